This design comes from an exercise in tuning for small area and a short achievable clock period on the open sky130 flow, not from production work.
RTL that was checked went through simulation tests only; none was proved equivalent to the original.
Order is by start time. A run may have started before the one above it ended, and the first run may already hold edits.
The series may have gaps, and a smaller design here may also do less where the tests do not look.
No functional check of the RTL was part of runs 3 to 6.
Power is estimated from default activity; no workload was simulated.

--- flow/config.mk ---
export PLATFORM = sky130hd
export DESIGN_NAME = top_module
export DESIGN_NICKNAME = top_module
export VERILOG_FILES = /design/flow/design.v
export SDC_FILE = /design/flow/constraint.sdc
export NUM_CORES = 4
export LEC_CHECK = 0
export CAP_MARGIN = 20
export CORE_MARGIN = 2
export CORE_UTILIZATION = 40
export SLEW_MARGIN = 20
--- flow/design.v ---
`timescale 1ns / 1ps
module instruction_fetch_unit (
    input clk,
    input rst,
    output reg [31:0] pc
);
    always @(posedge clk or posedge rst) begin
        if (rst) begin
            pc <= 32'b0;        
        end else begin
                pc <= pc + 4;      
            end
        end
endmodule
`timescale 1ns / 1ps
module register_file_unit1(
     input clk,                    
    input rst,                    
    input [4:0] rs1,              
    input [4:0] rs2,              
    input [4:0] rd,               
    input [31:0] write_data,      
    input reg_write_enable,       
    output [31:0] data_rs1,       
    output [31:0] data_rs2        
);
    reg [31:0] registers [0:31];
    integer i;
    always @(posedge clk or posedge rst) begin
        if (rst) begin
            for (i = 0; i < 32; i = i + 1) begin
                registers[i] <= i;  
            end
        end else begin
            if (reg_write_enable && (rd != 0)) begin
                registers[rd] <= write_data;   
            end
        end
    end
    assign data_rs1 = (rs1 == 0) ? 32'b0 : registers[rs1];
    assign data_rs2 = (rs2 == 0) ? 32'b0 : registers[rs2];
endmodule
`timescale 1ns / 1ps
module control_unit1(
    input  [6:0] opcode,
    input  [2:0] funct3,
    input  [6:0] funct7,
    output reg [3:0] alu_control,
    output reg       reg_write_enable
);
    always @(*) begin
        alu_control      = 4'b0000;
        reg_write_enable = 0;
        case (opcode)
            7'b0110011: begin
                reg_write_enable = 1;
                case (funct3)
                    3'b000: begin
                        if (funct7 == 7'b0100000)
                            alu_control = 4'b0001;  
                        else
                            alu_control = 4'b0000;  
                    end
                    3'b111: alu_control = 4'b0010;  
                    3'b110: alu_control = 4'b0011;  
                    3'b100: alu_control = 4'b0100;  
                    3'b010: alu_control = 4'b0101;  
                    default: alu_control = 4'b0000;
                endcase
            end
            7'b0010011: begin
                reg_write_enable = 1;
                case (funct3)
                    3'b000: alu_control = 4'b0000;  
                    3'b111: alu_control = 4'b0010;  
                    3'b110: alu_control = 4'b0011;  
                    3'b100: alu_control = 4'b0100;  
                    3'b010: alu_control = 4'b0101;  
                    default: alu_control = 4'b0000;  
                endcase
            end
            default: begin
                alu_control      = 4'b0000;
                reg_write_enable = 0;
            end
        endcase
    end
endmodule
`timescale 1ns / 1ps
module arithmetic_logic_unit1(
    input [31:0] operand1,
    input [31:0] operand2,
    input [3:0] alu_control,     
    output reg [31:0] alu_result,
    output zero_flag
);
   always @(*) begin
    case (alu_control)
        4'b0000: alu_result = operand1 + operand2;         
        4'b0001: alu_result = operand1 - operand2;         
        4'b0010: alu_result = operand1 & operand2;         
        4'b0011: alu_result = operand1 | operand2;         
        4'b0100: alu_result = operand1 ^ operand2;         
        4'b0101: alu_result = (operand1 < operand2) ? 1 : 0;  
        default: alu_result = 32'b0;
    endcase
end
    assign zero_flag = (alu_result == 0);
endmodule
`timescale 1ns / 1ps
module top_module(
    input clk,
    input rst,
    input [31:0] ins_in,
    output [31:0] pc_out,
    output [31:0] ins_out,
    output [31:0] alu_result_out
);
    wire [31:0] pc;
    wire [31:0] ins_code;
    wire [31:0] data_rs1, data_rs2;
    wire [3:0]  alu_control;
    wire        reg_write_enable;
    wire [31:0] alu_out;
    wire        zero_flag;
    reg  [63:0] pipeline_IF_ID;    
    reg  [73:0] pipeline_ID_EX;    
    reg [37:0] pipeline_EX_MEM;   
    reg  [37:0] pipeline_MEM_WB;   
    wire [31:0] IF_ID_pc   = pipeline_IF_ID[63:32];
    wire [31:0] IF_ID_ins  = pipeline_IF_ID[31:0];
    wire [6:0]  opcode = IF_ID_ins[6:0];
    wire [4:0]  rd     = IF_ID_ins[11:7];
    wire [2:0]  funct3 = IF_ID_ins[14:12];
    wire [4:0]  rs1    = IF_ID_ins[19:15];
    wire [4:0]  rs2    = IF_ID_ins[24:20];
    wire [6:0]  funct7 = IF_ID_ins[31:25];
    wire [31:0] imm_i = {{20{IF_ID_ins[31]}}, IF_ID_ins[31:20]};
    wire [31:0] ID_EX_op1  = pipeline_ID_EX[73:42];
    wire [31:0] ID_EX_op2  = pipeline_ID_EX[41:10];
    wire [4:0]  ID_EX_rd   = pipeline_ID_EX[9:5];
    wire [3:0]  ID_EX_ctrl = pipeline_ID_EX[4:1];
    wire        ID_EX_we   = pipeline_ID_EX[0];
    wire [31:0] EX_MEM_alu_out = pipeline_EX_MEM[37:6];
    wire [4:0]  EX_MEM_rd      = pipeline_EX_MEM[5:1];
    wire        EX_MEM_we      = pipeline_EX_MEM[0];
    wire [31:0] MEM_WB_wb_data = pipeline_MEM_WB[37:6];
    wire [4:0]  MEM_WB_rd      = pipeline_MEM_WB[5:1];
    wire        MEM_WB_we      = pipeline_MEM_WB[0];
    instruction_fetch_unit ifu(
        clk,
        rst,
        pc
    );
    assign ins_code = ins_in;
    register_file_unit1 rfu(
        clk,
        rst,
        rs1,
        rs2,
        MEM_WB_rd,
        MEM_WB_wb_data,
        MEM_WB_we,
        data_rs1,
        data_rs2
    );
    control_unit1 cu( 
        opcode,
        funct3,
        funct7,
        alu_control,
        reg_write_enable
    );
    arithmetic_logic_unit1 alu (
        ID_EX_op1,
        ID_EX_op2,
        ID_EX_ctrl,
        alu_out,
        zero_flag
    );
    always @(posedge clk or posedge rst) begin
        if (rst) begin
            pipeline_IF_ID  <= 64'd0;
            pipeline_ID_EX  <= 74'd0;
            pipeline_EX_MEM <= 38'd0;
            pipeline_MEM_WB <= 38'd0;
        end else begin
            pipeline_IF_ID <= { pc, ins_code };
            pipeline_ID_EX <= { data_rs1,
                                (opcode == 7'b0010011) ? imm_i : data_rs2,
                                rd,
                                alu_control,
                                reg_write_enable };
            pipeline_EX_MEM <= { alu_out, ID_EX_rd, ID_EX_we };
            pipeline_MEM_WB <= { EX_MEM_alu_out, EX_MEM_rd, EX_MEM_we };
        end
    end
    assign pc_out         = pc;
    assign ins_out        = ins_code;
    assign alu_result_out = alu_out;
endmodule
--- flow/run.sh ---
#!/bin/bash
# synth_recipe.tcl (not shown) runs the flow's synth.tcl, then flattens the netlist and writes it again
# the make line also repeats each setting of config.mk as NAME=value (left out here)
make -C /OpenROAD-flow-scripts/flow DESIGN_CONFIG=/design/flow/config.mk WORK_HOME=/design/flow/orfs CLKGATE_MAP_FILE= SYNTH_SCRIPT=/design/flow/synth_recipe.tcl finish
--- flow/constraint.sdc ---
create_clock -name core_clock -period 6.5 [get_ports {clk}]
set_input_delay 1.3000 -clock core_clock [delete_from_list [all_inputs] [get_ports {clk}]]
set_output_delay 1.3000 -clock core_clock [all_outputs]
set_load 0.01 [all_outputs]
==> metrics.md, run 1 <==
| Metric | Value |
|---|---|
| Run status | complete, no violations |
| RSZ-0062 raised after global routing | no |
| Worst hold endpoint | pipeline_ID_EX[7]$_DFF_PP0_ |
| Die H | between 300 and 400 um |
| Die ar. | 152000 um^2 |
| Setup CP Type | flip-flop to primary output |
| Pwr dens | 244 nW/um^2 |
| Final-layout fill cell count | 13500 |
| Root Buffer | clkbuf_16 |
| Worst EP required | 5200 ps |
| Fin util | 45.9% |
| Hold/Removal Path Class | flip-flop to flip-flop |
| DRT iter0 DRCs | 9645 |
| CP max stage cell | clkdlybuf4s50_1 |
| Endpoint class of the critical path | primary output |
| Via count | approximately 51000 |
| Min Tclk post-route | 6100 ps |
| GRT overflow | 0 |
| Initial Utilization | 40.3% |
| Setup Viol. Count Final | 0 |
| Post-Route WL | between 200000 and 300000 um |
| Lkg Pwr | slightly above 30 nW |
| R2R Setup Slk | 1920 ps |
| Fin area | 67800 um^2 |
| Vias in the first global route | between 40000 and 50000 |
| Ys async rst share | 100% |
| Post-synth top flop | dfrtp_1 |
| Critical-path cell list | inv_1 > ha_1 > inv_2 > a21oi_1 > o31ai_1 > a2111oi_1 > buf_4 > o31ai_2 > a21oi_2 > or4_1 > a311oi_2 > mux2_2 > o22ai_1 > clkdlybuf4s50_1 |
| Global-route usage over all layers | a little over a third |
| Post-synth EDFFs | 0 |
| Top Ports | 130 |
| Placed insts | ~6800 |
| Yosys warning count | 6 |
| Largest net degree at the start of global routing | 112 |
| FF-to-FF Start | pipeline_IF_ID[15]$_DFF_PP0_ |
| Netlist cell types | 77 |
| Post-synthesis cell count | 5038 |
| Final period utilization | 93.8% |
| Worst vdd ir | 0.000317 V |
| Met1 usage | 44.9% |
| Max Slew Vio Count | 0 |
| Met2 Track Usage GR | 50.0% |
| # DRC | 0 |
| Most Crowded Layer GR | met2 |
| TritonCTS buffer count | 134 |
| Setup bufs post-CTS | 0 |
| Hold path startpoint | pipeline_IF_ID[9]$_DFF_PP0_ |
| Fin Setup TNS | 0 ps |
| Area Overhead vs Synth | 13.9% |
| Core area | about 150000 um^2 |
| Final HPWL DP | 155000 um |
| Multi-input gate area | between 20000 and 30000 um^2 |
| GR Util met3 | 14.9% |
| Worst Max-Slew Pin Slew | 1250 ps |
| R2r worst-path depth | 8 |
| Via density | between 7 and 8 |
| Worst EP arrival | 4800 ps |
| CP Launch Type | flip-flop |
| CP Max Fanout | 9 |
| Final-report hold violation count | 0 |
| Clk latency of the worst-skew pair | slightly below 800 ps |
| Max-cap viol count | 0 |
| Max incr delay on CP | 500 ps |
| Synthesized area per cell | 11.8 um^2 |
| RePlAce Congestion | 0.965 |
| DRT antenna net count | 0 |
| Sequential area share after synthesis | between 50 and 60% |
| Share of layout cells above drive strength 1 | 30.7% |
| Max Clk Rate | 0.164 GHz |
| Gates resized, CTS repair | 0 |
| Global-route wire length before repair | 383000 um |
| Post-Synthesis Cell Area | slightly below 60000 um^2 |
| Post-DP Area | 63200 um^2 |
| Initial antenna violation count | 15 |
| Drt wl/cell | 39.4 um |
| FF-to-FF End | pipeline_ID_EX[70]$_DFF_PP0_ |
| Clock buffer depth | 3 |
| Pwr Total | 16.6 mW |
| Worst Hold Depth | 0 |
| CTS tree | done |
| Row count | 141 |
| First-pass detailed-route iteration total | 9 |
| Sequential Area | 30200 um^2 |
| Clock-pin slew on the worst setup and hold paths | 60 ps |
| Slew HR | between 10% and 20% |
| Setup Skew | a little under 40 ps |
| Fin nets | around 5100 |
| Port-buffer cells | between 100 and 150 |
| Clk sinks | roughly 1200 |
| Seq cells post-synth | 1203 |
| Clock H-tree levels | 4 |
| Die width | a little under 400 um |
| Cts hold-fix bufs | 0 |
| Cell Count, Final, Fillers Out | between 7000 and 8000 |
power breakdown:
group	total [mW]	switching, mW	internal, mW
Sequential	7.76	0.185	7.57
Clock	7.92	3.33	4.60
Combinational	0.900	0.654	0.246
critical path: cells and delay by family, from the launching register on:
family	cells	cell delay [ps]
buffers and inverters	4	910
DFF	1	400
muxes	1	200
AOI/OAI and AO/OA	7	1630
and+or+nand+nor	1	430
adders and majority gates	1	440
sequential cells by signal, summed over array words and instances (netlist names):
| register | count |
|---|---|
| pipeline_EX_MEM | 38 |
| pipeline_IF_ID | 32 |
| pipeline_ID_EX | 73 |
| rfu.registers | 992 |
| pipeline_MEM_WB | 38 |
| ifu.pc | 30 |
logic make-up after synthesis:
family / synth area share (%)
AO/OA/AOI/OAI: 17.2
flip-flops: 50.7
multiplexers: 18.9
AND/OR/NAND/NOR: 6.02
buffers and inverters: 4.00
adder cells (fa/ha/maj): 2.38
XOR/XNOR: 0.735
other: 0.00630
cell usage in the layout (no fill, tap or decap), drive strengths merged, types with 9 or more instances in the layout:
cell / netlist / routed
a21o: 16 / 16
a21oi: 196 / 196
a221oi: 221 / 221
a222oi: 64 / 64
a22o: 220 / 220
a22oi: 403 / 403
a31oi: 9 / 9
and3: 14 / 14
buf: 108 / 158
bufinv: 0 / 10
clkbuf: 382 / 190
clkdlybuf4s50: 0 / 127
clkinv: 1 / 23
dfrtp: 1123 / 1123
dfstp: 80 / 80
ha: 110 / 110
inv: 102 / 116
mux2: 996 / 996
nand2: 133 / 133
nand2b: 16 / 16
nand3: 97 / 97
nand4: 145 / 145
nor2: 154 / 154
nor3: 88 / 88
nor4: 18 / 18
o211ai: 10 / 10
o21ai: 117 / 117
o21bai: 9 / 9
o221ai: 14 / 14
o22ai: 16 / 16
o31ai: 14 / 14
or3: 11 / 11
xnor2: 40 / 40
xor2: 10 / 10
synth_stat cells, types with 7 or more instances:
cell type,instances,area (um^2)
dfrtp_1,1123,28100
mux2_2,978,11000
a22oi_1,403,3030
clkbuf_1,382,1430
a221oi_1,221,1940
a22o_1,220,1930
a21oi_1,193,966
nor2_1,154,578
nand4_1,145,907
nand2_1,133,499
ha_1,110,1380
o21ai_0,100,500
nand3_1,97,485
inv_1,95,357
nor3_1,88,440
dfstp_2,80,2100
a222oi_1,64,641
buf_1,59,221
xnor2_1,40,350
buf_4,35,263
mux2_1,18,203
o21ai_1,17,85.1
a21o_1,16,120
nand2b_1,16,100
nor4_1,16,100
o22ai_1,16,100
and3_1,14,87.6
buf_2,13,65.1
o221ai_1,13,114
o31ai_1,13,97.6
or3_1,11,68.8
o211ai_1,10,75.1
xor2_1,10,87.6
a31oi_1,9,56.3
o21bai_1,9,67.6
nand3b_1,8,60.1
o22a_1,8,70.1
a211oi_1,7,52.6
inv_2,7,26.3
nor2b_1,7,43.8
o21a_1,7,52.6
per-stage QoR:
stage                     hold slack (ps)  setup WS [ps]
after CTS                             346            389
after global routing                  352            138
after global placement                335           1220
final                                 345            403
after floorplan                       331         -11350
after detailed placement              335           1230
per-layer routing:
| layer | vias to the layer above | part of all wire (%) |
|---|---|---|
| met5 | - | 0.054 |
| met2 | 4662 | 41 |
| met3 | 1432 | 15 |
| met4 | 20 | 7.9 |
| li1 | 19200 | - |
| met1 | 25700 | 36 |
final cells by class:
cell class | instances | area share [%]
sequential | 1203 | 44.5
tap | 1930 | 3.56
timing repair buffer | 285 | 4.02
antenna | 5 | 0.0184
clock buffer | 190 | 5.74
inverter | 103 | 0.575
multi-input combinational | 3243 | 40.7
clock inverter | 49 | 0.887
how the worst max path moves through the flow:
| stage | startpoint | cells past startpoint | slack, ps | to |
|---|---|---|---|---|
| after floorplan | rst | 1 | -11350 | ifu.pc[10]$_DFF_PP0_ |
| after global placement | pipeline_ID_EX[45]$_DFF_PP0_ | 13 | 1220 | alu_result_out[31] |
| after detailed placement | pipeline_ID_EX[42]$_DFF_PP0_ | 15 | 1230 | alu_result_out[26] |
| after CTS | pipeline_ID_EX[42]$_DFF_PP0_ | 15 | 390 | alu_result_out[26] |
| after global routing | pipeline_ID_EX[57]$_DFF_PP0_ | 12 | 140 | alu_result_out[31] |
| final | pipeline_ID_EX[59]$_DFF_PP0_ | 14 | 400 | alu_result_out[26] |
==> run 2, diff against run 1 <==
==> flow/design.v (replaced) <==
`timescale 1ns / 1ps
module instruction_fetch_unit (
    input clk,
    input rst,
    output [31:0] pc
);
    reg [29:0] pc_word;
    always @(posedge clk or posedge rst) begin
        if (rst)
            pc_word <= 30'b0;
        else
            pc_word <= pc_word + 30'd1;
    end
    assign pc = {pc_word, 2'b00};
endmodule
`timescale 1ns / 1ps
module register_file_unit1(
    input         clk,
    input         rst,
    input  [31:1] sel1,           
    input  [31:1] sel2,           
    input  [4:0]  wr_rd,          
    input  [31:0] wr_data,
    output [31:0] data1,
    output [31:0] data2
);
    wire [31:0] and1 [1:31];
    wire [31:0] and2 [1:31];
    genvar g;
    generate
        for (g = 1; g < 32; g = g + 1) begin : xr
            reg [4:0]  lo;
            reg [31:5] hi;
            reg        written;
            wire       we = (wr_rd == g);
            always @(posedge clk or posedge rst) begin
                if (rst) begin
                    lo      <= g;
                    written <= 1'b0;
                end else if (we) begin
                    lo      <= wr_data[4:0];
                    written <= 1'b1;
                end
            end
            always @(posedge clk)
                if (we)
                    hi <= wr_data[31:5];
            assign and1[g] = {{27{sel1[g] & written}} & hi, {5{sel1[g]}} & lo};
            assign and2[g] = {{27{sel2[g] & written}} & hi, {5{sel2[g]}} & lo};
        end
    endgenerate
    reg [31:0] r1, r2;
    integer i;
    always @(*) begin
        r1 = 32'b0;
        r2 = 32'b0;
        for (i = 1; i < 32; i = i + 1) begin
            r1 = r1 | and1[i];
            r2 = r2 | and2[i];
        end
    end
    assign data1 = r1;
    assign data2 = r2;
endmodule
`timescale 1ns / 1ps
module control_unit1(
    input  [31:0] ins,
    output [5:0]  alu_sel,
    output        alu_inv,
    output        is_itype,
    output [4:0]  rd_w
);
    wire [6:0] opcode = ins[6:0];
    wire [2:0] funct3 = ins[14:12];
    wire [6:0] funct7 = ins[31:25];
    wire rtype = (opcode == 7'b0110011);
    wire itype = (opcode == 7'b0010011);
    wire alu   = rtype | itype;
    wire op_sub = rtype & (funct3 == 3'b000) & (funct7 == 7'b0100000);
    wire op_and = alu & (funct3 == 3'b111);
    wire op_or  = alu & (funct3 == 3'b110);
    wire op_xor = alu & (funct3 == 3'b100);
    wire op_slt = alu & (funct3 == 3'b010);
    wire op_add = ~(op_sub | op_and | op_or | op_xor | op_slt);
    assign alu_sel  = {op_slt, op_xor, op_or, op_and, op_sub, op_add};
    assign alu_inv  = op_sub | op_slt;
    assign is_itype = itype;
    assign rd_w     = alu ? ins[11:7] : 5'd0;
endmodule
`timescale 1ns / 1ps
module arithmetic_logic_unit1(
    input  [31:0] operand1,
    input  [31:0] operand2,
    input  [5:0]  alu_sel,
    input         alu_inv,
    output [31:0] alu_result
);
    wire [32:0] sum = {1'b0, operand1} + {1'b0, operand2 ^ {32{alu_inv}}} + {32'b0, alu_inv};
    wire ltu = ~sum[32];
    assign alu_result = ({32{alu_sel[0] | alu_sel[1]}} & sum[31:0])
                      | ({32{alu_sel[2]}} & (operand1 & operand2))
                      | ({32{alu_sel[3]}} & (operand1 | operand2))
                      | ({32{alu_sel[4]}} & (operand1 ^ operand2))
                      | {31'b0, alu_sel[5] & ltu};
endmodule
`timescale 1ns / 1ps
module top_module(
    input clk,
    input rst,
    input [31:0] ins_in,
    output [31:0] pc_out,
    output [31:0] ins_out,
    output [31:0] alu_result_out
);
    wire [31:0] pc;
    instruction_fetch_unit ifu(
        .clk(clk),
        .rst(rst),
        .pc(pc)
    );
    wire [5:0] alu_sel;
    wire       alu_inv;
    wire       is_itype;
    wire [4:0] rd_w;
    control_unit1 cu(
        .ins(ins_in),
        .alu_sel(alu_sel),
        .alu_inv(alu_inv),
        .is_itype(is_itype),
        .rd_w(rd_w)
    );
    wire [4:0] rs1 = ins_in[19:15];
    wire [4:0] rs2 = ins_in[24:20];
    wire [31:0] imm_i = {{20{ins_in[31]}}, ins_in[31:20]};
    reg [31:1] sel1, sel2;
    integer j;
    always @(*) begin
        for (j = 1; j < 32; j = j + 1) begin
            sel1[j] = (rs1 == j);
            sel2[j] = (rs2 == j) & ~is_itype;
        end
    end
    reg [31:0] ex_op1, ex_op2;
    reg [5:0]  ex_sel;
    reg        ex_inv;
    reg [4:0]  ex_rd;
    reg [31:0] m_res;           
    reg [4:0]  m_rd;
    reg [31:0] wb_res;          
    reg [4:0]  wb_rd;
    wire [31:0] data1, data2;
    register_file_unit1 rfu(
        .clk(clk),
        .rst(rst),
        .sel1(sel1),
        .sel2(sel2),
        .wr_rd(wb_rd),
        .wr_data(wb_res),
        .data1(data1),
        .data2(data2)
    );
    wire [31:0] alu_out;
    arithmetic_logic_unit1 alu(
        .operand1(ex_op1),
        .operand2(ex_op2),
        .alu_sel(ex_sel),
        .alu_inv(ex_inv),
        .alu_result(alu_out)
    );
    always @(posedge clk) begin
        ex_op1 <= data1;
        ex_op2 <= data2 | ({32{is_itype}} & imm_i);
        wb_res <= m_res;
    end
    always @(posedge clk or posedge rst) begin
        if (rst) begin
            ex_sel <= 6'b0;
            ex_inv <= 1'b0;
            ex_rd  <= 5'b0;
            m_res  <= 32'b0;
            m_rd   <= 5'b0;
            wb_rd  <= 5'b0;
        end else begin
            ex_sel <= alu_sel;
            ex_inv <= alu_inv;
            ex_rd  <= rd_w;
            m_res  <= alu_out;
            m_rd   <= ex_rd;
            wb_rd  <= m_rd;
        end
    end
    assign pc_out         = pc;
    assign ins_out        = ins_in;
    assign alu_result_out = m_res;
endmodule
==> metrics.md, run 2 <==
| Metric | Value |
|---|---|
| Vias in the first global route | around 40000 |
| Fin util | 46.6% |
| Hold/Removal Path Class | flip-flop to flip-flop |
| Most frequent cells in the layout | edfxtp_1 (837), a22oi_1 (403), a22o_1 (217), a221oi_1 (207), dfrtp_1 (189) |
| Die ar. | 133000 um^2 |
| Root Buffer | clkbuf_16 |
| Share of layout cells above drive strength 1 | 17.9% |
| RSZ-0062 raised after global routing | no |
| Via density | between 7 and 8 |
| Max Clk Rate | 0.218 GHz |
| Worst vdd ir | 0.000236 V |
| Number of flip-flops in the largest register | 837 |
| Post-synth top flop | edfxtp_1 |
| TritonCTS buffer count | 133 |
| Max Slew Vio Count | 0 |
| Setup Skew | about 28 ps |
| Clk latency of the worst-skew pair | 790 ps |
| Final setup margin | between 1500 and 2000 ps |
| Seq cells post-synth | 1203 |
| Endpoint class of the critical path | primary output |
| Worst EP arrival | 3290 ps |
| Post-Synthesis Cell Area | 52200 um^2 |
| Slew HR | 11.2% |
| Top Ports | 130 |
| Synth top area share | between 40% and 50% |
| Synth area leader | edfxtp_1 |
| Die H | 365 um |
| CP Launch Type | primary input |
| Synth top cells by count | edfxtp_1 (837), a22oi_1 (403), a22o_1 (217) |
| Final period utilization | a little over two thirds |
| Cts hold-fix bufs | 0 |
| Clk sinks | 1203 |
| Core area | 129000 um^2 |
| Final-report hold violation count | 0 |
| Synthesized area per cell | 13.7 um^2 |
| Top reg by flops | rfu.xr.hi |
| Pre-CTS setup slack | 1310 ps |
| Initial antenna violation count | 14 |
| R2R Setup Slk | 2040 ps |
| Synth top area cells | edfxtp_1 (48%), dfrtp_1 (9.1%), a22oi_1 (5.8%) |
| Largest registers | rfu.xr.hi x837, rfu.xr.lo x155 |
| Final HPWL DP | around 140000 um |
| Worst Max-Slew Pin Slew | 1330 ps |
| Setup bufs post-CTS | 0 |
| Setup CP Type | primary input to primary output |
| Worst EP required | 5200 ps |
| Worst setup path end | ins_out[24] |
| Post-Route WL | 242000 um |
| DRT antenna net count | 0 |
| Yosys warning count | 3 |
| Initial Utilization | approximately two fifths |
| DRT iter0 DRCs | 10200 |
| CTS tree | done |
| Commonest non-fill, non-tap cell in the layout | edfxtp_1 |
| Die width | around 370 um |
| Setup Viol. Count Final | 0 |
| Fin Setup TNS | 0 ps |
| Worst Setup SP | ins_in[24] |
| Run status | complete, no violations |
| Area Overhead vs Synth | 15.5% |
| FF-to-FF Start | ex_inv$_DFF_PP0_ |
| Worst hold slack | 346 ps |
| Post-synthesis cell count | 3803 |
| Sequential area share after synthesis | 64.9% |
| Gates resized, CTS repair | 0 |
| Netlist cell types | 75 |
| Fin nets | 4066 |
| Min Tclk post-route | 4590 ps |
| Via count | 42400 |
| Port-buffer cells | 127 |
| RePlAce Congestion | between 1 and 1.5 |
| Lkg Pwr | 22.6 nW |
| R2r worst-path depth | 12 |
| Pwr dens | 274 nW/um^2 |
| Ys async rst share | 22.4% |
| Clock-pin slew on the worst setup and hold paths | 50 ps |
| GRT overflow | 0 |
| Global-route wire length before repair | 327000 um |
| FF-to-FF End | m_res[0]$_DFF_PP0_ |
| Most numerous cell in the Yosys netlist | edfxtp_1 |
| Clock buffer depth | 3 |
| Largest net degree at the start of global routing | 116 |
| Clock H-tree levels | 4 |
| Drt wl/cell | between 40 and 50 um |
| Max-cap viol count | 0 |
| Row count | 132 |
| Post-synth EDFFs | 837 |
| Global-route usage over all layers | 35.7% |
| First-pass detailed-route iteration total | 16 |
| CP Max Fanout | 19 |
| # DRC | 0 |
## run 2: changes by cell type in the layout (fill, tap and decap cells not counted), moves of 51 or more
cell      before  now
nor3_1        82   31
edfxtp_1       0  837
a21oi_1      193   66
o21ai_0       99   48
nor2_4        71    9
a222oi_1      64  115
dfrtp_1     1114  189
mux2_2       978  141
dfxtp_1        0   89
## run 2: layout make-up
class	count	area [um^2]
timing repair buffer	286	2540
tap	1742	2180
multi-input combinational	2188	16800
clock inverter	62	649
clock buffer	182	3750
sequential	1203	33900
fill	11400	69200
inverter	123	472
antenna	9	22.5
## run 2: worst min path at each step
stage / cells past startpoint / to / startpoint / slack (ps)
after floorplan: 0 / m_rd[0]$_DFF_PP0_ / ex_rd[0]$_DFF_PP0_ / 330
after global placement: 0 / wb_rd[0]$_DFF_PP0_ / m_rd[0]$_DFF_PP0_ / 340
after detailed placement: 0 / m_rd[4]$_DFF_PP0_ / ex_rd[4]$_DFF_PP0_ / 330
after CTS: 0 / m_rd[4]$_DFF_PP0_ / ex_rd[4]$_DFF_PP0_ / 350
after global routing: 0 / wb_rd[4]$_DFF_PP0_ / m_rd[4]$_DFF_PP0_ / 350
final: 0 / m_rd[4]$_DFF_PP0_ / ex_rd[4]$_DFF_PP0_ / 350
## run 2: per-stage QoR
step	total power [mW]	std cells	instance area (um^2)
2_1_floorplan	8.70	3804	52200
3_3_place_gp	8.93	5541	55800
3_5_place_dp	8.93	5542	55900
4_1_cts	16.5	5786	60300
5_1_grt	16.9	5786	60300
6_report	16.5	5795	60300
## run 2: report_power, final
part / switching, mW / internal, mW / leakage, nW
logic: 0.241 / 0.131 / 8.37
clock network: 3.29 / 4.44 / 2.14
registers: 0.148 / 8.28 / 12.1
## run 2: cell families (layout without fill, tap and decap cells)
| family | count (synthesis) | in the layout | synth area share, % |
|---|---|---|---|
| xor gates and xnor gates | 83 | 83 | 1.39 |
| AOI/OAI and AO/OA | 1124 | 1124 | 17.3 |
| buffers and inverters | 413 | 653 | 3.36 |
| muxes | 157 | 157 | 3.44 |
| other | 1 | 11 | 0.00718 |
| adders and majority gates | 98 | 98 | 2.36 |
| DFF | 1203 | 1203 | 64.9 |
| and+or+nand+nor | 724 | 724 | 7.23 |
## run 2: critical path, stage by stage
cell and delay (ps):
clkdlybuf4s50_1 970, buf_4 420, clkdlybuf4s50_1 600
## run 2: layer usage
layer / up-vias / GRT usage [%] / wire length (um)
li1: 15600 / - / -
met1: 20800 / 45.3 / 85300
met2: 4722 / 50.2 / 97800
met3: 1271 / 16.1 / 40600
met4: 10 / 20.4 / 18100
met5: - / 0 / 64
==> run 3, diff against run 2 <==
--- a/flow/design.v
+++ b/flow/design.v
@@ -30,22 +30,22 @@
     generate
         for (g = 1; g < 32; g = g + 1) begin : xr
-            reg [4:0]  lo;
-            reg [31:5] hi;
+            reg [31:0] x;
             reg        written;
             wire       we = (wr_rd == g);
             always @(posedge clk or posedge rst) begin
-                if (rst) begin
-                    lo      <= g;
+                if (rst)
                     written <= 1'b0;
-                end else if (we) begin
-                    lo      <= wr_data[4:0];
+                else if (we)
                     written <= 1'b1;
-                end
             end
             always @(posedge clk)
                 if (we)
-                    hi <= wr_data[31:5];
-            assign and1[g] = {{27{sel1[g] & written}} & hi, {5{sel1[g]}} & lo};
-            assign and2[g] = {{27{sel2[g] & written}} & hi, {5{sel2[g]}} & lo};
+                    x <= wr_data;
+            wire [4:0] rv = g;
+            wire [4:0] lo = (x[4:0] & {5{written}}) | (rv & {5{~written}});
+            wire       s1 = sel1[g] & written;
+            wire       s2 = sel2[g] & written;
+            assign and1[g] = {{27{s1}} & x[31:5], {5{sel1[g]}} & lo};
+            assign and2[g] = {{27{s2}} & x[31:5], {5{sel2[g]}} & lo};
         end
     endgenerate
--- a/flow/config.mk
+++ b/flow/config.mk
@@ -9,3 +9,4 @@
 export CORE_MARGIN = 2
 export CORE_UTILIZATION = 40
+export SETUP_SLACK_MARGIN = 3.7
 export SLEW_MARGIN = 20
==> metrics.md, run 3 <==
| Metric | Value |
|---|---|
| Run status | complete, no violations |
| Die H | 363 um |
| DRT iter0 DRCs | around 11000 |
| Largest net degree at the start of global routing | 52 |
| Number of flip-flops in the largest register | 992 |
| Clock-pin slew on the worst setup and hold paths | 70 ps |
| Root Buffer | clkbuf_16 |
| Final-report hold violation count | 0 |
| Fin Setup TNS | 0 ps |
| Die ar. | about 130000 um^2 |
| Setup Skew | 41.5 ps |
| Most frequent cells in the layout | edfxtp_1 (992), a22oi_1 (416), buf_4 (357), a22o_1 (152), nand4_1 (144) |
| Core area | ~130000 um^2 |
| Vias in the first global route | 41600 |
| Commonest non-fill, non-tap cell in the layout | edfxtp_1 |
| Share of layout cells above drive strength 1 | 28.4% |
| Post-synth top flop | edfxtp_1 |
| Max Slew Vio Count | 0 |
| Synth area leader | edfxtp_1 |
| Synth top area share | 57.8% |
| Top Ports | 130 |
| Hold/Removal Path Class | flip-flop to flip-flop |
| Worst Max-Slew Pin Slew | approximately 1200 ps |
| Synth top cells by count | edfxtp_1 (992), a22oi_1 (461), a221oi_1 (184) |
| Synthesized area per cell | 13.9 um^2 |
| Worst vdd ir | 0.000176 V |
| First-pass detailed-route iteration total | 17 |
| CTS tree | done |
| Worst EP arrival | 4310 ps |
| DRT antenna net count | 0 |
| Sequential area share after synthesis | 67.1% |
| Switching portion of total power | 23.5% |
| RePlAce Congestion | ~1.1 |
| Clock H-tree levels | 4 |
| Post-Synthesis Cell Area | a little over 50000 um^2 |
| Max Clk Rate | 0.279 GHz |
| Cts hold-fix bufs | 0 |
| Post-Route WL | approximately 280000 um |
| Clk sinks | 1203 |
| Global-route usage over all layers | between 40 and 50% |
| Clock Power Share | approximately 45% |
| Final-layout fill cell count | 10500 |
| GRT overflow | 0 |
| Final period utilization | 55.1% |
| Row count | approximately 130 |
| Switching power | 4.15 mW |
| Global-route wire length before repair | 362000 um |
| CP Launch Type | flip-flop |
| Post-synth EDFFs | 992 |
| Worst EP required | 7230 ps |
| Clock buffer depth | 3 |
| Via count | 46000 |
| Placed insts | 5393 |
| Pwr dens | 266 nW/um^2 |
| Port-buffer cells | 127 |
| Setup Viol. Count Final | 0 |
| Yosys warning count | 3 |
| Most numerous cell in the Yosys netlist | edfxtp_1 |
| Max-cap viol count | 0 |
| Sequential power share | 50.3% |
| Endpoint class of the critical path | flip-flop |
| Drt wl/cell | between 40 and 50 um |
| Final HPWL DP | 144000 um |
| Netlist cell types | 79 |
| Slew HR | 21.0% |
| Fin nets | 4392 |
| Ys async rst share | 9.56% |
| Via density | 7.60 |
| Pint | 13.5 mW |
| Initial antenna violation count | 20 |
| Area Overhead vs Synth | 28.8% |
| Setup CP Type | flip-flop to flip-flop |
| # DRC | 0 |
| CP Max Fanout | 4 |
| Clk latency of the worst-skew pair | 810 ps |
| TritonCTS buffer count | 130 |
| Lkg Pwr | 24.4 nW |
| Initial Utilization | between 40% and 50% |
| Die width | 363 um |
| Top reg by flops | rfu.xr.x |
| Seq cells post-synth | 1203 |
| Combinational share of power | 4.8% |
| Synth top area cells | edfxtp_1 (58%), a22oi_1 (6.7%), dfrtp_1 (5.6%) |
| RSZ-0062 raised after global routing | yes |
| Post-synthesis cell count | 3720 |
| Cell Count, Final, Fillers Out | 6055 |
| Min Tclk post-route | 3580 ps |
==> run 3: changes by cell type after synthesis, moves of 33 or more <==
cell,previous run,this run
a22o_1,217,152
a22oi_1,403,461
dfrtp_1,190,115
dfstp_2,80,0
edfxtp_1,837,992
mux2_2,141,0
nand2b_1,24,70
nand4_1,111,144
nor2_1,79,131
==> run 3: area by class of cell <==
cell class	count	area [um^2]	share of cell area (%)
timing repair buffer	646	6960	10.5
clock inverter	79	1020	1.54
tap	1662	2080	3.13
inverter	128	484	0.729
clock buffer	163	3540	5.33
multi-input combinational	2152	17700	26.6
antenna	22	55.1	0.0829
sequential	1203	34600	52.1
==> run 3: per-stage QoR <==
step	cell area (um^2)	power (mW)	util, %	hold slack [ps]	setup WS, ps
after floorplan	53300	9.19	-	331	3090
after detailed placement	56100	9.64	43.9	336	1430
after global routing	66400	18.0	51.9	359	2830
final	66400	17.7	52.0	347	2920
after CTS	65400	17.5	51.2	346	3010
after global placement	56100	9.63	43.9	334	1480
==> run 3: power groups by stage <==
stage / logic (mW) / registers [mW] / clock network (mW)
floorplan: 0.280 / 8.91 / 0
global placement: 0.599 / 9.04 / 0
detailed placement: 0.602 / 9.04 / 0
CTS: 0.758 / 8.87 / 7.91
global route: 0.865 / 8.89 / 8.20
finish: 0.844 / 8.89 / 7.94
==> run 3: routing by layer <==
layer  part of all wire, %  GRT usage, %  wire length, um
met1                    33          48.3            90500
met5                  0.26          1.23              719
met2                    38          54.2           106000
met4                   9.9          29.2            27400
met3                    19          24.1            52900
==> run 3: what timing repair did <==
item                                    in CTS  in global routing
endpoints found under the setup margin     363                123
buffers inserted                           309                 54
cloned                                      30                  3
pin swaps                                  138                 82
resized for setup                          783                101
==> run 3: worst paths after layout <==
check,startpoint,endpoint,slack [ps],cells past startpoint
min reg2reg,m_rd[3]$_DFF_PP0_,wb_rd[3]$_DFF_PP0_,350,0
min,m_rd[3]$_DFF_PP0_,wb_rd[3]$_DFF_PP0_,350,0
min in group asynchronous,rst,m_res[4]$_DFF_PP0_,930,2
max reg2reg,ex_inv$_DFF_PP0_,m_res[0]$_DFF_PP0_,2920,12
max,ex_inv$_DFF_PP0_,m_res[0]$_DFF_PP0_,2920,12
max in group asynchronous,rst,ifu.pc_word[1]$_DFF_PP0_,4470,3
==> run 3: kinds of logic after synthesis <==
logic type | count (synthesis) | share of synthesized area, %
AND/OR/NAND/NOR | 819 | 8.50
multiplexers | 1 | 0.0194
XOR/XNOR | 87 | 1.48
flip-flops | 1203 | 67.1
other | 1 | 0.00727
AO/OA/AOI/OAI | 1125 | 17.3
adder cells (fa/ha/maj) | 98 | 2.39
buffers and inverters | 386 | 3.27
==> run 3: worst max-delay path, stage by stage, from the launching register on <==
cell and delay, ps:
dfrtp_4 530, buf_12 160, xor2_1 150, ha_1 330
o21ai_2 160, a21oi_2 70, o31a_1 300, o311a_4 350
a2111oi_4 400, a21oi_2 120, a221o_2 480, or3b_1 370
nand3_1 90
==> run 4, diff against run 3 <==
--- a/flow/config.mk
+++ b/flow/config.mk
@@ -9,4 +9,4 @@
 export CORE_MARGIN = 2
 export CORE_UTILIZATION = 40
-export SETUP_SLACK_MARGIN = 3.7
+export SETUP_SLACK_MARGIN = 3.3
 export SLEW_MARGIN = 20
==> metrics.md, run 4 <==
| Metric | Value |
|---|---|
| DRT iter0 DRCs | 11200 |
| DRT antenna net count | 0 |
| Post-synthesis cell count | 3720 |
| Slew HR | 20.1% |
| Core area | 128000 um^2 |
| Initial antenna violation count | 18 |
| Setup Skew | 54.1 ps |
| Final-report hold violation count | 0 |
| Vias in the first global route | slightly below 40000 |
| Netlist cell types | slightly below 80 |
| Synth area leader | edfxtp_1 |
| Largest family of logic cells by synthesized area | compound AO/OA/AOI/OAI gates |
| Fin nets | approximately 4200 |
| RePlAce Congestion | 1.04 |
| Post-synth top flop | edfxtp_1 |
| Clk latency of the worst-skew pair | 800 ps |
| Top Ports | 130 |
| CP Launch Type | flip-flop |
| Via density | 7.50 |
| Commonest non-fill, non-tap cell in the layout | edfxtp_1 |
| Post-Synthesis Cell Area | 51600 um^2 |
| Hold/Removal Path Class | flip-flop to flip-flop |
| Simple-Gate Fraction of Synth Area | 8.50% |
| Post-synthesis mux area share | 0.0194% |
| Worst Hold Depth | 0 |
| Synthesized area per cell | 13.9 um^2 |
| Area Overhead vs Synth | 21.8% |
| CP Max Fanout | 5 |
| Sequential Area | between 30000 and 40000 um^2 |
| Final-layout fill cell count | 11000 |
| Final setup margin | 2860 ps |
| Drt wl/cell | 44.8 um |
| Max Clk Rate | about 0.27 GHz |
| Final period utilization | between 50% and 60% |
| Clock-pin slew on the worst setup and hold paths | around 60 ps |
| Compound-Gate Fraction of Synth Area | 17.3% |
| Die width | between 300 and 400 um |
| Fin Setup TNS | 0 ps |
| Top reg by flops | rfu.xr.x |
| Largest net degree at the start of global routing | 116 |
| Synth top area share | 57.8% |
| # DRC | 0 |
| Pre-CTS setup slack | 1080 ps |
| Global-route wire length before repair | about 340000 um |
| First-pass detailed-route iteration total | 14 |
| Run status | complete, no violations |
| Yosys warning count | 3 |
| Max-cap viol count | 0 |
| Number of flip-flops in the largest register | 992 |
| Endpoint class of the critical path | flip-flop |
| Cts hold-fix bufs | 0 |
| Seq cells post-synth | 1203 |
| R2r worst-path depth | 14 |
| Port-buffer cells | around 130 |
| Initial Utilization | 40.3% |
| Clk sinks | 1203 |
| Pwr dens | 275 nW/um^2 |
| Worst Max-Slew Pin Slew | about 1200 ps |
| Die H | 363 um |
| Synth Area in Adders | 2.39% |
| Lkg Pwr | 22.4 nW |
| Synth top area cells | edfxtp_1 (58%), a22oi_1 (6.7%), dfrtp_1 (5.6%) |
| Share of layout cells above drive strength 1 | 20.5% |
| Max Slew Vio Count | 0 |
| Row count | 131 |
| Worst EP required | 7180 ps |
| Worst vdd ir | 0.000222 V |
| GRT overflow | 0 |
| Global-route usage over all layers | between 30% and 40% |
| Most frequent cells in the layout | edfxtp_1 (992), a22oi_1 (451), buf_4 (224), a22o_1 (152), nand4_1 (144) |
| Sequential area share after synthesis | 67.1% |
| Most numerous cell in the Yosys netlist | edfxtp_1 |
| Synth top cells by count | edfxtp_1 (992), a22oi_1 (461), a221oi_1 (184) |
| RSZ-0062 raised after global routing | yes |
| Clock buffer depth | 3 |
| CTS tree | done |
| Via count | 43600 |
| Post-synth EDFFs | 992 |
| Clock H-tree levels | 3 |
| Final HPWL DP | 145000 um |
| Die ar. | 132000 um^2 |
| Min Tclk post-route | 3640 ps |
| Setup Viol. Count Final | 0 |
| Root Buffer | clkbuf_16 |
| Worst EP arrival | around 4300 ps |
| Multi-input gate area | between 15000 and 20000 um^2 |
| Setup CP Type | flip-flop to flip-flop |
| Xor/xnor cell area share of the yosys netlist | 1.48% |
| Ys async rst share | 9.56% |
| Post-Route WL | between 200000 and 300000 um |
| TritonCTS buffer count | 119 |
==> run 4: logic make-up (layout without fill, tap and decap cells) <==
| group | Yosys count | in the layout |
|---|---|---|
| xor gates and xnor gates | 87 | 87 |
| buffers and inverters | 386 | 795 |
| muxes | 1 | 1 |
| DFF | 1203 | 1203 |
| other | 1 | 20 |
| AOI/OAI and AO/OA | 1125 | 1125 |
| adders and majority gates | 98 | 98 |
| and+or+nand+nor | 819 | 827 |
==> run 4: final timing paths <==
kind | start | endpoint | slack [ps]
min | ex_rd[4]$_DFF_PP0_ | m_rd[4]$_DFF_PP0_ | 350
max | ex_inv$_DFF_PP0_ | m_res[0]$_DFF_PP0_ | 2860
max in group asynchronous | rst | rfu.xr[11].written$_DFFE_PP0N_ | 4820
min in group asynchronous | rst | m_res[25]$_DFF_PP0_ | 1060
min reg2reg | ex_rd[4]$_DFF_PP0_ | m_rd[4]$_DFF_PP0_ | 350
max reg2reg | ex_inv$_DFF_PP0_ | m_res[0]$_DFF_PP0_ | 2860
==> run 4: critical path: stages (launching register included) <==
cell,delay [ps]
dfrtp_4,500
buf_6,130
buf_12,130
buf_12,130
xor2_1,150
ha_1,350
a211oi_2,270
o21bai_2,120
a31oi_2,190
a21oi_2,100
a2111oi_4,410
a21oi_2,120
a221o_2,440
or3b_1,380
nand3_2,100
==> run 4: layer usage <==
metal / part of all wire, % / global-route usage [%] / wire, um / vias up
li1: - / - / - / 15800
met1: 34 / 47.4 / 88400 / 21300
met4: 8.2 / 23.9 / 21400 / 14
met3: 18 / 19.1 / 47200 / 1371
met2: 40 / 52.6 / 103000 / 5161
met5: 0.20 / 1.96 / 529 / -
==> run 4: repair_timing <==
action                                  4_1_cts  5_1_grt
cloned                                        9        6
setup buffers                                96       53
pin swaps                                    54       85
resized for setup                           317      146
endpoints found under the setup margin      129       61
==> run 4: power by group <==
group	switching, mW	internal [mW]	total (mW)
registers	0.309	8.59	8.90
clock network	3.21	4.47	7.67
logic	0.434	0.234	0.668
total	3.95	13.3	17.2
==> run 4: stage by stage <==
step	area (um^2)	power (mW)	utilization, %	hold WS [ps]	instances
after floorplan	52200	9.17	-	331	3721
after global placement	55700	9.61	43.6	334	5403
after detailed placement	55800	9.62	43.7	335	5408
after CTS	61600	17.1	48.2	349	5741
after global routing	62800	17.6	49.1	356	5802
final	62800	17.2	49.1	348	5818
==> run 4: final cells by class <==
type	count	share of cell area [%]
tap	1662	3.31
inverter	128	0.771
clock inverter	74	1.67
multi-input combinational	2140	26.7
timing repair buffer	439	7.10
sequential	1203	55.1
clock buffer	154	5.28
antenna	18	0.0717
==> run 5, diff against run 4 <==
--- a/flow/design.v
+++ b/flow/design.v
@@ -96,6 +96,7 @@
     output [31:0] alu_result
 );
-    wire [32:0] sum = {1'b0, operand1} + {1'b0, operand2 ^ {32{alu_inv}}} + {32'b0, alu_inv};
-    wire ltu = ~sum[32];
+    wire [33:0] sum_c = {1'b0, operand1, 1'b1} + {1'b0, operand2, alu_inv};
+    wire [31:0] sum = sum_c[32:1];
+    wire ltu = ~sum_c[33];
     assign alu_result = ({32{alu_sel[0] | alu_sel[1]}} & sum[31:0])
                       | ({32{alu_sel[2]}} & (operand1 & operand2))
@@ -170,5 +171,5 @@
     always @(posedge clk) begin
         ex_op1 <= data1;
-        ex_op2 <= data2 | ({32{is_itype}} & imm_i);
+        ex_op2 <= (data2 | ({32{is_itype}} & imm_i)) ^ {32{alu_inv}};
         wb_res <= m_res;
     end
--- a/flow/config.mk
+++ b/flow/config.mk
@@ -9,4 +9,4 @@
 export CORE_MARGIN = 2
 export CORE_UTILIZATION = 40
-export SETUP_SLACK_MARGIN = 3.3
+export SETUP_SLACK_MARGIN = 3.7
 export SLEW_MARGIN = 20
==> metrics.md, run 5 <==
| Metric | Value |
|---|---|
| Clk sinks | 1203 |
| Port-buffer cells | roughly 130 |
| Die width | 363 um |
| Xor/xnor cell area share of the yosys netlist | 1.11% |
| Post-synthesis cell count | 3719 |
| Pre-CTS setup slack | 1180 ps |
| Simple-Gate Fraction of Synth Area | 8.75% |
| Synthesized area per cell | 13.8 um^2 |
| Root Buffer | clkbuf_16 |
| Max Clk Rate | approximately 0.3 GHz |
| Min Tclk post-route | 3240 ps |
| Synth top area cells | edfxtp_1 (58%), a22oi_1 (6.5%), dfrtp_1 (5.6%) |
| Max Slew Vio Count | 0 |
| Compound-Gate Fraction of Synth Area | 18.1% |
| RSZ-0062 raised after global routing | yes |
| Final setup margin | 3260 ps |
| Setup Skew | 63.0 ps |
| CP Launch Type | primary input |
| Area Overhead vs Synth | 26.5% |
| Number of flip-flops in the largest register | 992 |
| Setup Viol. Count Final | 0 |
| Most numerous cell in the Yosys netlist | edfxtp_1 |
| CP Max Fanout | 8 |
| Combinational share of power | 4.5% |
| Synth top cells by count | edfxtp_1 (992), a22oi_1 (444), a221oi_1 (181) |
| Run status | complete, no violations |
| Sequential area share after synthesis | about two thirds |
| Clock buffer depth | 3 |
| Most frequent cells in the layout | edfxtp_1 (992), a22oi_1 (396), buf_4 (300), a22o_1 (166), nand4_1 (137) |
| Post-synth EDFFs | 992 |
| Max-cap viol count | 0 |
| Top reg by flops | rfu.xr.x |
| Lkg Pwr | 22.9 nW |
| Final-report hold violation count | 0 |
| CTS tree | done |
| Share of layout cells above drive strength 1 | 27.9% |
| Largest family of logic cells by synthesized area | compound AO/OA/AOI/OAI gates |
| Final HPWL DP | 136000 um |
| Final-layout fill cell count | 10600 |
| Synth area leader | edfxtp_1 |
| Via density | 7.68 |
| Fin util | 51.0% |
| Cts hold-fix bufs | 0 |
| Seq cells post-synth | around 1200 |
| Via count | 45600 |
| Post-synth top flop | edfxtp_1 |
| Worst Max-Slew Pin Slew | around 1200 ps |
| Fin nets | 4248 |
| RePlAce Congestion | 1.02 |
| Switching power | between 4 and 5 mW |
| Ys async rst share | 9.56% |
| Die H | ~360 um |
| Top Ports | 130 |
| Netlist cell types | 84 |
| Fin area | 65100 um^2 |
| Initial antenna violation count | 26 |
| Final period utilization | 49.9% |
| GRT overflow | 0 |
| Clock-pin slew on the worst setup and hold paths | 60 ps |
| Commonest non-fill, non-tap cell in the layout | edfxtp_1 |
| Drt wl/cell | around 45 um |
| Sequential power share | a little over half |
| Endpoint class of the critical path | flip-flop |
| Clk latency of the worst-skew pair | 780 ps |
| Setup CP Type | primary input to flip-flop |
| Switching portion of total power | 23.6% |
| Fin Setup TNS | 0 ps |
| Post-Synthesis Cell Area | 51500 um^2 |
| Worst hold slack | 344 ps |
| Post-synthesis mux area share | 0.0778% |
| Yosys warning count | 3 |
| Worst EP required | 7140 ps |
| Worst EP arrival | ~3900 ps |
| Clock H-tree levels | 3 |
| Row count | 131 |
| Vias in the first global route | approximately 41000 |
| Clock Power Share | 43.3% |
| Pint | approximately 13 mW |
| Synth Area in Adders | 1.64% |
| Global-route wire length before repair | 349000 um |
| Pwr dens | 261 nW/um^2 |
| Worst vdd ir | 0.000282 V |
| # DRC | 0 |
| Largest net degree at the start of global routing | between 100 and 150 |
| Core area | 128000 um^2 |
| DRT iter0 DRCs | roughly 12000 |
| TritonCTS buffer count | 121 |
| First-pass detailed-route iteration total | 14 |
| Initial Utilization | 40.3% |
| Synth top area share | 57.9% |
| DRT antenna net count | 0 |
| Post-Route WL | approximately 270000 um |
| Global-route usage over all layers | 39.0% |
| Die ar. | between 100000 and 150000 um^2 |
| Post-DP Area | 56000 um^2 |
| Hold/Removal Path Class | flip-flop to flip-flop |
| Slew HR | 22.9% |
run 5: cell families (layout without fill, tap and decap cells):
| group | Yosys count | after routing |
|---|---|---|
| AOI/OAI and AO/OA | 1180 | 1182 |
| xor gates and xnor gates | 65 | 65 |
| adders and majority gates | 67 | 67 |
| buffers and inverters | 370 | 886 |
| DFF | 1203 | 1203 |
| muxes | 4 | 4 |
| other | 1 | 23 |
| and+or+nand+nor | 829 | 846 |
run 5: final cells by class:
type	instances	area (um^2)	share of cell area [%]
antenna	21	52.6	0.0807
clock buffer	151	3300	5.07
clock inverter	79	870	1.34
inverter	96	364	0.559
multi-input combinational	2166	17600	27.1
sequential	1203	34700	53.3
tap	1662	2080	3.19
timing repair buffer	560	6130	9.41
run 5: final timing paths:
kind | slack [ps] | end | depth (start not counted) | startpoint
hold / removal | 340 | m_rd[4]$_DFF_PP0_ | 0 | ex_rd[4]$_DFF_PP0_
max in group asynchronous | 4810 | rfu.xr[19].written$_DFFE_PP0N_ | 3 | rst
min in group asynchronous | 1130 | ifu.pc_word[24]$_DFF_PP0_ | 3 | rst
setup / recovery | 3260 | ex_op2[29]$_DFF_P_ | 15 | ins_in[2]
hold reg to reg | 340 | m_rd[4]$_DFF_PP0_ | 0 | ex_rd[4]$_DFF_PP0_
setup reg to reg | 3500 | ex_op2[1]$_DFF_P_ | 8 | rfu.xr[3].written$_DFFE_PP0N_
run 5: what timing repair did:
action | CTS | global route
buffers inserted | 193 | 99
pin swaps | 114 | 120
gates resized for setup | 725 | 145
cloned | 21 | 13
endpoints found under the setup margin | 195 | 113
run 5: power groups by stage:
stage	Clock [mW]	Combinational, mW	Sequential (mW)
final	7.36	0.768	8.86
after global routing	7.64	0.788	8.86
after CTS	7.34	0.677	8.84
after detailed placement	0	0.578	9.00
after global placement	0	0.576	9.00
after floorplan	0	0.282	8.88
run 5: per-layer routing:
layer	GRT usage, %	share of wire [%]	vias to the layer above
li1	-	-	16200
met1	46.9	32	21900
met2	52.9	38	5658
met3	21.3	19	1798
met4	27.0	10	24
met5	0.962	0.17	-
run 5: stage by stage:
| step | cells | power (mW) |
|---|---|---|
| 5_1_grt | 5919 | 17.3 |
| 6_report | 5938 | 17.0 |
| 3_5_place_dp | 5361 | 9.58 |
| 4_1_cts | 5805 | 16.8 |
| 3_3_place_gp | 5358 | 9.57 |
| 2_1_floorplan | 3720 | 9.17 |
run 5: critical path: stages:
cell	delay, ps
buf_8	100
nand4bb_4	260
nor3_4	200
buf_6	150
buf_8	140
buf_12	140
nor2_4	120
and3_4	270
buf_4	150
buf_12	160
a222oi_1	300
nand4_1	140
nor3_1	160
nand3_1	120
xnor2_1	150
==> run 6, diff against run 5 <==
--- a/flow/config.mk
+++ b/flow/config.mk
@@ -11,2 +11,3 @@
 export SETUP_SLACK_MARGIN = 3.7
 export SLEW_MARGIN = 20
+export TNS_END_PERCENT = 10
==> metrics.md, run 6 <==
| Metric | Value |
|---|---|
| Commonest non-fill, non-tap cell in the layout | edfxtp_1 |
| Worst vdd ir | roughly 0.00027 V |
| Die H | 363 um |
| Clock-pin slew on the worst setup and hold paths | 60 ps |
| Post-synth top flop | edfxtp_1 |
| Setup CP Type | flip-flop to flip-flop |
| Placed insts | 5392 |
| Drt wl/cell | 46.0 um |
| Sequential area share after synthesis | 67.2% |
| Cts hold-fix bufs | 0 |
| Share of layout cells above drive strength 1 | a little under a quarter |
| DRT antenna net count | 0 |
| Max Slew Vio Count | 0 |
| Cell Count, Final, Fillers Out | 5890 |
| Post-synthesis cell count | ~3700 |
| First-pass detailed-route iteration total | 17 |
| Top reg by flops | rfu.xr.x |
| R2r worst-path depth | 7 |
| Initial Utilization | 40.3% |
| Sequential Area | around 35000 um^2 |
| Die width | about 360 um |
| R2R Setup Slk | 3240 ps |
| Ys async rst share | 9.56% |
| Initial antenna violation count | 27 |
| Final HPWL DP | 144000 um |
| Max Clk Rate | 0.307 GHz |
| Global-route wire length before repair | ~350000 um |
| Post-synth EDFFs | a little under 1000 |
| Synth top area share | 57.9% |
| Seq cells post-synth | 1203 |
| Via density | 7.67 |
| Worst EP arrival | a little under 4000 ps |
| Row count | 131 |
| Most frequent cells in the layout | edfxtp_1 (992), a22oi_1 (422), buf_4 (254), a22o_1 (166), a221oi_1 (157) |
| Pwr Total | 17.4 mW |
| Yosys warning count | 3 |
| Hold/Removal Path Class | flip-flop to flip-flop |
| Port-buffer cells | 127 |
| Top Ports | 130 |
| Min Tclk post-route | 3260 ps |
| FF-to-FF End | ex_op1[27]$_DFF_P_ |
| Worst hold endpoint | wb_rd[4]$_DFF_PP0_ |
| FF-to-FF Start | rfu.xr[27].written$_DFFE_PP0N_ |
| Pwr dens | around 270 nW/um^2 |
| Worst Max-Slew Pin Slew | 1220 ps |
| Root Buffer | clkbuf_16 |
| Largest net degree at the start of global routing | 43 |
| GRT overflow | 0 |
| Multi-input gate area | around 17000 um^2 |
| Max-cap viol count | 0 |
| Lkg Pwr | 22.3 nW |
| TritonCTS buffer count | 130 |
| Clock buffer depth | 3 |
| Most numerous cell in the Yosys netlist | edfxtp_1 |
| Post-Route WL | roughly 270000 um |
| Worst EP required | 7190 ps |
| DRT iter0 DRCs | about 11000 |
| CP Max Fanout | 15 |
| CP Launch Type | flip-flop |
| CTS tree | done |
| Fin Setup TNS | 0 ps |
| Final-report hold violation count | 0 |
| Post-Synthesis Cell Area | 51500 um^2 |
| Number of flip-flops in the largest register | 992 |
| Clk sinks | 1203 |
| RSZ-0062 raised after global routing | yes |
| Netlist cell types | 84 |
| # DRC | 0 |
| Synth top cells by count | edfxtp_1 (992), a22oi_1 (444), a221oi_1 (181) |
| Core area | 128000 um^2 |
| Synthesized area per cell | 13.8 um^2 |
| Synth top area cells | edfxtp_1 (58%), a22oi_1 (6.5%), dfrtp_1 (5.6%) |
| Final period utilization | 50.1% |
| Vias in the first global route | 40900 |
| Endpoint class of the critical path | flip-flop |
| Global-route usage over all layers | 39.7% |
| Setup Viol. Count Final | 0 |
| RePlAce Congestion | between 1 and 1.5 |
| Worst Hold Depth | 0 |
| Die ar. | 132000 um^2 |
| Run status | complete, no violations |
| Via count | 45200 |
| Fin nets | 4201 |
| Clk latency of the worst-skew pair | 800 ps |
| Area Overhead vs Synth | 24.1% |
| Setup Skew | roughly 44 ps |
| Final-layout fill cell count | 10700 |
| Hold path startpoint | m_rd[4]$_DFF_PP0_ |
| Clock H-tree levels | 4 |
| Synth area leader | edfxtp_1 |
| Slew HR | 18.5% |
-- run 6: metrics by stage --
stage               hold slack, ps  setup WS [ps]  area (um^2)  util [%]
floorplan                      331           3190        51500         -
global placement               336           1300        55300      43.3
detailed placement             336           1280        55300      43.3
CTS                            352           3420        62400      48.9
global route                   356           3330        63900      50.0
finish                         351           3240        63900      50.1
-- run 6: metal layers --
metal	wire length, um	GRT usage, %	vias up
met5	844	2.11	-
met4	25900	27.8	34
met3	51600	23.0	1690
met2	104000	52.9	5512
met1	88800	47.4	21900
li1	-	-	16100
-- run 6: repair_timing --
| item | in CTS | in global routing |
|---|---|---|
| pin swaps | 101 | 82 |
| gates resized for setup | 476 | 184 |
| buffers inserted | 143 | 62 |
| gates cloned | 23 | 7 |
| endpoints found under the hold margin | 0 | 0 |
| endpoints found under the setup margin | 258 | 238 |
-- run 6: cells by family after synthesis --
family,Yosys count,share of synthesized area [%]
AOI/OAI and AO/OA,1180,18.1
xor gates and xnor gates,65,1.11
adders and majority gates,67,1.64
buffers and inverters,370,3.16
DFF,1203,67.2
muxes,4,0.0778
other,1,0.00728
and+or+nand+nor,829,8.75
-- run 6: critical path, cell delays in order, from the launching register on --
cell and delay (ps):
dfrtp_1 890, inv_1 380, nor3_2 630, buf_4 500, buf_4 300, a222oi_1 110
nand4_1 160, or3_1 170
-- run 6: power breakdown --
part	switching, mW	internal (mW)
clock	3.25	4.56
sequential	0.291	8.58
combinational	0.472	0.258
-- run 6: cell type report --
class,count,area share [%]
antenna,20,0.0783
clock buffer,176,5.68
clock inverter,63,1.28
inverter,96,0.576
multi-input combinational,2167,26.5
sequential,1203,54.3
tap,1662,3.25
timing repair buffer,503,8.32
-- run 6: worst max-delay path by stage --
stage | startpoint | end | slack, ps | cells past startpoint
after global placement | ins_in[21] | ex_op2[27]$_DFF_P_ | 1300 | 11
after CTS | ins_in[13] | ins_out[13] | 3420 | 2
after global routing | ins_in[19] | ex_op1[25]$_DFF_P_ | 3330 | 9
after floorplan | ins_in[2] | ex_op2[21]$_DFF_P_ | 3190 | 11
final | rfu.xr[27].written$_DFFE_PP0N_ | ex_op1[27]$_DFF_P_ | 3240 | 7
after detailed placement | ins_in[21] | ex_op2[27]$_DFF_P_ | 1280 | 11
==> run 7, diff against run 6 <==
--- a/flow/design.v
+++ b/flow/design.v
@@ -18,4 +18,6 @@
     input         clk,
     input         rst,
+    input  [4:0]  rs1,            
+    input  [4:0]  rs2,            
     input  [31:1] sel1,           
     input  [31:1] sel2,           
@@ -27,32 +29,30 @@
     wire [31:0] and1 [1:31];
     wire [31:0] and2 [1:31];
+    reg  [31:1] written;
     genvar g;
     generate
         for (g = 1; g < 32; g = g + 1) begin : xr
             reg [31:0] x;
-            reg        written;
             wire       we = (wr_rd == g);
             always @(posedge clk or posedge rst) begin
                 if (rst)
-                    written <= 1'b0;
-                else if (we)
-                    written <= 1'b1;
+                    written[g] <= 1'b0;
+                else
+                    written[g] <= written[g] | we;
             end
             always @(posedge clk)
                 if (we)
                     x <= wr_data;
-            wire [4:0] rv = g;
-            wire [4:0] lo = (x[4:0] & {5{written}}) | (rv & {5{~written}});
-            wire       s1 = sel1[g] & written;
-            wire       s2 = sel2[g] & written;
-            assign and1[g] = {{27{s1}} & x[31:5], {5{sel1[g]}} & lo};
-            assign and2[g] = {{27{s2}} & x[31:5], {5{sel2[g]}} & lo};
+            assign and1[g] = {32{sel1[g] & written[g]}} & x;
+            assign and2[g] = {32{sel2[g] & written[g]}} & x;
         end
     endgenerate
+    wire unw1 = |(sel1 & ~written);
+    wire unw2 = |(sel2 & ~written);
     reg [31:0] r1, r2;
     integer i;
     always @(*) begin
-        r1 = 32'b0;
-        r2 = 32'b0;
+        r1 = {27'b0, {5{unw1}} & rs1};
+        r2 = {27'b0, {5{unw2}} & rs2};
         for (i = 1; i < 32; i = i + 1) begin
             r1 = r1 | and1[i];
@@ -139,7 +139,10 @@
         for (j = 1; j < 32; j = j + 1) begin
             sel1[j] = (rs1 == j);
-            sel2[j] = (rs2 == j) & ~is_itype;
-        end
-    end
+            sel2[j] = (rs2 == j);
+        end
+    end
+    wire [31:0] op2_fix = imm_i ^ {32{alu_inv}};
+    wire [31:0] op2_rd0 = is_itype ? op2_fix : {32{alu_inv}};
+    wire [31:0] op2_rd1 = is_itype ? op2_fix : {32{~alu_inv}};
     reg [31:0] ex_op1, ex_op2;
     reg [5:0]  ex_sel;
@@ -154,4 +157,6 @@
         .clk(clk),
         .rst(rst),
+        .rs1(rs1),
+        .rs2(rs2),
         .sel1(sel1),
         .sel2(sel2),
@@ -171,5 +176,5 @@
     always @(posedge clk) begin
         ex_op1 <= data1;
-        ex_op2 <= (data2 | ({32{is_itype}} & imm_i)) ^ {32{alu_inv}};
+        ex_op2 <= op2_rd1 & data2 | op2_rd0 & ~data2;
         wb_res <= m_res;
     end
--- a/flow/config.mk
+++ b/flow/config.mk
@@ -9,4 +9,5 @@
 export CORE_MARGIN = 2
 export CORE_UTILIZATION = 40
+export CTS_BUF_LIST = sky130_fd_sc_hd__clkbuf_8
 export SETUP_SLACK_MARGIN = 3.7
 export SLEW_MARGIN = 20
==> metrics.md, run 7 <==
| Metric | Value |
|---|---|
| Run status | complete, no violations |
| R2r worst-path depth | 3 |
| Most frequent cells in the layout | edfxtp_1 (992), a22oi_1 (426), a221oi_1 (220), buf_4 (219), a22o_1 (216) |
| Slew HR | between 10% and 20% |
| # DRC | 0 |
| Post-Route WL | roughly 250000 um |
| Worst EP required | 7050 ps |
| Initial antenna violation count | 19 |
| Share of layout cells above drive strength 1 | 21.2% |
| Post-synth top flop | edfxtp_1 |
| GRT overflow | 0 |
| Worst vdd ir | roughly 0.00023 V |
| CTS tree | done |
| Row count | 131 |
| Clock buffer depth | 3 |
| Lkg Pwr | 22.0 nW |
| Synth top area cells | edfxtp_1 (58%), a22oi_1 (6.3%), dfrtp_1 (5.6%) |
| Via count | 43700 |
| Global-route wire length before repair | 332000 um |
| Final period utilization | between 40% and 50% |
| Initial Utilization | 40.2% |
| Max-cap viol count | 0 |
| Post-synthesis cell count | 3640 |
| Top Ports | 130 |
| Clock H-tree levels | 4 |
| Seq cells post-synth | 1203 |
| Cts hold-fix bufs | 0 |
| Setup CP Type | flip-flop to flip-flop |
| Min Tclk post-route | 3110 ps |
| Max Clk Rate | 0.321 GHz |
| Synth top cells by count | edfxtp_1 (992), a22oi_1 (426), a221oi_1 (226) |
| Hold/Removal Path Class | flip-flop to flip-flop |
| Final-report hold violation count | 0 |
| Synth area leader | edfxtp_1 |
| Fin nets | 4014 |
| CP Launch Type | flip-flop |
| FF-to-FF End | rfu.xr[9].x[13]$_DFFE_PP_ |
| Max Slew Vio Count | 0 |
| CP Max Fanout | 20 |
| Ys async rst share | 9.56% |
| Worst Max-Slew Pin Slew | approximately 1300 ps |
| Worst Setup SP | wb_rd[2]$_DFF_PP0_ |
| Via density | 7.58 |
| Post-Synthesis Cell Area | 51100 um^2 |
| Fin Setup TNS | 0 ps |
| Clk sinks | around 1200 |
| FF-to-FF Start | wb_rd[2]$_DFF_PP0_ |
| Vias in the first global route | 40200 |
| Number of flip-flops in the largest register | 992 |
| Root Buffer | clkbuf_8 |
| Most Crowded Layer GR | met2 |
| Worst setup path end | rfu.xr[9].x[13]$_DFFE_PP_ |
| RSZ-0062 raised after global routing | yes |
| Commonest non-fill, non-tap cell in the layout | edfxtp_1 |
| Final HPWL DP | 134000 um |
| TritonCTS buffer count | 192 |
| Pre-CTS setup slack | about 1500 ps |
| Most numerous cell in the Yosys netlist | edfxtp_1 |
| Synth top area share | approximately 60% |
| Post-synth EDFFs | 992 |
| Core area | ~130000 um^2 |
| DRT iter0 DRCs | around 13000 |
| DRT antenna net count | 0 |
| Fin util | 47.8% |
| Met2 Track Usage GR | a little over 50% |
| Area Overhead vs Synth | 18.9% |
| Met1 usage | between 40% and 50% |
| Port-buffer cells | 127 |
| Pwr dens | around 270 nW/um^2 |
| GR Util met3 | 21.3% |
| Yosys warning count | 3 |
| Drt wl/cell | 43.7 um |
| First-pass detailed-route iteration total | 22 |
| Largest net degree at the start of global routing | 68 |
| Endpoint class of the critical path | flip-flop |
| RePlAce Congestion | 0.997 |
| Final setup margin | 3390 ps |
| Sequential area share after synthesis | approximately 68% |
| Setup Viol. Count Final | 0 |
| Netlist cell types | 78 |
| Global-route usage over all layers | 37.1% |
| Clk latency of the worst-skew pair | approximately 960 ps |
| Setup Skew | 52.5 ps |
| Die ar. | 131000 um^2 |
| Synthesized area per cell | 14.0 um^2 |
| Die H | 361 um |
| Worst EP arrival | 3670 ps |
| Clock-pin slew on the worst setup and hold paths | 70 ps |
| R2R Setup Slk | 3390 ps |
| Top reg by flops | rfu.xr.x |
| Die width | 361 um |
==> run 7: cell families (layout without fill, tap and decap cells) <==
| family | Yosys count | after routing | share of synthesized area (%) |
|---|---|---|---|
| buffers and inverters | 447 | 886 | 3.68 |
| xor gates and xnor gates | 51 | 51 | 0.889 |
| and+or+nand+nor | 672 | 677 | 7.06 |
| DFF | 1203 | 1203 | 67.7 |
| adders and majority gates | 67 | 67 | 1.65 |
| muxes | 34 | 34 | 0.747 |
| AOI/OAI and AO/OA | 1165 | 1165 | 18.2 |
| other | 1 | 24 | 0.00734 |
==> run 7: metrics by stage <==
stage	hold slack [ps]	area, um^2	instances	power (mW)
6_report	339	60700	5769	16.1
5_1_grt	356	60700	5749	16.4
4_1_cts	350	59800	5703	16.0
3_5_place_dp	336	54600	5255	9.27
3_3_place_gp	334	54600	5255	9.27
2_1_floorplan	331	51100	3641	8.99
==> run 7: final cells by class <==
cell class                 count  area [um^2]
sequential                  1203        34600
fill                       11000        66500
antenna                       22         55.1
inverter                     123          468
timing repair buffer         398         3820
multi-input combinational   1996        15700
tap                         1662         2080
clock buffer                 214         2950
clock inverter               151         1080
==> run 7: layer usage <==
layer / up-vias / wire length [um] / part of all wire, %
met5: - / 660 / 0.26
met1: 21000 / 80200 / 32
met4: 28 / 23700 / 9.4
met3: 1769 / 48600 / 19
li1: 15600 / - / -
met2: 5377 / 98600 / 39
==> run 7: worst min path at each step <==
stage | startpoint | endpoint | slack [ps] | depth (start not counted)
after CTS | ex_rd[3]$_DFF_PP0_ | m_rd[3]$_DFF_PP0_ | 350 | 0
final | ex_rd[1]$_DFF_PP0_ | m_rd[1]$_DFF_PP0_ | 340 | 0
after global routing | ex_rd[3]$_DFF_PP0_ | m_rd[3]$_DFF_PP0_ | 360 | 0
after floorplan | ex_rd[0]$_DFF_PP0_ | m_rd[0]$_DFF_PP0_ | 330 | 0
after detailed placement | ex_rd[3]$_DFF_PP0_ | m_rd[3]$_DFF_PP0_ | 340 | 0
after global placement | m_rd[1]$_DFF_PP0_ | wb_rd[1]$_DFF_PP0_ | 330 | 0
==> run 7: timing repair <==
item | in CTS | in global routing
gates cloned | 7 | 2
endpoints found under the setup margin | 234 | 233
resized for setup | 456 | 113
setup buffers | 76 | 40
pin swaps | 25 | 49
==> run 7: critical path: stages, from the launching register on <==
cell      delay [ps]
dfrtp_1          400
nand2b_1         530
nor2_4          1040
buf_4            650
==> run 7: power by group <==
part	internal, mW	switching [mW]
logic	0.201	0.298
clock network	3.62	3.26
registers	8.51	0.223
total	12.3	3.78
==> run 8, diff against run 7 <==
--- a/flow/config.mk
+++ b/flow/config.mk
@@ -9,6 +9,8 @@
 export CORE_MARGIN = 2
 export CORE_UTILIZATION = 40
-export CTS_BUF_LIST = sky130_fd_sc_hd__clkbuf_8
-export SETUP_SLACK_MARGIN = 3.7
+export CTS_BUF_LIST = sky130_fd_sc_hd__clkbuf_8 sky130_fd_sc_hd__clkbuf_16
+export CTS_CLUSTER_DIAMETER = 80
+export CTS_CLUSTER_SIZE = 24
+export SETUP_SLACK_MARGIN = 3.6
 export SLEW_MARGIN = 20
 export TNS_END_PERCENT = 10
==> metrics.md, run 8 <==
| Metric | Value |
|---|---|
| Max Clk Rate | approximately 0.31 GHz |
| Area Overhead vs Synth | 16.7% |
| RePlAce Congestion | around 1.0 |
| Post-Route WL | between 200000 and 300000 um |
| Worst Max-Slew Pin Slew | 1340 ps |
| DRT iter0 DRCs | 12900 |
| Number of flip-flops in the largest register | 992 |
| Max Slew Vio Count | 0 |
| Vias in the first global route | between 30000 and 40000 |
| CTS tree | done |
| Top reg by flops | rfu.xr.x |
| Lkg Pwr | 20.9 nW |
| Final-layout fill cell count | 10900 |
| Pwr dens | 228 nW/um^2 |
| Fin nets | 3939 |
| Min Tclk post-route | 3200 ps |
| Clk sinks | 1203 |
| Drt wl/cell | 45.9 um |
| Setup Viol. Count Final | 0 |
| CP Max Fanout | 15 |
| Synth area leader | edfxtp_1 |
| TritonCTS buffer count | 59 |
| Slew HR | 10.7% |
| Share of layout cells above drive strength 1 | 19.0% |
| Die width | 361 um |
| Global-route usage over all layers | a little under two fifths |
| RSZ-0062 raised after global routing | yes |
| CP Launch Type | primary input |
| Hold/Removal Path Class | flip-flop to flip-flop |
| Synth top cells by count | edfxtp_1 (992), a22oi_1 (426), a221oi_1 (226) |
| Synthesized area per cell | ~14 um^2 |
| Endpoint class of the critical path | flip-flop |
| Top Ports | 130 |
| Worst vdd ir | roughly 0.00022 V |
| Post-synth top flop | edfxtp_1 |
| Via density | 7.86 |
| R2R Setup Slk | 3390 ps |
| Final HPWL DP | 134000 um |
| Cell Count, Final, Fillers Out | 5587 |
| Fin Setup TNS | 0 ps |
| Compound-Gate Fraction of Synth Area | 18.2% |
| Most numerous cell in the Yosys netlist | edfxtp_1 |
| Synth top area share | 58.3% |
| # DRC | 0 |
| Ys async rst share | 9.56% |
| Yosys warning count | 3 |
| Most frequent cells in the layout | edfxtp_1 (992), a22oi_1 (426), buf_4 (241), a22o_1 (216), a221oi_1 (206) |
| Commonest non-fill, non-tap cell in the layout | edfxtp_1 |
| Post-synthesis mux area share | 0.747% |
| Post-Synthesis Cell Area | around 51000 um^2 |
| Pwr Total | 13.6 mW |
| Row count | 131 |
| Sequential area share after synthesis | about two thirds |
| Synth top area cells | edfxtp_1 (58%), a22oi_1 (6.3%), dfrtp_1 (5.6%) |
| Port-buffer cells | 127 |
| Final period utilization | 49.3% |
| Largest family of logic cells by synthesized area | compound AO/OA/AOI/OAI gates |
| Post-synth EDFFs | 992 |
| Clk latency of the worst-skew pair | 740 ps |
| Worst hold slack | 353 ps |
| Setup Skew | slightly below 30 ps |
| Post-synthesis cell count | 3640 |
| Synth Area in Adders | 1.65% |
| Max-cap viol count | 0 |
| Worst EP required | around 7000 ps |
| Clock-pin slew on the worst setup and hold paths | 90 ps |
| Final-report hold violation count | 0 |
| Seq cells post-synth | 1203 |
| Global-route wire length before repair | 333000 um |
| Placed insts | 5255 |
| GRT overflow | 0 |
| Worst EP arrival | approximately 3900 ps |
| Xor/xnor cell area share of the yosys netlist | 0.889% |
| DRT antenna net count | 0 |
| Die H | 361 um |
| Core area | 127000 um^2 |
| Setup CP Type | primary input to flip-flop |
| Via count | 43900 |
| First-pass detailed-route iteration total | 15 |
| Clock buffer depth | 3 |
| Clock H-tree levels | 2 |
| Netlist cell types | 78 |
| Largest net degree at the start of global routing | 68 |
| Die ar. | 131000 um^2 |
| Root Buffer | clkbuf_16 |
| Run status | complete, no violations |
| Initial Utilization | 40.2% |
| Initial antenna violation count | 28 |
| Simple-Gate Fraction of Synth Area | approximately 7% |
[run 8: worst paths after layout]
path / cells past startpoint / endpoint / startpoint
max in group asynchronous: 3 / m_res[24]$_DFF_PP0_ / rst
max reg2reg: 3 / rfu.xr[12].x[29]$_DFFE_PP_ / wb_rd[2]$_DFF_PP0_
min reg2reg: 0 / m_rd[3]$_DFF_PP0_ / ex_rd[3]$_DFF_PP0_
min in group asynchronous: 2 / ifu.pc_word[19]$_DFF_PP0_ / rst
min: 0 / m_rd[3]$_DFF_PP0_ / ex_rd[3]$_DFF_PP0_
max: 9 / ex_op1[21]$_DFF_P_ / ins_in[18]
[run 8: cell families (layout without fill, tap and decap cells)]
logic type | Yosys count | after routing
DFF | 1203 | 1203
AOI/OAI and AO/OA | 1165 | 1165
adders and majority gates | 67 | 67
other | 1 | 38
and+or+nand+nor | 672 | 684
muxes | 34 | 34
buffers and inverters | 447 | 683
xor gates and xnor gates | 51 | 51
[run 8: power by group]
part / leakage [nW] / internal [mW] / switching (mW)
sequential: 11.5 / 8.49 / 0.223
combinational: 8.37 / 0.210 / 0.313
clock: 1.02 / 1.76 / 2.59
total: 20.9 / 10.5 / 3.13
[run 8: worst max-delay path, stage by stage]
cell	delay (ps)
buf_4	170
inv_2	100
nor2_2	480
and3_4	620
buf_4	350
buf_4	290
a22oi_1	140
nand4_1	100
or4_1	220
[run 8: layer usage]
| layer | track usage [%] | wire length (um) |
|---|---|---|
| met1 | 43.8 | 81100 |
| met2 | 50.9 | 99300 |
| met3 | 21.0 | 49600 |
| met4 | 26.3 | 25700 |
| met5 | 2.26 | 543 |
[run 8: area by class of cell]
| type | count | area (um^2) | area share (%) |
|---|---|---|---|
| flip-flops and latches | 1203 | 34600 | 58.1 |
| multi-input cells | 2003 | 16000 | 26.8 |
| repair buffers | 449 | 4530 | 7.59 |
| well taps | 1662 | 2080 | 3.49 |
| clock buffers | 63 | 1550 | 2.61 |
| inverters | 123 | 468 | 0.785 |
| clock inverters | 48 | 254 | 0.426 |
| diodes | 36 | 90.1 | 0.151 |
[run 8: through the flow]
stage | area (um^2) | utilization, % | worst slack, ps
floorplan | 51100 | - | 3080
global placement | 54600 | 42.9 | 1460
detailed placement | 54600 | 42.9 | 1450
CTS | 57800 | 45.5 | 3330
global route | 59500 | 46.8 | 3360
finish | 59600 | 46.9 | 3300
[run 8: repair_timing]
| action | in CTS | in global routing |
|---|---|---|
| gates resized for setup | 382 | 171 |
| gates cloned | 13 | 6 |
| setup buffers | 67 | 96 |
| endpoints found under the setup margin | 213 | 213 |
| hold buffers | 0 | 0 |
| pin swaps | 33 | 66 |
==> run 9, diff against run 8 <==
--- a/flow/design.v
+++ b/flow/design.v
@@ -93,11 +93,10 @@
     input  [31:0] operand2,
     input  [5:0]  alu_sel,
-    input         alu_inv,
     output [31:0] alu_result
 );
-    wire [33:0] sum_c = {1'b0, operand1, 1'b1} + {1'b0, operand2, alu_inv};
-    wire [31:0] sum = sum_c[32:1];
-    wire ltu = ~sum_c[33];
-    assign alu_result = ({32{alu_sel[0] | alu_sel[1]}} & sum[31:0])
+    wire [32:0] s = {1'b0, operand1} + {1'b0, operand2};
+    wire ltu = s[32];
+    assign alu_result = ({32{alu_sel[0]}} & s[31:0])
+                      | ({32{alu_sel[1]}} & ~s[31:0])
                       | ({32{alu_sel[2]}} & (operand1 & operand2))
                       | ({32{alu_sel[3]}} & (operand1 | operand2))
@@ -142,10 +141,10 @@
         end
     end
-    wire [31:0] op2_fix = imm_i ^ {32{alu_inv}};
-    wire [31:0] op2_rd0 = is_itype ? op2_fix : {32{alu_inv}};
-    wire [31:0] op2_rd1 = is_itype ? op2_fix : {32{~alu_inv}};
+    wire [31:0] op1_rd0 = {32{alu_inv}};
+    wire [31:0] op1_rd1 = {32{~alu_inv}};
+    wire [31:0] op2_rd0 = is_itype ? imm_i : 32'b0;
+    wire [31:0] op2_rd1 = is_itype ? imm_i : 32'hffffffff;
     reg [31:0] ex_op1, ex_op2;
     reg [5:0]  ex_sel;
-    reg        ex_inv;
     reg [4:0]  ex_rd;
     reg [31:0] m_res;           
@@ -171,9 +170,8 @@
         .operand2(ex_op2),
         .alu_sel(ex_sel),
-        .alu_inv(ex_inv),
         .alu_result(alu_out)
     );
     always @(posedge clk) begin
-        ex_op1 <= data1;
+        ex_op1 <= op1_rd1 & data1 | op1_rd0 & ~data1;
         ex_op2 <= op2_rd1 & data2 | op2_rd0 & ~data2;
         wb_res <= m_res;
@@ -182,5 +180,4 @@
         if (rst) begin
             ex_sel <= 6'b0;
-            ex_inv <= 1'b0;
             ex_rd  <= 5'b0;
             m_res  <= 32'b0;
@@ -189,5 +186,4 @@
         end else begin
             ex_sel <= alu_sel;
-            ex_inv <= alu_inv;
             ex_rd  <= rd_w;
             m_res  <= alu_out;
==> flow/flow/run.sh (new file) <==
#!/bin/bash
# Layout flow: the standard layout (standard.sh: ORFS synthesis through finish,
# unchanged), except that the port buffers that buffer_ports inserts on every input
# and output are sky130_fd_sc_hd__buf_2 instead of the default delay-buffer cell.
# The make output goes to flow_make.log in this folder; ORFS keeps each step's own
# log under orfs/logs/.
set -euo pipefail
cd "$(dirname "$0")/.."
bash standard.sh "BUFFER_PORTS_ARGS=-buffer_cell sky130_fd_sc_hd__buf_2" finish > flow_make.log 2>&1
==> flow/standard.sh (new file) <==
#!/bin/bash
# synth_recipe.tcl (not shown) runs the flow's synth.tcl, then flattens the netlist and writes it again
# the make line also repeats each setting of config.mk as NAME=value (left out here)
make -C /OpenROAD-flow-scripts/flow DESIGN_CONFIG=/design/flow/config.mk WORK_HOME=/design/flow/orfs CLKGATE_MAP_FILE= SYNTH_SCRIPT=/design/flow/synth_recipe.tcl "${@:-finish}"
removed: flow/run.sh
==> metrics.md, run 9 <==
| Metric | Value |
|---|---|
| Run status | complete, no violations |
| Xor/xnor cell area share of the yosys netlist | 1.05% |
| Initial antenna violation count | 25 |
| Via count | 42900 |
| Clock buffer depth | 3 |
| Clock Power Share | 33.5% |
| Port-buffer cells | roughly 130 |
| Die H | 364 um |
| Share of layout cells above drive strength 1 | 19.0% |
| Setup CP Type | primary input to flip-flop |
| Core area | 128000 um^2 |
| RePlAce Congestion | approximately 0.99 |
| Endpoint class of the critical path | flip-flop |
| Largest net degree at the start of global routing | 58 |
| Hold/Removal Path Class | flip-flop to flip-flop |
| Setup Skew | 30.6 ps |
| Final-layout fill cell count | 11200 |
| Synth top area cells | edfxtp_1 (58%), dfrtp_1 (5.5%), a221oi_1 (5.2%) |
| Max Clk Rate | about 0.32 GHz |
| Synth top cells by count | edfxtp_1 (992), a22oi_1 (327), a221oi_1 (305) |
| Clock H-tree levels | 2 |
| Sequential power share | 63.5% |
| Pwr Total | between 10 and 15 mW |
| Die width | 364 um |
| Max incr delay on CP | 690 ps |
| Yosys warning count | 3 |
| DRT antenna net count | 0 |
| CP Launch Type | primary input |
| Simple-Gate Fraction of Synth Area | 6.92% |
| Worst path bufs/invs | 2 |
| Drt wl/cell | 44.2 um |
| Row count | 131 |
| Global-route wire length before repair | 327000 um |
| Switching portion of total power | 23.0% |
| Max Slew Vio Count | 0 |
| Placed insts | about 5400 |
| Initial Utilization | 40.4% |
| Worst vdd ir | 0.000235 V |
| Sequential area share after synthesis | 66.8% |
| DRT iter0 DRCs | 11100 |
| Post-synthesis mux area share | 0.774% |
| Post-synth top flop | edfxtp_1 |
| RSZ-0062 raised after global routing | yes |
| First-pass detailed-route iteration total | 17 |
| Critical Path Most Common Cell | nor3_1 |
| Pwr dens | 236 nW/um^2 |
| Worst EP arrival | 3730 ps |
| GRT overflow | 0 |
| Combinational share of power | 3.0% |
| CP Max Fanout | 20 |
| Global-route usage over all layers | 35.9% |
| Commonest non-fill, non-tap cell in the layout | edfxtp_1 |
| Final HPWL DP | between 100000 and 150000 um |
| TritonCTS buffer count | 61 |
| Netlist cell types | roughly 80 |
| Slew HR | between 20% and 30% |
| Synthesized area per cell | about 14 um^2 |
| Compound-Gate Fraction of Synth Area | roughly a fifth |
| Root Buffer | clkbuf_16 |
| Pint | 10.6 mW |
| Die ar. | 132000 um^2 |
| Pre-CTS setup slack | about 2000 ps |
| Sequential Area | 34600 um^2 |
| CP max stage cell | and3_4 |
| Synth area leader | edfxtp_1 |
| Clk latency of the worst-skew pair | about 730 ps |
| Max-cap viol count | 0 |
| Final-report hold violation count | 0 |
| Vias in the first global route | a little under 40000 |
| Clock-pin slew on the worst setup and hold paths | 100 ps |
| Synth Area in Adders | approximately 1.6% |
| Seq cells post-synth | 1202 |
| Largest family of logic cells by synthesized area | compound AO/OA/AOI/OAI gates |
| Synth top area share | 57.6% |
| Lkg Pwr | between 20 and 25 nW |
| Post-synthesis cell count | 3729 |
| R2R Setup Slk | roughly 3500 ps |
| Post-DP Area | 54700 um^2 |
| Clk sinks | 1202 |
| Final setup margin | between 3000 and 4000 ps |
| Worst Max-Slew Pin Slew | 1190 ps |
| Post-synth EDFFs | approximately 990 |
| Most numerous cell in the Yosys netlist | edfxtp_1 |
| Fin area | 58700 um^2 |
| Top Ports | 130 |
| Min Tclk post-route | 3110 ps |
| Top reg by flops | rfu.xr.x |
| Setup Viol. Count Final | 0 |
| Critical-path cell list | buf_6 > nor3_1 > and3_4 > buf_4 > a22o_1 > a221oi_1 > nand3_1 > nor3_1 > nor2_1 |
| Kind of cell adding the most delay to the critical path | simple AND/OR/NAND/NOR gates |
| Worst EP required | 7120 ps |
| Switching power | ~3.2 mW |
| Fin Setup TNS | 0 ps |
| Post-Synthesis Cell Area | around 52000 um^2 |
| # DRC | 0 |
| Multi-input gate area | 16600 um^2 |
| Cell Count, Final, Fillers Out | approximately 5600 |
| Final period utilization | 47.8% |
| Post-Route WL | 248000 um |
| Most frequent cells in the layout | edfxtp_1 (992), a22oi_1 (327), a22o_1 (302), a221oi_1 (300), buf_4 (190) |
| CTS tree | done |
| Ys async rst share | 9.48% |
| Area Overhead vs Synth | 13.4% |
| Via density | 7.64 |
| Number of flip-flops in the largest register | 992 |
| Fin nets | 3923 |
==> run 9: cell types whose count changed in the layout (fill, tap and decap cells not counted), sizes merged, moves of 19 or more <==
cell and delta:
a21oi +29, a221oi +77, a222oi -57, a22o +86, a22oi -99, clkdlybuf4s50 -61
diode -23, dlygate4sd2 -21, inv -33, nand3 -54, nor2 +41, nor3 +19
or4 -24
==> run 9: path summary, 6_finish.rpt <==
kind / to / from / cells past startpoint
max: ex_op2[11]$_DFF_P_ / ins_in[21] / 9
max in group asynchronous: m_res[17]$_DFF_PP0_ / rst / 3
min: m_rd[4]$_DFF_PP0_ / ex_rd[4]$_DFF_PP0_ / 0
min in group asynchronous: ifu.pc_word[20]$_DFF_PP0_ / rst / 2
max reg2reg: rfu.xr[25].x[29]$_DFFE_PP_ / wb_rd[2]$_DFF_PP0_ / 3
min reg2reg: m_rd[4]$_DFF_PP0_ / ex_rd[4]$_DFF_PP0_ / 0
==> run 9: kinds of logic after synthesis <==
family | Yosys count
xor gates and xnor gates | 62
other | 1
DFF | 1202
muxes | 35
and+or+nand+nor | 685
adders and majority gates | 66
AOI/OAI and AO/OA | 1248
buffers and inverters | 430
==> run 9: metal layers <==
metal | share of wire (%) | GRT usage [%]
met1 | 32 | 42.5
met2 | 40 | 51.1
met5 | 0.26 | 1.13
met3 | 18 | 18.3
met4 | 9.9 | 23.5
==> run 9: cell type report <==
cell class	count	area share [%]
multi-input cells	2105	28.2
clock buffers	65	2.75
well taps	1729	3.69
flip-flops and latches	1202	59.0
repair buffers	359	4.97
clock inverters	51	0.665
inverters	94	0.612
diodes	13	0.0554
==> run 9: worst register-to-register path, cell delays in order (launching register included) <==
cell	delay (ps)
dfrtp_1	410
nand2b_1	570
nor2_4	1030
buf_4	630
==> run 9: what timing repair did <==
item,in CTS,in global routing
pin swaps,22,51
setup endpoints to repair,114,150
gates resized for setup,145,122
hold buffers,0,0
cloned,2,5
buffers inserted,44,45
==> run 9: power by group through the flow <==
stage,Sequential [mW],Clock (mW),Combinational [mW]
after floorplan,8.79,0,0.234
after global placement,8.92,0,0.355
after detailed placement,8.92,0,0.359
after CTS,8.75,4.59,0.376
after global routing,8.78,4.87,0.444
final,8.78,4.64,0.415
==> run 9: per-stage QoR <==
step | utilization, % | hold WS, ps
after floorplan | - | 331
after global placement | 42.7 | 333
after detailed placement | 42.7 | 335
after CTS | 45.0 | 331
after global routing | 45.8 | 321
final | 45.9 | 339
==> run 10, diff against run 9 <==
==> flow/flow/run.sh (replaced) <==
#!/bin/bash
# Layout flow: the standard layout (standard.sh: ORFS synthesis through finish,
# unchanged), with two changes to how cells are chosen:
#  - the port buffers that buffer_ports inserts on every input and output are
#    sky130_fd_sc_hd__buf_2 instead of the default delay-buffer cell;
#  - clock tree synthesis runs without dummy load cells (the clock buffers, cluster
#    size and diameter are the ones in config.mk).
# The make output goes to flow_make.log in this folder; ORFS keeps each step's own
# log under orfs/logs/.
set -euo pipefail
cd "$(dirname "$0")/.."
CTS="-sink_clustering_enable -repair_clock_nets -dont_use_dummy_load"
CTS="$CTS -buf_list {sky130_fd_sc_hd__clkbuf_8 sky130_fd_sc_hd__clkbuf_16}"
CTS="$CTS -sink_clustering_size 24 -sink_clustering_max_diameter 80"
bash standard.sh "BUFFER_PORTS_ARGS=-buffer_cell sky130_fd_sc_hd__buf_2" \
  "CTS_ARGS=$CTS" finish > flow_make.log 2>&1
==> metrics.md, run 10 <==
| Metric | Value |
|---|---|
| R2r worst-path depth | 3 |
| Setup Skew | 45.0 ps |
| Post-synth top flop | edfxtp_1 |
| FF-to-FF End | rfu.xr[11].x[2]$_DFFE_PP_ |
| Ys async rst share | 9.48% |
| Fin Setup TNS | 0 ps |
| Worst vdd ir | 0.000234 V |
| Synth top area share | 57.6% |
| Via density | 7.71 |
| Fin util | ~46% |
| GRT overflow | 0 |
| Endpoint class of the critical path | flip-flop |
| Hold path startpoint | ex_rd[4]$_DFF_PP0_ |
| Clk sinks | 1202 |
| Max Slew Vio Count | 0 |
| R2R Setup Slk | 3490 ps |
| Row count | 131 |
| Min Tclk post-route | between 3000 and 4000 ps |
| DRT iter0 DRCs | 11600 |
| Synth area leader | edfxtp_1 |
| Seq cells post-synth | 1202 |
| Vias in the first global route | 39200 |
| Yosys warning count | 3 |
| Netlist cell types | 79 |
| CP Max Fanout | 20 |
| Pwr dens | 228 nW/um^2 |
| Most numerous cell in the Yosys netlist | edfxtp_1 |
| Largest net degree at the start of global routing | 58 |
| Max-cap viol count | 0 |
| Setup CP Type | primary input to flip-flop |
| Worst EP required | between 7000 and 8000 ps |
| Drt wl/cell | 44.7 um |
| First-pass detailed-route iteration total | 13 |
| Lkg Pwr | 20.3 nW |
| Initial antenna violation count | 29 |
| Worst EP arrival | 3860 ps |
| Synthesized area per cell | 13.9 um^2 |
| Share of layout cells above drive strength 1 | between 10% and 20% |
| Top Ports | 130 |
| Sequential area share after synthesis | ~67% |
| CP Launch Type | primary input |
| CTS tree | done |
| Post-Synthesis Cell Area | 51700 um^2 |
| Max Clk Rate | 0.304 GHz |
| Root Buffer | clkbuf_16 |
| Run status | complete, no violations |
| Hold/Removal Path Class | flip-flop to flip-flop |
| Via count | 43100 |
| Worst hold endpoint | m_rd[4]$_DFF_PP0_ |
| FF-to-FF Start | wb_rd[2]$_DFF_PP0_ |
| Slew HR | 22.6% |
| Global-route usage over all layers | 36.0% |
| Clk latency of the worst-skew pair | 720 ps |
| Final period utilization | a little over 50% |
| TritonCTS buffer count | around 60 |
| Clock-pin slew on the worst setup and hold paths | 100 ps |
| Final-report hold violation count | 0 |
| Final HPWL DP | 137000 um |
| Post-synth EDFFs | between 900 and 1000 |
| Clock buffer depth | 3 |
| Die H | 364 um |
| Worst Max-Slew Pin Slew | 1160 ps |
| Worst Hold Depth | 0 |
| Die width | between 300 and 400 um |
| Top reg by flops | rfu.xr.x |
| Commonest non-fill, non-tap cell in the layout | edfxtp_1 |
| Synth top area cells | edfxtp_1 (58%), dfrtp_1 (5.5%), a221oi_1 (5.2%) |
| Global-route wire length before repair | 327000 um |
| Cts hold-fix bufs | 0 |
| Synth top cells by count | edfxtp_1 (992), a22oi_1 (327), a221oi_1 (305) |
| Pwr Total | 13.3 mW |
| Port-buffer cells | 127 |
| Area Overhead vs Synth | 12.8% |
| # DRC | 0 |
| DRT antenna net count | 0 |
| Fin nets | 3936 |
| Core area | 128000 um^2 |
| Initial Utilization | 40.4% |
| Number of flip-flops in the largest register | 992 |
| Post-synthesis cell count | 3729 |
| Clock H-tree levels | 2 |
| Post-Route WL | between 200000 and 250000 um |
| Setup Viol. Count Final | 0 |
| RSZ-0062 raised after global routing | yes |
| Cell Count, Final, Fillers Out | between 5000 and 6000 |
| Die ar. | 132000 um^2 |
| Most frequent cells in the layout | edfxtp_1 (992), a22oi_1 (327), a221oi_1 (302), a22o_1 (302), buf_4 (205) |
| Placed insts | 5393 |
| RePlAce Congestion | just under 1 |
[run 10: area by class of cell]
cell class / instances / area (um^2)
Fill cell: 11200 / 69700
Sequential cell: 1202 / 34600
Multi-Input combinational cell: 2106 / 16600
Timing Repair Buffer: 371 / 2980
Tap cell: 1729 / 2160
Clock buffer: 61 / 1530
Inverter: 94 / 359
Antenna cell: 25 / 62.6
[run 10: critical path, stage by stage]
cell	delay (ps)
buf_4	190
nor3_1	600
and3_4	690
buf_4	380
a22o_1	190
a221oi_1	50
nand3_1	110
nor3_1	60
nor2_1	280
[run 10: cells by family (layout without fill, tap and decap cells)]
family          Yosys count  after routing  synth area share [%]
compound gates         1248           1248                  19.4
xor+xnor                 62             62                  1.05
fa+ha+maj                66             66                  1.61
buf+inv                 430            526                  3.47
flops                  1202           1202                  66.8
mux                      35             35                 0.774
other cells               1             27               0.00725
simple gates            685            693                  6.92
[run 10: repair_timing]
item,4_1_cts,5_1_grt
cloned,2,6
hold endpoints to repair,0,0
setup endpoints to repair,110,146
buffers inserted,57,44
pin swaps,26,42
gates resized for setup,152,118
[run 10: worst max-delay path by stage]
stage / start / endpoint / slack [ps] / cells past startpoint
detailed placement: ins_in[20] / ex_op2[24]$_DFF_P_ / 2010 / 10
floorplan: ins_in[18] / ex_op1[4]$_DFF_P_ / 3380 / 10
global route: ins_in[19] / ex_op1[3]$_DFF_P_ / 3410 / 9
CTS: ex_op1[11]$_DFF_P_ / m_res[24]$_DFF_PP0_ / 3490 / 11
global placement: ins_in[20] / ex_op2[24]$_DFF_P_ / 2020 / 10
finish: ins_in[21] / ex_op2[11]$_DFF_P_ / 3220 / 9
[run 10: per-stage QoR]
step	setup WS [ps]	hold WS, ps	cell area [um^2]
floorplan	3380	331	51700
global placement	2020	333	54600
detailed placement	2010	335	54700
CTS	3490	323	57400
global route	3410	322	58300
finish	3220	341	58400
[run 10: power by group]
part           leakage [nW]  internal [mW]  switching, mW
Combinational          7.89          0.157          0.265
Sequential             11.6           8.50          0.285
Clock                 0.752           1.66           2.44
[run 10: layer usage]
layer,global-route usage [%],vias up,part of all wire [%]
met5,0.581,-,0.31
met4,23.5,43,9.9
met3,18.2,1754,19
met2,51.4,5273,40
met1,42.6,20600,31
li1,-,15500,-
==> run 11, diff against run 10 <==
==> flow/flow/run.sh (replaced) <==
#!/bin/bash
# Layout flow: the standard layout (standard.sh: ORFS synthesis through finish,
# unchanged), except that the port buffers that buffer_ports inserts on every input
# and output are sky130_fd_sc_hd__buf_2 instead of the default delay-buffer cell.
# The make output goes to flow_make.log in this folder; ORFS keeps each step's own
# log under orfs/logs/.
set -euo pipefail
cd "$(dirname "$0")/.."
bash standard.sh "BUFFER_PORTS_ARGS=-buffer_cell sky130_fd_sc_hd__buf_2" finish > flow_make.log 2>&1
--- a/flow/config.mk
+++ b/flow/config.mk
@@ -12,5 +12,5 @@
 export CTS_CLUSTER_DIAMETER = 80
 export CTS_CLUSTER_SIZE = 24
-export SETUP_SLACK_MARGIN = 3.6
+export SETUP_SLACK_MARGIN = 3.75
 export SLEW_MARGIN = 20
 export TNS_END_PERCENT = 10
==> metrics.md, run 11 <==
| Metric | Value |
|---|---|
| TritonCTS buffer count | 61 |
| Largest net degree at the start of global routing | 58 |
| FF-to-FF Start | wb_rd[0]$_DFF_PP0_ |
| Synth top cells by count | edfxtp_1 (992), a22oi_1 (327), a221oi_1 (305) |
| RSZ-0062 raised after global routing | yes |
| GRT overflow | 0 |
| Netlist cell types | 79 |
| Number of cells on the critical path | 3 |
| Core area | 128000 um^2 |
| Top reg by flops | rfu.xr.x |
| Yosys warning count | 3 |
| Fin area | about 60000 um^2 |
| Final-layout fill cell count | between 10000 and 15000 |
| Worst EP required | ~7000 ps |
| Final period utilization | 46.1% |
| Synthesized area per cell | approximately 14 um^2 |
| Max incr delay on CP | 920 ps |
| Max Clk Rate | about 0.33 GHz |
| Pwr dens | 232 nW/um^2 |
| Port-buffer cells | about 130 |
| Post-Synthesis Cell Area | a little over 50000 um^2 |
| Row count | 131 |
| Final-report hold violation count | 0 |
| CTS tree | done |
| Worst hold endpoint | wb_rd[0]$_DFF_PP0_ |
| Vias in the first global route | 39400 |
| Worst vdd ir | 0.000235 V |
| Post-DP Area | between 50000 and 60000 um^2 |
| Share of layout cells above drive strength 1 | 21.1% |
| Synth top area cells | edfxtp_1 (58%), dfrtp_1 (5.5%), a221oi_1 (5.2%) |
| Most numerous cell in the Yosys netlist | edfxtp_1 |
| Worst Hold Depth | 0 |
| Kind of cell adding the most delay to the critical path | simple AND/OR/NAND/NOR gates |
| R2r worst-path depth | 3 |
| Placed insts | between 5000 and 6000 |
| Ys async rst share | 9.48% |
| Worst Max-Slew Pin Slew | between 1000 and 1500 ps |
| DRT iter0 DRCs | 11900 |
| Post-synth top flop | edfxtp_1 |
| Fin Setup TNS | 0 ps |
| Number of flip-flops in the largest register | about 990 |
| Hold/Removal Path Class | flip-flop to flip-flop |
| Critical-path cell list | nand3b_1 > nor2_4 > buf_4 |
| Via density | 7.69 |
| Max Slew Vio Count | 0 |
| Initial antenna violation count | 23 |
| CP Max Fanout | 23 |
| Root Buffer | clkbuf_16 |
| Worst path bufs/invs | 1 |
| Clk latency of the worst-skew pair | 740 ps |
| Clock-pin slew on the worst setup and hold paths | 100 ps |
| Commonest non-fill, non-tap cell in the layout | edfxtp_1 |
| FF-to-FF End | rfu.xr[18].x[19]$_DFFE_PP_ |
| Global-route wire length before repair | 326000 um |
| Lkg Pwr | between 20 and 25 nW |
| Multi-input gate area | 16900 um^2 |
| Slew HR | 21.5% |
| Pre-CTS setup slack | 2010 ps |
| Drt wl/cell | 44.4 um |
| Die width | 364 um |
| Setup CP Type | flip-flop to flip-flop |
| Setup Viol. Count Final | 0 |
| Fin util | ~47% |
| Via count | approximately 44000 |
| CP max stage cell | nor2_4 |
| Hold path startpoint | m_rd[0]$_DFF_PP0_ |
| Clk sinks | 1202 |
| Most frequent cells in the layout | edfxtp_1 (992), a22oi_1 (327), a22o_1 (302), a221oi_1 (293), buf_4 (229) |
| Top Ports | between 100 and 150 |
| Initial Utilization | 40.4% |
| DRT antenna net count | 0 |
| Final HPWL DP | 137000 um |
| Cell Count, Final, Fillers Out | roughly 5700 |
| Setup Skew | between 40 and 50 ps |
| Clock buffer depth | 3 |
| Final setup margin | 3500 ps |
| Seq cells post-synth | 1202 |
| Fin nets | 3984 |
| Run status | complete, no violations |
| Sequential area share after synthesis | 66.8% |
| Post-synthesis cell count | about 3700 |
| Global-route usage over all layers | 35.9% |
| CP Launch Type | flip-flop |
| Worst EP arrival | 3370 ps |
| Die ar. | ~130000 um^2 |
| Synth area leader | edfxtp_1 |
| Die H | 364 um |
| Max-cap viol count | 0 |
| Sequential Area | 34700 um^2 |
| Min Tclk post-route | 3000 ps |
| R2R Setup Slk | 3500 ps |
| # DRC | 0 |
| Area Overhead vs Synth | 15.4% |
| Post-Route WL | 252000 um |
| Post-synth EDFFs | 992 |
| RePlAce Congestion | 0.988 |
| First-pass detailed-route iteration total | 22 |
| Clock H-tree levels | 2 |
| Synth top area share | 57.6% |
| Endpoint class of the critical path | flip-flop |
-- run 11: worst max path at each step --
stage / start / end / slack, ps
after detailed placement: ins_in[20] / ex_op2[24]$_DFF_P_ / 2010
after global placement: ins_in[20] / ex_op2[24]$_DFF_P_ / 2020
after global routing: wb_rd[2]$_DFF_PP0_ / rfu.xr[12].x[29]$_DFFE_PP_ / 3530
final: wb_rd[0]$_DFF_PP0_ / rfu.xr[18].x[19]$_DFFE_PP_ / 3500
after floorplan: ins_in[18] / ex_op1[4]$_DFF_P_ / 3380
after CTS: ins_in[24] / ins_out[24] / 3600
-- run 11: power by group --
| group | total, mW | switching, mW | leakage, nW | internal, mW |
|---|---|---|---|---|
| clock network | 4.65 | 2.65 | 1.09 | 2.00 |
| registers | 8.78 | 0.285 | 11.6 | 8.49 |
| logic | 0.450 | 0.275 | 8.30 | 0.175 |
-- run 11: cell type report --
type / count / share of cell area, %
flip-flops and latches: 1202 / 58.0
multi-input cells: 2106 / 28.2
repair buffers: 419 / 6.08
well taps: 1729 / 3.62
clock buffers: 65 / 2.70
clock inverters: 51 / 0.654
inverters: 94 / 0.607
diodes: 15 / 0.0628
-- run 11: metal layers --
metal	wire length [um]	vias to the layer above	global-route usage (%)
met5	406	-	0.799
met4	26000	26	24.2
met1	78600	20900	42.2
met2	99800	5404	51.0
met3	47200	1778	18.2
li1	-	15600	-
-- run 11: stage by stage --
| step | power (mW) | hold slack [ps] |
|---|---|---|
| final | 13.9 | 341 |
| after global routing | 14.1 | 328 |
| after CTS | 13.7 | 331 |
| after detailed placement | 9.27 | 335 |
| after global placement | 9.27 | 333 |
| after floorplan | 9.02 | 331 |
-- run 11: cells by family (layout without fill, tap and decap cells) --
kind of cell | after synthesis | in the layout | share of synthesized area, %
other | 1 | 17 | 0.00725
buffers and inverters | 430 | 629 | 3.47
muxes | 35 | 35 | 0.774
DFF | 1202 | 1202 | 66.8
adders and majority gates | 66 | 66 | 1.61
xor gates and xnor gates | 62 | 62 | 1.05
and+or+nand+nor | 685 | 693 | 6.92
AOI/OAI and AO/OA | 1248 | 1248 | 19.4
-- run 11: timing repair --
action,CTS,global route
endpoints found under the hold margin,0,0
setup endpoints to repair,243,322
gates resized for setup,213,168
gates cloned,2,8
setup buffers,72,74
hold buffers,0,0
pin swaps,41,52
==> run 12, diff against run 11 <==
--- a/flow/config.mk
+++ b/flow/config.mk
@@ -12,5 +12,5 @@
 export CTS_CLUSTER_DIAMETER = 80
 export CTS_CLUSTER_SIZE = 24
-export SETUP_SLACK_MARGIN = 3.75
+export SETUP_SLACK_MARGIN = 3.6
 export SLEW_MARGIN = 20
-export TNS_END_PERCENT = 10
+export TNS_END_PERCENT = 30
==> metrics.md, run 12 <==
| Metric | Value |
|---|---|
| Run status | complete, no violations |
| FF-to-FF Start | wb_rd[4]$_DFF_PP0_ |
| Slew HR | a little under 20% |
| Cell Count, Final, Fillers Out | about 5600 |
| Sequential area share after synthesis | 66.8% |
| Ys async rst share | 9.48% |
| Post-synthesis cell count | 3729 |
| Clk latency of the worst-skew pair | 740 ps |
| Switching power | 3.19 mW |
| Synth area leader | edfxtp_1 |
| RePlAce Congestion | 0.988 |
| Worst Max-Slew Pin Slew | 1210 ps |
| Worst EP arrival | between 3000 and 4000 ps |
| Critical-path cell list | buf_4 > nor2_2 > and3_4 > buf_4 > a22o_1 > a221oi_1 > nand3_1 > nor3_1 > nor2_1 |
| Die width | 364 um |
| Global-route wire length before repair | 327000 um |
| CP Launch Type | primary input |
| Clock H-tree levels | 2 |
| Post-Synthesis Cell Area | 51700 um^2 |
| Synth top cells by count | edfxtp_1 (992), a22oi_1 (327), a221oi_1 (305) |
| Sequential Area | 34600 um^2 |
| Final-layout fill cell count | ~11000 |
| Hold path startpoint | m_rd[0]$_DFF_PP0_ |
| R2r worst-path depth | 3 |
| Worst hold slack | roughly 330 ps |
| Netlist cell types | 79 |
| Worst hold endpoint | wb_rd[0]$_DFF_PP0_ |
| Max Clk Rate | between 0.3 and 0.4 GHz |
| TritonCTS buffer count | roughly 60 |
| CP max stage cell | and3_4 |
| Fin util | 45.8% |
| Worst vdd ir | 0.000235 V |
| Post-synth EDFFs | just under 1000 |
| Area Overhead vs Synth | 13.4% |
| DRT antenna net count | 0 |
| Port-buffer cells | between 100 and 150 |
| Multi-input gate area | 16600 um^2 |
| Top reg by flops | rfu.xr.x |
| Fin nets | 3921 |
| Drt wl/cell | between 40 and 50 um |
| Hold/Removal Path Class | flip-flop to flip-flop |
| Share of layout cells above drive strength 1 | 18.9% |
| Pwr dens | 236 nW/um^2 |
| Commonest non-fill, non-tap cell in the layout | edfxtp_1 |
| Most numerous cell in the Yosys netlist | edfxtp_1 |
| Vias in the first global route | 39200 |
| Global-route usage over all layers | between 30 and 40% |
| Core area | ~130000 um^2 |
| Yosys warning count | 3 |
| Largest net degree at the start of global routing | 58 |
| Clock-pin slew on the worst setup and hold paths | 100 ps |
| Worst Hold Depth | 0 |
| Die ar. | 132000 um^2 |
| FF-to-FF End | rfu.xr[12].x[29]$_DFFE_PP_ |
| Clock Power Share | 33.5% |
| Fin Setup TNS | 0 ps |
| Final period utilization | 48.4% |
| Switching portion of total power | 23.0% |
| Seq cells post-synth | 1202 |
| # DRC | 0 |
| Min Tclk post-route | 3150 ps |
| Initial antenna violation count | 24 |
| Number of flip-flops in the largest register | just under 1000 |
| RSZ-0062 raised after global routing | yes |
| Critical Path Most Common Cell | buf_4 |
| Initial Utilization | 40.4% |
| R2R Setup Slk | 3440 ps |
| Clock buffer depth | 3 |
| CTS tree | done |
| DRT iter0 DRCs | 11200 |
| Row count | about 130 |
| Endpoint class of the critical path | flip-flop |
| GRT overflow | 0 |
| Setup Skew | between 40 and 50 ps |
| Setup Viol. Count Final | 0 |
| Worst EP required | slightly above 7000 ps |
| Post-Route WL | ~250000 um |
| Max-cap viol count | 0 |
| Placed insts | 5393 |
| Sequential power share | 63.4% |
| Final HPWL DP | 137000 um |
| Synthesized area per cell | 13.9 um^2 |
| Final-report hold violation count | 0 |
| Most frequent cells in the layout | edfxtp_1 (992), a22oi_1 (327), a221oi_1 (303), a22o_1 (302), buf_4 (192) |
| First-pass detailed-route iteration total | 15 |
| Lkg Pwr | 20.5 nW |
| Synth top area share | 57.6% |
| Root Buffer | clkbuf_16 |
| Via density | ~7.7 |
| Combinational share of power | under 10% |
| Via count | 43200 |
| Post-synth top flop | edfxtp_1 |
| Max Slew Vio Count | 0 |
| Pint | about 11 mW |
| CP Max Fanout | 14 |
| Clk sinks | 1202 |
| Top Ports | 130 |
| Max incr delay on CP | approximately 570 ps |
| Die H | 364 um |
| Setup CP Type | primary input to flip-flop |
| Synth top area cells | edfxtp_1 (58%), dfrtp_1 (5.5%), a221oi_1 (5.2%) |
==> run 12: logic make-up (layout without fill, tap and decap cells) <==
logic type | count (synthesis) | in the layout | share of synthesized area, %
buffers and inverters | 430 | 568 | 3.47
other | 1 | 20 | 0.00725
adders and majority gates | 66 | 66 | 1.61
AOI/OAI and AO/OA | 1248 | 1248 | 19.4
muxes | 35 | 35 | 0.774
DFF | 1202 | 1202 | 66.8
xor gates and xnor gates | 62 | 62 | 1.05
and+or+nand+nor | 685 | 691 | 6.92
==> run 12: power groups by stage <==
stage	Sequential [mW]	Clock, mW	Combinational, mW
5_1_grt	8.78	4.87	0.446
4_1_cts	8.75	4.59	0.377
3_3_place_gp	8.92	0	0.355
2_1_floorplan	8.79	0	0.234
3_5_place_dp	8.92	0	0.359
6_report	8.78	4.64	0.417
==> run 12: metrics by stage <==
step	power, mW	cell area (um^2)	setup slack (ps)
6_report	13.8	58700	3350
3_3_place_gp	9.27	54600	2020
2_1_floorplan	9.02	51700	3380
3_5_place_dp	9.27	54700	2010
4_1_cts	13.7	57800	3500
5_1_grt	14.1	58600	3480
==> run 12: worst max path at each step <==
| stage | start | slack, ps | endpoint |
|---|---|---|---|
| 2_1_floorplan | ins_in[18] | 3380 | ex_op1[4]$_DFF_P_ |
| 3_3_place_gp | ins_in[20] | 2020 | ex_op2[24]$_DFF_P_ |
| 3_5_place_dp | ins_in[20] | 2010 | ex_op2[24]$_DFF_P_ |
| 4_1_cts | ins_in[24] | 3500 | ins_out[24] |
| 5_1_grt | ins_in[23] | 3480 | ex_op2[23]$_DFF_P_ |
| 6_report | ins_in[22] | 3350 | ex_op2[11]$_DFF_P_ |
==> run 12: metal layers <==
| layer | up-vias | wire length [um] | share of wire [%] | track usage, % |
|---|---|---|---|---|
| met5 | - | 375 | 0.15 | 1.23 |
| met4 | 24 | 24300 | 9.7 | 23.2 |
| met3 | 1768 | 46400 | 19 | 18.0 |
| met2 | 5290 | 99300 | 40 | 51.4 |
| met1 | 20700 | 78900 | 32 | 42.6 |
| li1 | 15500 | - | - | - |
==> run 12: critical path: cells and delay by family <==
| kind | cells | cell delay, ps |
|---|---|---|
| simple gates | 5 | 1510 |
| buf+inv | 2 | 630 |
| compound gates | 2 | 270 |
==> run 12: final cells by class <==
cell class | instances | area share (%)
timing repair buffer | 358 | 4.89
inverter | 94 | 0.608
multi-input combinational | 2104 | 28.3
tap | 1729 | 3.69
sequential | 1202 | 59.1
clock inverter | 51 | 0.665
antenna | 18 | 0.0768
clock buffer | 65 | 2.75
==> run 12: timing repair <==
action | 4_1_cts | 5_1_grt
endpoints found under the setup margin | 114 | 141
resized for setup | 153 | 118
hold buffers | 0 | 0
gates cloned | 2 | 4
setup buffers | 54 | 34
pin swaps | 30 | 36
==> run 13, diff against run 12 <==
--- a/flow/config.mk
+++ b/flow/config.mk
@@ -12,5 +12,5 @@
 export CTS_CLUSTER_DIAMETER = 80
 export CTS_CLUSTER_SIZE = 24
-export SETUP_SLACK_MARGIN = 3.6
+export SETUP_SLACK_MARGIN = 3.75
 export SLEW_MARGIN = 20
-export TNS_END_PERCENT = 30
+export TNS_END_PERCENT = 0
==> metrics.md, run 13 <==
| Metric | Value |
|---|---|
| Run status | complete, no violations |
| Slew HR | 21.1% |
| Placed insts | ~5400 |
| Pint | 10.6 mW |
| Core area | ~130000 um^2 |
| Combinational share of power | slightly below 3% |
| Post-synth top flop | edfxtp_1 |
| Netlist cell types | 79 |
| Fin Setup TNS | 0 ps |
| Post-synth EDFFs | 992 |
| Initial Utilization | 40.4% |
| Die width | 364 um |
| Area Overhead vs Synth | 12.4% |
| Post-Synthesis Cell Area | 51700 um^2 |
| Global-route wire length before repair | 323000 um |
| Share of layout cells above drive strength 1 | between 10% and 20% |
| Number of flip-flops in the largest register | 992 |
| Worst Setup SP | ins_in[24] |
| Clock Power Share | 33.5% |
| Clk latency of the worst-skew pair | 740 ps |
| Synth top cells by count | edfxtp_1 (992), a22oi_1 (327), a221oi_1 (305) |
| Worst EP arrival | 3820 ps |
| Port-buffer cells | about 130 |
| Min Tclk post-route | 3170 ps |
| Worst hold slack | 330 ps |
| RePlAce Congestion | 0.988 |
| Largest net degree at the start of global routing | 58 |
| TritonCTS buffer count | 61 |
| Worst Max-Slew Pin Slew | about 1200 ps |
| Synthesized area per cell | 13.9 um^2 |
| Final HPWL DP | 137000 um |
| Hold path startpoint | m_rd[0]$_DFF_PP0_ |
| Vias in the first global route | 39000 |
| Via count | 42400 |
| DRT iter0 DRCs | 11100 |
| Row count | roughly 130 |
| Max Slew Vio Count | 0 |
| RSZ-0062 raised after global routing | yes |
| Final-layout fill cell count | roughly 11000 |
| FF-to-FF Start | wb_rd[4]$_DFF_PP0_ |
| DRT antenna net count | 0 |
| Global-route usage over all layers | 35.5% |
| # DRC | 0 |
| Top Ports | 130 |
| Most numerous cell in the Yosys netlist | edfxtp_1 |
| Clock-pin slew on the worst setup and hold paths | ~100 ps |
| Final period utilization | 48.8% |
| Sequential area share after synthesis | 66.8% |
| Max-cap viol count | 0 |
| CP Max Fanout | 22 |
| CTS tree | done |
| Root Buffer | clkbuf_16 |
| CP Launch Type | primary input |
| Max Clk Rate | 0.315 GHz |
| Switching power | around 3.2 mW |
| Worst vdd ir | 0.000235 V |
| Via density | 7.60 |
| Post-Route WL | 245000 um |
| Post-synthesis cell count | 3729 |
| Cts hold-fix bufs | 0 |
| Worst EP required | around 7200 ps |
| Drt wl/cell | approximately 44 um |
| Pwr dens | 238 nW/um^2 |
| Synth top area share | 57.6% |
| Clock H-tree levels | 2 |
| Final-report hold violation count | 0 |
| WL met1 | 77800 um |
| Initial antenna violation count | 23 |
| Met3 routed WL | roughly 46000 um |
| Hold/Removal Path Class | flip-flop to flip-flop |
| Lkg Pwr | about 20 nW |
| Die ar. | 132000 um^2 |
| Setup Viol. Count Final | 0 |
| Fin util | 45.4% |
| Die H | 364 um |
| Endpoint class of the critical path | flip-flop |
| Fin nets | 3895 |
| Most frequent cells in the layout | edfxtp_1 (992), a22oi_1 (327), a221oi_1 (303), a22o_1 (302), buf_4 (179) |
| Setup Skew | 39.3 ps |
| GRT overflow | 0 |
| Setup CP Type | primary input to flip-flop |
| Met2 WL | 97800 um |
| Commonest non-fill, non-tap cell in the layout | edfxtp_1 |
| Clock buffer depth | 3 |
| Synth top area cells | edfxtp_1 (58%), dfrtp_1 (5.5%), a221oi_1 (5.2%) |
| Top Layer Used | met5 |
| Sequential power share | between 60% and 70% |
| Ys async rst share | approximately a tenth |
| Cell Count, Final, Fillers Out | 5586 |
| First-pass detailed-route iteration total | 17 |
| Yosys warning count | 3 |
| Top reg by flops | rfu.xr.x |
| Switching portion of total power | 22.9% |
| Synth area leader | edfxtp_1 |
| Seq cells post-synth | approximately 1200 |
| Clk sinks | 1202 |
## run 13: cell counts after synthesis
No cell type changed its count.
## run 13: cells by family (layout without fill, tap and decap cells)
logic type / Yosys count / in the layout / synth area share (%)
multiplexers: 35 / 35 / 0.774
other: 1 / 11 / 0.00725
AO/OA/AOI/OAI: 1248 / 1248 / 19.4
flip-flops: 1202 / 1202 / 66.8
XOR/XNOR: 62 / 62 / 1.05
buffers and inverters: 430 / 542 / 3.47
adder cells (fa/ha/maj): 66 / 66 / 1.61
AND/OR/NAND/NOR: 685 / 691 / 6.92
## run 13: metrics by stage
| step | instance area, um^2 | setup slack (ps) | total power, mW |
|---|---|---|---|
| floorplan | 51700 | 3380 | 9.02 |
| global placement | 54600 | 2020 | 9.27 |
| detailed placement | 54700 | 2010 | 9.27 |
| CTS | 57700 | 3600 | 13.7 |
| global route | 58100 | 3490 | 14.1 |
| finish | 58200 | 3330 | 13.8 |
## run 13: routing by layer
layer / vias up / global-route usage, %
met2: 5039 / 50.9
met5: - / 1.23
met1: 20400 / 42.4
met3: 1613 / 17.2
met4: 34 / 22.5
li1: 15400 / -
## run 13: power groups by stage
| stage | Combinational [mW] | Clock, mW | Sequential, mW |
|---|---|---|---|
| 2_1_floorplan | 0.234 | 0 | 8.79 |
| 3_3_place_gp | 0.355 | 0 | 8.92 |
| 3_5_place_dp | 0.359 | 0 | 8.92 |
| 4_1_cts | 0.383 | 4.59 | 8.74 |
| 5_1_grt | 0.434 | 4.86 | 8.78 |
| 6_report | 0.403 | 4.64 | 8.78 |
## run 13: final cells by class
cell class | count | area [um^2] | share of cell area [%]
clock inverters | 51 | 390 | 0.671
inverters | 94 | 357 | 0.613
flip-flops and latches | 1202 | 34600 | 59.6
diodes | 9 | 22.5 | 0.0387
clock buffers | 65 | 1620 | 2.78
well taps | 1729 | 2160 | 3.72
repair buffers | 332 | 2610 | 4.49
multi-input cells | 2104 | 16400 | 28.1
## run 13: worst max-delay path, cell delays in order
cell	delay, ps
buf_8	150
nand2_1	110
nor2_2	440
and3_2	540
buf_4	580
a22o_1	220
a221oi_1	50
nand3_1	130
o32a_1	270
## run 13: path summary, 6_finish.rpt
check	slack [ps]	cells past startpoint	end
worst min-delay path	330	0	wb_rd[0]$_DFF_PP0_
worst max-delay path	3330	9	ex_op2[7]$_DFF_P_
worst max register to register	3520	3	rfu.xr[12].x[23]$_DFFE_PP_
worst min register to register	330	0	wb_rd[0]$_DFF_PP0_
max in group asynchronous	4750	3	m_res[24]$_DFF_PP0_
min in group asynchronous	530	2	ifu.pc_word[20]$_DFF_PP0_
## run 13: what timing repair did
item                                    in CTS  in global routing
pin swaps                                   27                 16
gates resized for setup                    191                 38
cloned                                       1                  5
endpoints found under the hold margin        0                  0
endpoints found under the setup margin     243                318
setup buffers                               31                 31

==> separate check: timing with driven ports <==
Ports are ideal in the flow. The routed layouts listed here were re-timed in OpenROAD.
Step 1 assumes that a clkbuf_16 drives the clock port and a buf_2 every other input.
Step 2 times the ports against the registers' clock, not the clock port: input delays grow and output delays shrink by t, the midpoint of the rising clock arrivals with the driver on.
Three values: no drivers, after step 1, after step 2; two values: the first two.
| run | t (ns) | slack for setup (ns) | worst setup path after step 2 | cell pins on the clock port's net |
|---|---|---|---|---|
| run 1 | 0.841 | 0.403 / 0.328 / 1.169 | register to output | 1 |
| run 2 | 0.850 | 1.910 / 1.888 / 1.117 | input to register | 1 |
| run 3 | 0.865 | 2.921 / 2.921 / 2.509 | input to register | 1 |
| run 4 | 0.856 | 2.862 / 2.862 / 2.400 | input to register | 1 |
| run 5 | 0.832 | 3.256 / 3.288 / 2.456 | input to register | 1 |
| run 6 | 0.862 | 3.244 / 3.244 / 2.447 | input to register | 1 |
| run 7 | 1.015 | 3.385 / 3.381 / 2.426 | input to register | 1 |
| run 8 | 0.803 | 3.297 / 3.280 / 2.535 | input to register | 1 |
| run 9 | 0.792 | 3.394 / 3.374 / 2.639 | input to register | 1 |
| run 10 | 0.770 | 3.216 / 3.265 / 2.494 | input to register | 1 |
| run 11 | 0.799 | 3.501 / 3.440 / 2.785 | input to register | 1 |
| run 12 | 0.793 | 3.353 / 3.399 / 2.605 | input to register | 1 |
| run 13 | 0.795 | 3.326 / 3.343 / 2.548 | input to register | 1 |
After both steps setup and hold are still met in every run listed. The setup slack of run 7, which loses most, moves by -0.004 ns with the drivers and by -0.959 ns with both steps.
